What follows belongs to an exercise in optimizing a design on an open flow for small area, a short achievable clock period and few clock cycles; a production flow would make more cautious choices.
Only simulation tests tie the RTL to the original design; equivalence was not proved.
Order is by start time. A run may have started before the one above it ended, and the first run may already hold edits.
Not every run is shown, and edits may drop behaviour that the tests do not exercise.
Power figures rest on the tool's default switching activity, not on a simulated workload.

**design/flow/run.sh**
```bash
#!/bin/bash
# synth_recipe.tcl (not shown) runs the flow's synth.tcl, then flattens the netlist and writes it again
# the make line also repeats each setting of config.mk as NAME=value (left out here)
make -C /OpenROAD-flow-scripts/flow DESIGN_CONFIG=/design/flow/config.mk WORK_HOME=/design/flow/orfs CLKGATE_MAP_FILE= SYNTH_SCRIPT=/design/flow/synth_recipe.tcl finish
```
**design/flow/config.mk**
```make
export PLATFORM = sky130hd
export DESIGN_NAME = mips
export DESIGN_NICKNAME = mips
export VERILOG_FILES = /design/flow/design.v
export SDC_FILE = /design/flow/constraint.sdc
export NUM_CORES = 4
export LEC_CHECK = 0
export CAP_MARGIN = 20
export CORE_MARGIN = 2
export CORE_UTILIZATION = 40
export PLACE_DENSITY = 0.6
export SLEW_MARGIN = 20
```
**design/flow/constraint.sdc**
```tcl
create_clock -name core_clock -period 12.0 [get_ports {clk}]
set_input_delay 2.4000 -clock core_clock [delete_from_list [all_inputs] [get_ports {clk}]]
set_output_delay 2.4000 -clock core_clock [all_outputs]
set_load 0.01 [all_outputs]
```
**design/flow/design.v**
```verilog
`timescale 1ns / 1ps
module decode(
	input [31:0] instr,
	output [51:0] instrbus,
	output RegWrite,
	output MemWrite,
	output Branch,
	output [4:0] A1,
	output [4:0] A2,
	output [4:0] A3,
	output [15:0] imm,
	output ALUmux,
	output isdm,
	output [2:0] tuse_rs,
	output [2:0] tuse_rt,
	output [2:0] tnew
	);
wire [4:0] rs;
wire [4:0] rt;
wire [4:0] rd;
wire [5:0] op;
wire [5:0] fuction;
assign rs=instr[25:21];
assign rt=instr[20:16];
assign rd=instr[15:11];
assign op=instr[31:26];
assign fuction=instr[5:0];
wire addu=((op==6'b000000)&&(fuction==6'b100001));
wire add=((op==6'b000000)&&(fuction==6'b100000));
wire subu=((op==6'b000000)&&(fuction==6'b100011));
wire sub=((op==6'b000000)&&(fuction==6'b100010));
wire ori=(op==6'b001101);
wire lw=(op==6'b100011);
wire sw=(op==6'b101011);
wire beq=(op==6'b000100);
wire bltz=((op==6'b000001)&&(rt==5'b00000));
wire bgez=((op==6'b000001)&&(rt==5'b00001));
wire bgtz=(op==6'b000111);
wire blez=(op==6'b000110);
wire bne=(op==6'b000101);
wire lui=(op==6'b001111);
wire j=(op==6'b000010);
wire jal=(op==6'b000011);
wire jr=((op==6'b000000)&&(fuction==6'b001000));
wire jalr=((op==6'b000000)&&(fuction==6'b001001));
wire addi=(op==6'b001000);
wire addiu=(op==6'b001001);
wire org=((op==6'b000000)&&(fuction==6'b100101)); 
wire nop=(instr==8'h000000);
wire bgezall=((op==6'b000001)&&(rt==5'b10011));
wire andg=((op==6'b000000)&&(fuction==6'b100100));
wire andi=(op==6'b001100);
wire xorg=((op==6'b000000)&&(fuction==6'b100110));
wire xori=(op==6'b001110);
wire norg=((op==6'b000000)&&(fuction==6'b100111));
wire slt=((op==6'b000000)&&(fuction==6'b101010));
wire sltu=((op==6'b000000)&&(fuction==6'b101011));
wire slti=(op==6'b001010);
wire sltiu=(op==6'b001011);
wire sll=((op==6'b000000)&&(fuction==6'b000000));
wire sllv=((op==6'b000000)&&(fuction==6'b000100));
wire srl=((op==6'b000000)&&(fuction==6'b000010));
wire srlv=((op==6'b000000)&&(fuction==6'b000110));
wire sra=((op==6'b000000)&&(fuction==6'b000011));
wire srav=((op==6'b000000)&&(fuction==6'b000111));
wire lb=(op==6'b100000);
wire lbu=(op==6'b100100);
wire lh=(op==6'b100001);
wire lhu=(op==6'b100101);
wire sb=(op==6'b101000);
wire sh=(op==6'b101001);
wire mult=((op==6'b000000)&&(fuction==6'b011000));
wire multu=((op==6'b000000)&&(fuction==6'b011001));
wire div=((op==6'b000000)&&(fuction==6'b011010));
wire divu=((op==6'b000000)&&(fuction==6'b011011));
wire mfhi=((op==6'b000000)&&(fuction==6'b010000));
wire mflo=((op==6'b000000)&&(fuction==6'b010010));
wire mthi=((op==6'b000000)&&(fuction==6'b010001));
wire mtlo=((op==6'b000000)&&(fuction==6'b010011));
assign instrbus={addu,subu,ori,lw,sw,beq,lui,j,jal,jr,nop,addi,org,add,jalr,bltz,bgezall,sub,addiu,andg,andi,xorg,xori,norg,slt,slti,sltiu,sltu,sll,sllv,srl,srlv,sra,srav,bne,blez,bgtz,bgez,lb,lbu,lh,lhu,sb,sh,mult,multu,div,divu,mfhi,mflo,mthi,mtlo};
assign RegWrite=(addu||subu||ori||lw||lui||jal||addi||org||add||jalr||bgezall||sub||addiu||andg||andi||xorg||xori||norg||slt||slti||sltiu||sltu||sll||sllv||srl||srlv||sra||srav||lb||lbu||lh||lhu||mfhi||mflo);
assign MemWrite=(sw||sb||sh);
assign Branch=beq;
assign ALUmux=(ori||lw||sw||lui||addi||addiu||andi||xori||slti||sltiu||lb||lbu||lh||lhu||sb||sh);
assign isdm=(mult||multu||div||divu||mfhi||mflo||mthi||mtlo);
assign A1=(instr[25:21]);
assign A2=(instr[20:16]);
assign A3=(addu||subu||org||add||jalr||sub||andg||xorg||norg||slt||sltu||sll||sllv||srl||srlv||sra||srav||mfhi||mflo)?(instr[15:11]):
			(jal||bgezall)?(5'b11111) : 
			(ori||lw||lui||addi||addiu||andi||xori||slti||sltiu||lb||lbu||lh||lhu)?(instr[20:16]):0; 
assign imm=instr[15:0];			
assign tuse_rs=(addu||subu||ori||lw||lb||lbu||lh||lhu||sw||sb||sh||addi||org||add||sub||addiu||andg||andi||xorg||xori||norg||slt||slti||sltiu||sltu||sllv||srlv||srav||mult||multu||div||divu||mthi||mtlo)? 1 : 
					(beq||jr||jalr||bltz||bgezall||bgez||bgtz||blez||bne)? 0 : 6 ;
assign tuse_rt=(sw||sb||sh)? 2 :
					(addu||subu||org||add||sub||andg||xorg||norg||slt||sltu||sll||sllv||srl||srlv||sra||srav||mult||multu||div||divu)? 1 : 
					(beq||bne)? 0 : 6 ;
assign tnew=(lw||lb||lbu||lh||lhu)? 3 :
				(addu||subu||ori||lui||addi||org||add||sub||addiu||andg||andi||xorg||xori||norg||slt||slti||sltiu||sltu||sll||sllv||srl||srlv||sra||srav||mfhi||mflo)? 2 : 
				(jal||jalr||bgezall)? 1 : 0;
endmodule
`timescale 1ns / 1ps
module IM_RF(
	input [31:0] instr,
	input [51:0] instrbus,
	input [31:0] pc,
	input [31:0] pc8,
	output reg [31:0] instrF,
	output reg [31:0] pcF,
	output reg [31:0] pc8F,
	input clk,
	input reset,
	input stall,
	input xiao
    );
wire [31:0] instrFL=instrF;
wire [31:0] pcFL=pcF;
wire [31:0] pc8FL=pc8F;
wire addu,subu,ori,lw,sw,beq,lui,j,jal,jr,nop,addi,org,add,jalr,bltz,bgezall,sub,addiu,andg,andi,xorg,xori,norg,slt,slti,sltiu,sltu,sll,sllv,srl,srlv,sra,srav,bne,blez,bgtz,bgez,lb,lbu,lh,lhu,sb,sh,mult,multu,div,divu,mfhi,mflo,mthi,mtlo;
assign {addu,subu,ori,lw,sw,beq,lui,j,jal,jr,nop,addi,org,add,jalr,bltz,bgezall,sub,addiu,andg,andi,xorg,xori,norg,slt,slti,sltiu,sltu,sll,sllv,srl,srlv,sra,srav,bne,blez,bgtz,bgez,lb,lbu,lh,lhu,sb,sh,mult,multu,div,divu,mfhi,mflo,mthi,mtlo}=instrbus;
always@(posedge clk)
begin
	if(reset)
	begin
		instrF<=0;
		pcF<=0;
		pc8F<=0;
	end
	else if(stall)
	begin
	instrF<=instrFL;
	pcF<=pcFL;
	pc8F<=pc8FL;
	end
	else if(xiao&&bgezall)
	begin
		instrF<=0;
		pcF<=0;
		pc8F<=0;
	end
	else
	begin
		instrF<=instr;
		pcF<=pc;
		pc8F<=pc8;
	end
end
endmodule
`timescale 1ns / 1ps
module RF_EX(
	input clk,
	input reset,
	input [31:0]immout,
	input [51:0] instrbus,
	input [31:0] RD1,
	input [31:0] RD2,
	input RegWrite, 
   input MemWrite, 
	input ALUmux,
	input [31:0] pc,
	input [31:0] pc8,
	input [4:0] A3,
	input [4:0] A1,
	input [4:0] A2,
	input [2:0] tnew,
	input [31:0] instr,
	input stall,
	output reg [31:0] immoutD,
	output reg [51:0] instrbusD,
	output reg [31:0] RD1D,
	output reg [31:0] RD2D,
	output reg RegWriteD, 
   output reg MemWriteD, 
	output reg ALUmuxD,
	output reg [31:0] pcD,
	output reg [31:0] pc8D,
	output reg [4:0] A3D,
	output reg [4:0] A1D,
	output reg [4:0] A2D,
	output reg [2:0] tnewD,
	output reg [31:0] instrD
    );
always@(posedge clk)
begin
	if(reset||stall)
	begin
	immoutD<=0;
	instrbusD<=0;
	RD1D<=0;
	RD2D<=0;
	RegWriteD<=0;
	MemWriteD<=0;
	ALUmuxD<=0;
	pcD<=0;
	pc8D<=0;
	A3D<=0;
	A1D<=0;
	A2D<=0;
	tnewD<=0;
	instrD<=0;
	end
	else
	begin
	immoutD<=immout;
	instrbusD<=instrbus;
	RD1D<=RD1;
	RD2D<=RD2;
	RegWriteD<=RegWrite;
	MemWriteD<=MemWrite;
	ALUmuxD<=ALUmux;
	pcD<=pc;
	pc8D<=pc8;
	A3D<=A3;
	A1D<=A1;
	A2D<=A2;
	instrD<=instr;
	if(tnew>0)
	tnewD<=tnew-1;
	else
	tnewD<=0;
	end
end
endmodule
`timescale 1ns / 1ps
module EX_DM(
	input clk,
	input reset,
	input [51:0] instrbus,
	input [31:0] RD1,
	input [31:0] RD2,
	input [31:0] ALUOUT,
	input RegWrite, 
   input MemWrite,
	input [31:0] pc,
	input [31:0] pc8,
	input [4:0] A3,
	input [4:0] A2,
	input [31:0] regdata,
	input [2:0] tnew,
	output reg [51:0] instrbusE,
	output reg [31:0] RD1E,
	output reg [31:0] RD2E,
	output reg [31:0] ALUOUTE,
	output reg RegWriteE, 
   output reg MemWriteE,
	output reg [31:0] pcE,
	output reg [31:0] pc8E,
	output reg [4:0] A3E,
	output reg [4:0] A2E,
	output reg [31:0] regdataE,
	output reg [2:0] tnewE
    );
always@(posedge clk)
begin
	if(reset)
	begin
	instrbusE<=0;
	RD1E<=0;
	RD2E<=0;
	ALUOUTE<=0;
	RegWriteE<=0;
	MemWriteE<=0;
	A3E<=0;
	regdataE<=0;
	A2E<=0;
	pcE<=0;
	pc8E<=0;
	tnewE<=0;
	end
	else
	begin
	instrbusE<=instrbus;
	RD1E<=RD1;
	RD2E<=RD2;
	ALUOUTE<=ALUOUT;
	RegWriteE<=RegWrite;
	MemWriteE<=MemWrite;
	A3E<=A3;
	A2E<=A2;
	regdataE<=regdata;
	pcE<=pc;
	pc8E<=pc8;
	if(tnew>0)
	tnewE<=tnew-1;
	else
	tnewE<=0;
	end
end
endmodule
`timescale 1ns / 1ps
module DM_WB(
	input clk,
	input reset,
	input [51:0] instrbus,
	input RegWrite,
	input [31:0] pc,
	input [4:0] A3,
	input [31:0] regdata,
	output reg [51:0] instrbusM,
	output reg RegWriteM,
	output reg [31:0] pcM,
	output reg [4:0] A3M,
	output reg [31:0] regdataM
    );
always@(posedge clk)
begin
if(reset)
begin
	instrbusM<=0;
	RegWriteM<=0;
	pcM<=0;
	A3M<=0;
	regdataM<=0;
end
else
begin
	instrbusM<=instrbus;
	RegWriteM<=RegWrite;
	pcM<=pc;
	A3M<=A3;
	regdataM<=regdata;
end
end
endmodule
`timescale 1ns / 1ps
module ALU(
    input [31:0] RD1,
    input [31:0] RD2,
    output [31:0] OUT,
	 input [51:0] instrbus,
	 input [31:0] instr,
	 output [31:0] regdata,
	 input [31:0] pc8,
	 input [31:0] hi,
	 input [31:0] lo
    );
wire addu,subu,ori,lw,sw,beq,lui,j,jal,jr,nop,addi,org,add,jalr,bltz,bgezall,sub,addiu,andg,andi,xorg,xori,norg,slt,slti,sltiu,sltu,sll,sllv,srl,srlv,sra,srav,bne,blez,bgtz,bgez,lb,lbu,lh,lhu,sb,sh,mult,multu,div,divu,mfhi,mflo,mthi,mtlo;
assign {addu,subu,ori,lw,sw,beq,lui,j,jal,jr,nop,addi,org,add,jalr,bltz,bgezall,sub,addiu,andg,andi,xorg,xori,norg,slt,slti,sltiu,sltu,sll,sllv,srl,srlv,sra,srav,bne,blez,bgtz,bgez,lb,lbu,lh,lhu,sb,sh,mult,multu,div,divu,mfhi,mflo,mthi,mtlo}=instrbus;
wire [4:0] s;
assign s=(sll||srl||sra) ? instr[10:6] :
			(sllv||srlv||srav) ? RD1[4:0] :
			0;
assign OUT=(addu||lw||sw||addi||add||addiu||lb||lbu||lh||lhu||sb||sh)? RD1+RD2 :
				(subu||sub)? RD1-RD2 :
				(ori||org)? RD1|RD2 :
				(norg) ? (~(RD1|RD2)) :
				(slt&&(($signed(RD1))<($signed(RD2)))) ? 1 :
				(slti&&(($signed(RD1))<($signed(RD2)))) ? 1 :
				((sltiu||sltu)&&(RD1<RD2)) ? 1 :
				(andg||andi) ? RD1&RD2 :
				(xorg||xori) ? (RD1^RD2) :
				(sll||sllv) ? (RD2<<s) :
				(srl||srlv) ? (RD2>>s) :
				(sra||srav) ? ($signed(($signed(RD2))>>>s)) :
				(lui)? {RD2[15:0],{16{1'b0}}} :
				0;
assign regdata=(addu||subu||ori||lui||addi||org||add||sub||addiu||andg||andi||xorg||xori||norg||slt||slti||sltiu||sltu||sll||sllv||srl||srlv||sra||srav) ? OUT :
					(jal||jalr||bgezall)? pc8 :
					(mfhi)? hi :
					(mflo)? lo :
					0;
endmodule
`timescale 1ns / 1ps
module another(
	input [15:0] imm,
	output [31:0] immout,
	input [51:0] instrbus,
	input [31:0] RD1,
	input [31:0] RD2,
	output EQU
    );
wire addu,subu,ori,lw,sw,beq,lui,j,jal,jr,nop,addi,org,add,jalr,bltz,bgezall,sub,addiu,andg,andi,xorg,xori,norg,slt,slti,sltiu,sltu,sll,sllv,srl,srlv,sra,srav,bne,blez,bgtz,bgez,lb,lbu,lh,lhu,sb,sh,mult,multu,div,divu,mfhi,mflo,mthi,mtlo;
assign {addu,subu,ori,lw,sw,beq,lui,j,jal,jr,nop,addi,org,add,jalr,bltz,bgezall,sub,addiu,andg,andi,xorg,xori,norg,slt,slti,sltiu,sltu,sll,sllv,srl,srlv,sra,srav,bne,blez,bgtz,bgez,lb,lbu,lh,lhu,sb,sh,mult,multu,div,divu,mfhi,mflo,mthi,mtlo}=instrbus;
assign immout=(lw||lb||lbu||lh||lhu||sw||sb||sh||beq||j||jr||jal||addi||bltz||bne||blez||bgtz||bgez||bgezall||addiu||slti||sltiu)? {{16{imm[15]}},imm} : {{16{1'b0}},imm};
assign EQU=(RD1==RD2)? 1 : 0;
endmodule
`timescale 1ns / 1ps
module zhuanfa(
    input [31:0] rsyuanRF,
    input [31:0] rtyuanRF,
    input [4:0] rsARF,
    input [4:0] rtARF,
    input [4:0] A3D,
    input [4:0] A3E,
	 input [4:0] A3M,
	 input [31:0] regdataD,
	 input [31:0] regdataE,
	 input [31:0] regdataM,
    output [31:0] rsrealRF,
    output [31:0] rtrealRF,
	 input [31:0] rsyuanEX,
    input [31:0] rtyuanEX,
    input [4:0] rsAEX,
    input [4:0] rtAEX,
    output [31:0] rsrealEX,
    output [31:0] rtrealEX,
	 input [31:0] rtyuanDM,
	 input [4:0] rtADM,
	 output [31:0] rtrealDM,
	 input [2:0] tuse_rs,
	 input [2:0] tuse_rt,
	 input [2:0] tnewD,
	 input [2:0] tnewE,
	 output stall,
	 input start,
	 input busy,
	 input isdm,
	 input [2:0] tnewEDM
    );
assign rsrealRF=((rsARF==A3D)&&(A3D!=0)&&(tnewD==0))? regdataD:
					((rsARF==A3E)&&(A3E!=0)&&(tnewE==0)) ? regdataE:
					rsyuanRF;
assign rtrealRF=((rtARF==A3D)&&(A3D!=0)&&(tnewD==0))? regdataD:
					((rtARF==A3E)&&(A3E!=0)&&(tnewE==0)) ? regdataE:
					rtyuanRF;
assign rsrealEX=((rsAEX==A3E)&&(A3E!=0)&&(tnewEDM==0)) ? regdataE:
					((rsAEX==A3M)&&(A3M!=0)) ? regdataM:
					rsyuanEX;
assign rtrealEX=((rtAEX==A3E)&&(A3E!=0)&&(tnewEDM==0)) ? regdataE:
					((rtAEX==A3M)&&(A3M!=0)) ? regdataM:
					rtyuanEX;
assign rtrealDM=((rtADM==A3M)&&(A3M!=0)) ? regdataM : rtyuanDM;
wire D=(((rsARF==A3D)||(rtARF==A3D))&&(A3D!=0))&&((tuse_rs<tnewD)||(tuse_rt<tnewD));
wire E=(((rsARF==A3E)||(rtARF==A3E))&&(A3E!=0))&&((tuse_rs<tnewE)||(tuse_rt<tnewE));
wire G=((isdm)&&(start||busy));
assign stall=D||E||G;
endmodule
`timescale 1ns / 1ps
module md(
	input [51:0] instrbus,
	input [31:0] RD1,
	input [31:0] RD2,
	output reg busy,
	output start,
	output [31:0] hi,
	output [31:0] lo,
	input clk,
	input reset
    );
reg [63:0] temp;
reg [31:0] count;
assign {hi,lo}=temp;
wire addu,subu,ori,lw,sw,beq,lui,j,jal,jr,nop,addi,org,add,jalr,bltz,bgezall,sub,addiu,andg,andi,xorg,xori,norg,slt,slti,sltiu,sltu,sll,sllv,srl,srlv,sra,srav,bne,blez,bgtz,bgez,lb,lbu,lh,lhu,sb,sh,mult,multu,div,divu,mfhi,mflo,mthi,mtlo;
assign {addu,subu,ori,lw,sw,beq,lui,j,jal,jr,nop,addi,org,add,jalr,bltz,bgezall,sub,addiu,andg,andi,xorg,xori,norg,slt,slti,sltiu,sltu,sll,sllv,srl,srlv,sra,srav,bne,blez,bgtz,bgez,lb,lbu,lh,lhu,sb,sh,mult,multu,div,divu,mfhi,mflo,mthi,mtlo}=instrbus;
assign start=(mult||multu||div||divu) ? 1 : 0;
reg [31:0] RD1R;
reg [31:0] RD2R;
reg [3:0] instr_r;
wire mult_r,multu_r,div_r,divu_r;
assign {mult_r,multu_r,div_r,divu_r}=instr_r;
reg [31:0] dq;       
reg [31:0] dr;       
reg negq;
reg negr;
wire sdiv_a=div&&RD1[31];
wire sdiv_b=div&&RD2[31];
wire [32:0] dtry={dr[31:0],dq[31]}-{1'b0,RD2R};
wire [31:0] qfin=negq ? (~dq+1) : dq;
wire [31:0] rfin=negr ? (~dr+1) : dr;
always@(posedge clk)
begin
if(reset)
	begin
	temp<=0;
	count<=0;
	RD1R<=0;
	RD2R<=0;
	busy<=0;
	instr_r<=0;
	dq<=0;
	dr<=0;
	negq<=0;
	negr<=0;
	end
else if((start)&&(count==0))
	begin
	busy<=1;
	count<=count+1;
	RD1R<=RD1;
	RD2R<=(div&&RD2[31]) ? (~RD2+1) : RD2;
	instr_r<={mult,multu,div,divu};
	dq<=sdiv_a ? (~RD1+1) : RD1;
	dr<=0;
	negq<=sdiv_a^sdiv_b;
	negr<=sdiv_a;
	end
else if((busy==1)&&(count==5)&&(mult_r))
	begin
	busy<=0;
	count<=0;
	temp<=(($signed(RD1R))*($signed(RD2R)));
	instr_r<=0;
	end
else if((busy)&&(count==5)&&(multu_r))
	begin
	busy<=0;
	count<=0;
	temp<=RD1R*RD2R;
	instr_r<=0;
	end
else if((busy)&&(count==33)&&(div_r||divu_r))
	begin
	busy<=0;
	count<=0;
	instr_r<=0;
	if(RD2R!=0)
		begin
		temp[31:0]<=qfin;
		temp[63:32]<=rfin;
		end
	end
else if((busy)&&(div_r||divu_r))
	begin
	count<=count+1;
	if(dtry[32])
		begin
		dr<={dr[30:0],dq[31]};
		dq<={dq[30:0],1'b0};
		end
	else
		begin
		dr<=dtry[31:0];
		dq<={dq[30:0],1'b1};
		end
	end
else if(busy==1)
	count<=count+1;
else if(mthi)
	begin
	count<=0;
	instr_r<=0;
	temp[63:32]<=RD1;
	end
else if(mtlo)
	begin
	count<=0;
	instr_r<=0;
	temp[31:0]<=RD1;
	end
else
	begin
	count<=0;
	instr_r<=0;
	end
end
endmodule
`timescale 1ns / 1ps
module GRF(
    input [4:0] A1,
    input [4:0] A2,
	 input [4:0] A3,
	 output [31:0] RD1,
	 output [31:0] RD2,
	 input [31:0] WD,
	 input [31:0] pc,
	 input clk,
	 input reset
    );
reg [31:0] rst [0:31];
integer i;
always@(posedge clk)
begin
	if(reset)
	begin
		for(i=0;i<=31;i=i+1)
		begin
			rst[i]<=0;
		end
	end
	else if(A3!=0)
	begin
	rst[A3]<=WD;
	end
end
assign RD1=((A1==A3)&&(A3!=0))? WD : rst[A1];
assign RD2=((A2==A3)&&(A3!=0))? WD : rst[A2];
endmodule
`timescale 1ns / 1ps
module IFU(
    input [31:0] imm,
	 input [31:0] instr,
	 input [31:0] RD1,
	 input [31:0] RD2,
	 input [31:0] pcRF,
    input clk,
    input reset,
    input Branch,
    input EQU,
	 input stall,
    output [31:0] out,
	 output [31:0] pc8,
	 output [31:0] wpc,
	 output xiao,
	 input [51:0] instrbus,
	 output [31:0] i_pc,
	 input [31:0] i_instr
    );
reg [31:0] pc;
assign pc8=pc+8;
assign wpc=pc;
wire addu,subu,ori,lw,sw,beq,lui,j,jal,jr,nop,addi,org,add,jalr,bltz,bgezall,sub,addiu,andg,andi,xorg,xori,norg,slt,slti,sltiu,sltu,sll,sllv,srl,srlv,sra,srav,bne,blez,bgtz,bgez,lb,lbu,lh,lhu,sb,sh,mult,multu,div,divu,mfhi,mflo,mthi,mtlo;
assign {addu,subu,ori,lw,sw,beq,lui,j,jal,jr,nop,addi,org,add,jalr,bltz,bgezall,sub,addiu,andg,andi,xorg,xori,norg,slt,slti,sltiu,sltu,sll,sllv,srl,srlv,sra,srav,bne,blez,bgtz,bgez,lb,lbu,lh,lhu,sb,sh,mult,multu,div,divu,mfhi,mflo,mthi,mtlo}=instrbus;
assign xiao=(($signed(RD1))<($signed(0)))? 1 : 0;
wire dayu=(($signed(RD1))>=($signed(0))) ? 1 : 0;
wire da=(($signed(RD1))>($signed(0))) ? 1 : 0;
wire xiaoyu=(($signed(RD1))<=($signed(0)))? 1 : 0;
wire budeng=(RD1!=RD2)? 1 : 0;
wire [31:0] npc;
assign npc=(stall) ? pc :
				(EQU&&Branch)? (pcRF+4+(imm<<2)):
				(bltz&&xiao)? (pcRF+4+(imm<<2)):
				(dayu&&bgezall)? (pcRF+4+(imm<<2)):
				(dayu&&bgez) ? (pcRF+4+(imm<<2)):
				(da&&bgtz) ? (pcRF+4+(imm<<2)):
				(xiaoyu&&blez) ? (pcRF+4+(imm<<2)):
				(budeng&&bne) ? (pcRF+4+(imm<<2)):
				(j||jal) ? {pcRF[31:28],instr[25:0],{2{1'b0}}}:
				(jr||jalr)? RD1 : pc+4;
always@(posedge clk)
begin
	if(reset)
	pc<=32'h00003000;
	else
	pc<=npc;
end
assign i_pc=pc;
assign out=i_instr;
endmodule
`timescale 1ns / 1ps
module DM(
    input [31:0] A,
    output [31:0] RD,
    input [31:0] WD,
	 input [31:0] pc,
	 input [31:0] regdata,
	 input [51:0] instrbus,
	 input [4:0] A3,
	 output [4:0] A3DM,
	 output [31:0] regdataDM,
    input WE,
    input clk,
    input reset,
	 output [31:0] m_addr,
	 output [31:0] m_wdata,
	 output [3:0] m_be,
	 input [31:0] m_rdata
    );
assign A3DM=A3;
wire addu,subu,ori,lw,sw,beq,lui,j,jal,jr,nop,addi,org,add,jalr,bltz,bgezall,sub,addiu,andg,andi,xorg,xori,norg,slt,slti,sltiu,sltu,sll,sllv,srl,srlv,sra,srav,bne,blez,bgtz,bgez,lb,lbu,lh,lhu,sb,sh,mult,multu,div,divu,mfhi,mflo,mthi,mtlo;
assign {addu,subu,ori,lw,sw,beq,lui,j,jal,jr,nop,addi,org,add,jalr,bltz,bgezall,sub,addiu,andg,andi,xorg,xori,norg,slt,slti,sltiu,sltu,sll,sllv,srl,srlv,sra,srav,bne,blez,bgtz,bgez,lb,lbu,lh,lhu,sb,sh,mult,multu,div,divu,mfhi,mflo,mthi,mtlo}=instrbus;
assign m_addr=A;
assign m_wdata=(sb)? {4{WD[7:0]}} :
				(sh)? {2{WD[15:0]}} :
				WD;
assign m_be=(!WE)? 4'b0000 :
				(sw)? 4'b1111 :
				(sb)? (4'b0001<<A[1:0]) :
				(sh)? ((A[1]==0)? 4'b0011 : 4'b1100) :
				4'b0000;
wire [31:0] RDword;
assign RDword=m_rdata;
wire [31:0] lbout;
assign lbout=(A[1:0]==0) ? {{24{RDword[7]}},RDword[7:0]} :
				(A[1:0]==1) ? {{24{RDword[15]}},RDword[15:8]} :
				(A[1:0]==2) ? {{24{RDword[23]}},RDword[23:16]} :
				(A[1:0]==3) ? {{24{RDword[31]}},RDword[31:24]} : 0;
wire [31:0] lbuout;
assign lbuout=(A[1:0]==0) ? {{24{1'b0}},RDword[7:0]} :
				(A[1:0]==1) ? {{24{1'b0}},RDword[15:8]} :
				(A[1:0]==2) ? {{24{1'b0}},RDword[23:16]} :
				(A[1:0]==3) ? {{24{1'b0}},RDword[31:24]} : 0;
wire [31:0] lhout;
assign lhout=((A[1:0]==0)||(A[1:0]==1))?{{16{RDword[15]}},RDword[15:0]} : 
				((A[1:0]==2)||(A[1:0]==3)) ?{{16{RDword[31]}},RDword[31:16]} : 0;
wire [31:0] lhuout;
assign lhuout=((A[1:0]==0)||(A[1:0]==1))?{{16{1'b0}},RDword[15:0]} : 
				((A[1:0]==2)||(A[1:0]==3)) ?{{16{1'b0}},RDword[31:16]} : 0;
assign RD=(lw) ? RDword :
			(lb)? lbout :
			(lbu) ? lbuout :
			(lh) ? lhout :
			(lhu) ?lhuout :
			0;
assign regdataDM=(addu||subu||ori||lui||jal||addi||org||add||jalr||bgezall||sub||addiu||andg||andi||xorg||xori||norg||slt||slti||sltiu||sltu||sll||sllv||srl||srlv||sra||srav||mfhi||mflo)? regdata:
				(lw||lb||lbu||lh||lhu) ? RD : 0;
endmodule
`timescale 1ns / 1ps
module mips(
	input clk,
	input reset,
	output [31:0] i_pc,
	input [31:0] i_instr,
	output [31:0] m_addr,
	output [31:0] m_wdata,
	output [3:0] m_be,
	input [31:0] m_rdata,
	output w_en,
	output [4:0] w_reg,
	output [31:0] w_data,
	output [31:0] w_pc
    );
wire [31:0] immoutRF;
wire [31:0] instrF;
wire [31:0] RD1RF;
wire BranchRF;
wire EQURF;
wire [31:0] instr;
wire [31:0] pc8;
wire [31:0] wpc;
wire [51:0] instrbusRF;
wire stall;
wire [31:0] rsrealRF;
wire [31:0] rtrealRF;
wire [31:0] pcF;
wire xiao;
IFU ifu (
    .imm(immoutRF), 
    .instr(instrF), 
    .RD1(rsrealRF), 
	 .RD2(rtrealRF),
    .clk(clk), 
    .reset(reset), 
    .Branch(BranchRF), 
    .EQU(EQURF), 
    .out(instr), 
    .pc8(pc8), 
    .wpc(wpc),
	 .instrbus(instrbusRF),
	 .stall(stall),
	 .pcRF(pcF),
	 .xiao(xiao),
	 .i_pc(i_pc),
	 .i_instr(i_instr)
    );
wire [31:0] pc8F;
IM_RF im_rf(
    .instr(instr), 
    .pc(wpc), 
    .pc8(pc8), 
    .instrF(instrF), 
    .pcF(pcF), 
    .pc8F(pc8F), 
    .clk(clk), 
    .reset(reset),
	 .stall(stall),
	 .xiao(xiao),
	 .instrbus(instrbusRF)
    );
wire RegWriteRF;
wire MemWriteRF;
wire [4:0] A1;
wire [4:0] A2;
wire [4:0] A3RF;
wire ALUmuxRF;
wire [15:0] imm;
wire [2:0] tuse_rsRF;
wire [2:0] tuse_rtRF;
wire [2:0] tnew;
wire [2:0] tnewD;
wire [2:0] tnewE;
wire isdm;
decode de (
    .instr(instrF), 
    .instrbus(instrbusRF), 
    .RegWrite(RegWriteRF), 
    .MemWrite(MemWriteRF), 
    .Branch(BranchRF), 
    .A1(A1), 
    .A2(A2), 
    .A3(A3RF),
	 .imm(imm),
	 .ALUmux(ALUmuxRF),
	 .isdm(isdm),
	 .tuse_rs(tuse_rsRF),
	 .tuse_rt(tuse_rtRF),
	 .tnew(tnew)
    );
wire [4:0] A3M;
wire [31:0] RD2RF;
wire [31:0] regdataM;
wire [31:0] pcM;
wire RegWriteM;
GRF grf (
    .A1(A1), 
    .A2(A2), 
    .A3(A3M), 
    .RD1(RD1RF), 
    .RD2(RD2RF), 
    .WD(regdataM), 
    .pc(pcM), 
    .clk(clk), 
    .reset(reset)
    );
wire [31:0] pc8D;
wire [4:0] A3D;
wire [4:0] A3E;
wire [31:0] regdataE;
wire busy;
wire start;
zhuanfa cmp (
    .rsyuanRF(RD1RF), 
    .rtyuanRF(RD2RF), 
    .rsARF(A1), 
    .rtARF(A2), 
    .A3D(A3D), 
    .A3E(A3E), 
    .A3M(A3M), 
    .regdataD(pc8D), 
    .regdataE(regdataE), 
    .regdataM(regdataM), 
    .rsrealRF(rsrealRF), 
    .rtrealRF(rtrealRF),
	 .tuse_rs(tuse_rsRF), 
    .tuse_rt(tuse_rtRF), 
    .tnewD(tnewD), 
    .tnewE(tnewE),  
    .stall(stall),
	 .busy(busy),
	 .start(start),
	 .isdm(isdm)
    );
another ano (
    .imm(imm), 
    .immout(immoutRF), 
    .instrbus(instrbusRF),
	 .RD1(rsrealRF),
	 .RD2(rtrealRF),
	 .EQU(EQURF)
    );
wire [31:0] immoutD;
wire [51:0] instrbusD;
wire [31:0] RD1D;
wire [31:0] RD2D;
wire RegWriteD;
wire MemWriteD;
wire ALUmuxD;
wire [31:0] pcD;
wire [4:0] A1D;
wire [4:0] A2D;
wire [31:0] instrD;
RF_EX rf_ex(
	.clk(clk),
	.reset(reset),
	.immout(immoutRF),
	.instrbus(instrbusRF),
	.RD1(rsrealRF),
	.RD2(rtrealRF),
	.RegWrite(RegWriteRF), 
   .MemWrite(MemWriteRF), 
	.ALUmux(ALUmuxRF),
	.pc(pcF),
	.pc8(pc8F),
	.A3(A3RF),
	.A1(A1),
	.A2(A2),
	.tnew(tnew),
	.stall(stall),
	.instr(instrF),
	.immoutD(immoutD),
	.instrbusD(instrbusD),
	.RD1D(RD1D),
	.RD2D(RD2D),
	.RegWriteD(RegWriteD), 
   .MemWriteD(MemWriteD), 
	.ALUmuxD(ALUmuxD),
	.pcD(pcD),
	.pc8D(pc8D),
	.A3D(A3D),
	.A1D(A1D),
	.A2D(A2D),
	.tnewD(tnewD),
	.instrD(instrD)
);
wire [31:0] ALURD2EX;
wire [31:0] ALUOUTEX;
wire [31:0] regdataEX;
wire [31:0] rsrealEX;
wire [31:0] rtrealEX;
wire [31:0] hi;
wire [31:0] lo;
zhuanfa ALU (
    .A3D(A3D), 
    .A3E(A3E), 
    .A3M(A3M), 
    .regdataE(regdataE), 
    .regdataM(regdataM),  
    .rsyuanEX(RD1D), 
    .rtyuanEX(RD2D), 
    .rsAEX(A1D), 
    .rtAEX(A2D), 
    .rsrealEX(rsrealEX), 
    .rtrealEX(rtrealEX),
	 .tnewEDM(tnewE)
    );
assign ALURD2EX=(ALUmuxD==1)?immoutD:rtrealEX;
ALU alu (
    .RD1(rsrealEX), 
    .RD2(ALURD2EX), 
    .OUT(ALUOUTEX),
	 .pc8(pc8D),
	 .regdata(regdataEX),
    .instrbus(instrbusD),
	 .instr(instrD),
	 .hi(hi),
	 .lo(lo)
    );
md md (
    .instrbus(instrbusD), 
    .RD1(rsrealEX), 
    .RD2(ALURD2EX), 
    .busy(busy), 
    .start(start), 
    .hi(hi), 
    .lo(lo), 
    .clk(clk), 
    .reset(reset)
    );
wire [51:0] instrbusE;
wire [31:0] RD1E;
wire [31:0] RD2E;
wire [31:0] ALUOUTE;
wire RegWriteE;
wire MemWriteE;
wire [31:0] pcE;
wire [31:0] pc8E;
wire [4:0] A2E;
EX_DM ex_dm(
	.clk(clk),
	.reset(reset),
	.instrbus(instrbusD),
	.RD1(rsrealEX),
	.RD2(rtrealEX),
	.ALUOUT(ALUOUTEX),
	.RegWrite(RegWriteD), 
   .MemWrite(MemWriteD), 
	.pc(pcD),
	.pc8(pc8D),
	.A3(A3D),
	.A2(A2D),
	.regdata(regdataEX),
	.tnew(tnewD),
	.instrbusE(instrbusE),
	.RD1E(RD1E),
	.RD2E(RD2E),
	.ALUOUTE(ALUOUTE),
	.RegWriteE(RegWriteE), 
   .MemWriteE(MemWriteE),
	.pcE(pcE),
	.pc8E(pc8E),
	.A3E(A3E),
	.A2E(A2E),
	.regdataE(regdataE),
	.tnewE(tnewE)
);
wire [31:0] regdataDM;
wire [31:0] RDDM;
wire [31:0] rtrealDM;
wire [4:0] A3DM;
zhuanfa dmf (
    .A3M(A3M), 
    .regdataE(regdataE), 
    .regdataM(regdataM), 
    .rtyuanDM(RD2E), 
    .rtADM(A2E), 
    .rtrealDM(rtrealDM)
    );
DM dm (
	.instrbus(instrbusE),
	.regdata(regdataE),
	.regdataDM(regdataDM),
    .A(ALUOUTE), 
    .RD(RDDM), 
    .WD(rtrealDM), 
    .pc(pcE), 
    .WE(MemWriteE), 
    .clk(clk),
    .reset(reset),
	 .A3DM(A3DM),
	 .A3(A3E),
	 .m_addr(m_addr),
	 .m_wdata(m_wdata),
	 .m_be(m_be),
	 .m_rdata(m_rdata)
    );
wire [51:0] instrbusM;
DM_WB dm_wb(
	.clk(clk),
	.reset(reset),
	.instrbus(instrbusE),
	.RegWrite(RegWriteE),  
	.pc(pcE),
	.A3(A3DM),
	.regdata(regdataDM),
	.instrbusM(instrbusM),
	.RegWriteM(RegWriteM), 
	.pcM(pcM),
	.A3M(A3M),
	.regdataM(regdataM)
);
assign w_en=(A3M!=0);
assign w_reg=A3M;
assign w_data=regdataM;
assign w_pc=pcM;
endmodule
```
==> results of run 1 <==
==> worst max-delay path: cells and delay by family (launching register included) <==
family	cells	cell delay (ns)
fa+ha+maj	9	4.42
buf+inv	5	0.28
simple gates	4	0.91
compound gates	9	2.68
xor+xnor	1	0.19
flops	1	1.01
==> where the power goes <==
group          switching (uW)  total (uW)  leakage [uW]  internal (uW)
Sequential                456        7490        0.0172           7030
Clock                    2790        6490       0.00327           3700
Combinational            5680        8310        0.0474           2630
==> cells in the mapped netlist, drive strengths merged, types with 319 or more instances <==
cell	instances	share of area, %
and2	515	2.0
mux4	583	8.3
ha	588	4.7
nor3	1096	3.5
edfxtp	1024	19
nor2	831	2.0
clkbuf	999	2.4
inv	2014	4.8
fa	1476	19
mux2i	319	2.0
dfxtp	820	10
a21oi	677	2.1
nand2	1540	3.7
o21ai	548	1.8
==> stage by stage <==
stage,instances,utilization (%)
after floorplan,16100,-
after CTS,21000,43.9
final,21000,43.9
after global routing,21000,43.9
after detailed placement,20700,42.2
after global placement,20700,42.2
==> how the worst max path moves through the flow <==
stage | startpoint | end | slack (ns) | depth (start not counted)
detailed placement | md.RD2R[8]$_SDFFE_PP0P_ | md.temp[63]$_SDFFE_PP0P_ | 2.47 | 28
floorplan | md.RD2R[5]$_SDFFE_PP0P_ | md.temp[63]$_SDFFE_PP0P_ | 3.59 | 32
finish | md.RD2R[8]$_SDFFE_PP0P_ | md.temp[63]$_SDFFE_PP0P_ | 2.43 | 28
CTS | md.RD2R[8]$_SDFFE_PP0P_ | md.temp[63]$_SDFFE_PP0P_ | 2.45 | 28
global placement | md.RD2R[14]$_SDFFE_PP0P_ | md.temp[63]$_SDFFE_PP0P_ | 2.48 | 28
global route | md.RD2R[8]$_SDFFE_PP0P_ | md.temp[63]$_SDFFE_PP0P_ | 2.11 | 30
==> registers in the layout, summed over array words and instances (netlist names), 10 cells and up, named ones only <==
signal,cells
dm_wb.pcM,32
ex_dm.regdataE,32
im_rf.pcF,29
dm_wb.regdataM,32
md.count,32
grf.rst,1024
im_rf.pc8F,32
rf_ex.instrD,10
rf_ex.RD2D,32
ex_dm.RD2E,32
rf_ex.pc8D,29
md.RD2R,32
rf_ex.pcD,32
ex_dm.ALUOUTE,32
md.RD1R,32
rf_ex.instrbusD,43
ex_dm.pcE,32
ifu.pc,32
ex_dm.instrbusE,37
im_rf.instrF,32
md.dr,32
md.temp,64
md.dq,32
rf_ex.RD1D,32
==> layer usage <==
layer / track usage (%) / vias up / routed length (um)
met3: 7.82 / 1586 / 73300
li1: - / 54300 / -
met5: 0 / - / 248
met4: 17.2 / 38 / 42900
met2: 47.0 / 7652 / 276000
met1: 43.3 / 65800 / 255000
==> area by class of cell <==
type,count,area [um^2]
Antenna cell,22,55.1
Fill cell,37700,220000
Sequential cell,1844,47200
Timing Repair Buffer,662,5740
Tap cell,5220,6530
Clock buffer,267,5650
Multi-Input combinational cell,10900,98400
Inverter,2039,7660
Clock inverter,96,1030
==> kinds of logic (layout without fill, tap and decap cells) <==
kind of cell	count (synthesis)	in the layout	share of synthesized area, %
mux	939	939	10.6
other cells	1	55	0.00238
fa+ha+maj	2064	2064	23.4
xor+xnor	458	458	2.54
compound gates	2556	2556	10.8
flops	1844	1844	29.9
buf+inv	3334	3064	8.23
simple gates	4847	4847	14.6
==> results.sh, run 1 <==
export IMPL_syn_inst=16000
export IMPL_place_gp_congestion=1.06
export IMPL_area_delta_synth_final_pct=9.21
export IMPL_synth_cell_type_count=117
export IMPL_min_path_type="register to register"
export IMPL_die_w_um=632
export IMPL_drive_gt1_share_pct=10.2
export IMPL_drcViolationCount=0
export IMPL_setup_ws_ns=2.43
export IMPL_cts_resized=0
export IMPL_io_buffers=235
export IMPL_cts_buffers=206
export IMPL_r2r_end="md.temp[63]$_SDFFE_PP0P_"
export IMPL_powerDensity_nw_per_um2=129
export IMPL_synth_seq_cells=1844
export IMPL_finalSetupViolations=0
export IMPL_ff2ff_setup_slack_ns=2.43
export IMPL_post_dp_cell_area_um2=166000
export IMPL_cts_root_buf="clkbuf_16"
export IMPL_placeableCoreArea_um2=393000
export IMPL_globalRoute_totalOverflow=0
export IMPL_ys_flop_type="edfxtp_1"
export IMPL_slew_headroom_pct=11.4
export IMPL_reg2reg_from="md.RD2R[8]$_SDFFE_PP0P_"
export IMPL_fin_crit_sh_pct=79.8
export IMPL_rsz0062_at_grt="no"
export IMPL_dieHeight_um=632
export IMPL_cpMostUsedCell="fa_1"
export IMPL_synth_seq_area_share_pct=29.9
export IMPL_ctsHoldBuffers=0
export IMPL_start_util_pct=40.2
export IMPL_drtIter0Drc=16900
export IMPL_gr_usage_all_layers_pct=31.9
export IMPL_startpoint_type="register"
export IMPL_cp_slowest_stage_delay_ns=1.01
export IMPL_r2r_cells=28
export IMPL_core_rowCount=230
export IMPL_end_kind="register"
export IMPL_synth_edf_count=1024
export IMPL_clk_latency_ns=0.91
export IMPL_clock_path_buffers=4
export IMPL_worstHoldPathCells=1
export IMPL_final_cell_mix="2004 x inv_1, 1533 x nand2_1, 1476 x fa_1, 1089 x nor3_1, 1024 x edfxtp_1"
export IMPL_vias=129000
export IMPL_post_cts_repair_setup_buffers=0
export IMPL_async_flop_share_pct=0
export IMPL_drtPass1Iterations=7
export IMPL_hold_start="ex_dm.pcE[9]$_SDFF_PP0_"
export IMPL_min_period_ns=9.57
export IMPL_worstMarginPinSlew_ns=1.32
export IMPL_cp_data_arrival_time_ns=10.36
export IMPL_fin_tns_setup_ns=0
export IMPL_postLayoutCellArea_um2=172000
export IMPL_syn_area_um2=158000
export IMPL_finalHoldViolCount=0
export IMPL_leakage_uw=0.0679
export IMPL_p_total_uw=22300
export IMPL_worstSetupPathType="register to register"
export IMPL_cts_sinks=1844
export IMPL_grt_max_degree=130
export IMPL_wirelength_um=647000
export IMPL_via_per_inst=6.15
export IMPL_critPathMaxFanout=35
export IMPL_cap_viol_max_count=0
export IMPL_min_to="dm_wb.pcM[9]$_SDFF_PP0_"
export IMPL_fmax_ghz=0.104
export IMPL_timing_hold_ws_ns=0.433
export IMPL_peakVddDrop_uv=122
export IMPL_postRouteAntennaNets=0
export IMPL_nets=17800
export IMPL_hpwl_um=472000
export IMPL_num_io_pins=236
export IMPL_syn_area_per_cell_um2=9.84
export IMPL_htreeDepth=4
export IMPL_antenna_found_initial=49
export IMPL_die_area_um2=400000
export IMPL_yosysWarnings=7
export IMPL_critical_path_required_ns=12.79
export IMPL_outcome="timing/DRC/antenna clean"
export IMPL_final_common_cell="inv_1"
export IMPL_cpMaxStageDelayCell="dfxtp_2"
export IMPL_wl_per_cell_um=30.8
export IMPL_skew_ns=0.0891
export IMPL_clk_pin_slew_worst_paths_ns=0.06
export IMPL_grt_pass1_vias=127000
export IMPL_grt_pass1_wl_um=928000
export IMPL_dp_slack_ns=2.47
export IMPL_tritoncts="built"
export IMPL_slew_viol_final=0
Testbench counts, summed over its fixed seeds: cycles 36,352.
==> inputs of run 2 (changes only) <==
==> design/flow/design.v (replaced) <==
`timescale 1ns / 1ps
module md(
	input clk,
	input reset,
	input mult,
	input multu,
	input div,
	input divu,
	input mthi,
	input mtlo,
	input [31:0] a,
	input [31:0] b,
	output reg busy,
	output [31:0] hi,
	output [31:0] lo
    );
reg [32:0] h;       
reg [31:0] l;       
reg [32:0] d;       
reg [34:0] d3;      
reg dc;
reg [4:0] cnt;
reg isdiv, ucor, negq, negr, last, pre;
reg one0, two0, neg0, one1, two1, neg1;    
assign hi = h[31:0];
assign lo = l;
function [2:0] booth(input [2:0] g);
	booth = {g[1] ^ g[0], (g == 3'b100) | (g == 3'b011), g[2] & ~(g[1] & g[0])};
endfunction
wire [36:0] dx = {{4{d[32]}}, d};
wire [36:0] pp0 = (({37{one0}} & dx) | ({37{two0}} & {dx[35:0], 1'b0})) ^ {37{neg0}};
wire [36:0] pp1 = (({37{one1}} & {dx[34:0], 2'b0}) | ({37{two1}} & {dx[33:0], 3'b0})) ^ {{35{neg1}}, 2'b0};
wire [36:0] hx = {{4{h[32]}}, h};
wire [36:0] cs_s = hx ^ pp0 ^ pp1;
wire [36:0] cs_c = {(hx[35:0] & pp0[35:0]) | (hx[35:0] & pp1[35:0]) | (pp0[35:0] & pp1[35:0]), neg0};
wire [36:0] ms = cs_s + cs_c + {34'd0, neg1, 2'b0};
wire [2:0] bn0 = booth(cnt == 5'd7 ? {2'b00, l[3]} : {l[5], l[4], l[3]});
wire [2:0] bn1 = booth(cnt == 5'd7 ? 3'b000 : {l[7], l[6], l[5]});
wire [2:0] bs0 = booth({b[1], b[0], 1'b0});
wire [2:0] bs1 = booth({b[3], b[2], b[1]});
wire [32:0] x1 = {h[31:0], l[31]};
wire [33:0] x2 = {h[31:0], l[31], l[30]};
wire [34:0] t1w = {2'b0, x1, 1'b1} + {{2{d[32]}}, d, dc};          
wire [35:0] taw = {2'b0, x2, 1'b1} + {{3{d[32]}}, d, dc};          
wire [35:0] tbw = {1'b0, x2, 1'b1} + {d3, dc};                     
wire [33:0] t1 = t1w[34:1];
wire [34:0] ta = taw[35:1];
wire [34:0] tb = tbw[35:1];
wire q1 = ~t1[33];
wire [32:0] x2s = q1 ? {t1[31:0], l[30]} : x2[32:0];       
wire q2 = q1 ? ~tb[34] : ~ta[34];
wire [31:0] r2 = q2 ? (q1 ? tb[31:0] : ta[31:0]) : x2s[31:0];
wire sb = div & b[31];
wire [31:0] lneg = ~l + 32'd1;
always @(posedge clk) begin
	if (reset) begin
		h <= 33'd0;
		l <= 32'd0;
		busy <= 1'b0;
	end else if (busy) begin
		cnt <= cnt + 5'd1;
		if (isdiv) begin
			if (pre) begin
				if (dc && (&d[31:0])) begin
					l <= d3[31:0];
					busy <= 1'b0;
				end else begin
					h <= 33'd0;
					if (negr) l <= lneg;
				end
				d3 <= {{2{d[32]}}, d} + {d[32], d, dc} + {34'd0, dc};
				pre <= 1'b0;
			end else if (last) begin
				h <= negr ? {1'b0, ~h[31:0] + 32'd1} : h;
				if (negq) l <= lneg;
				busy <= 1'b0;
			end else begin
				h <= {1'b0, r2};
				l <= {l[29:0], q1, q2};
				if (cnt == 5'd16) last <= 1'b1;
			end
		end else if (last) begin
			h <= ms[32:0];
			busy <= 1'b0;
		end else begin
			h <= ms[36:4];
			l <= {ms[3:0], l[31:4]};
			{one0, two0, neg0} <= bn0;
			{one1, two1, neg1} <= bn1;
			if (cnt == 5'd7) begin
				if (ucor) last <= 1'b1;
				else busy <= 1'b0;
			end
		end
	end else if (mult | multu) begin
		busy <= 1'b1;
		isdiv <= 1'b0;
		last <= 1'b0;
		cnt <= 5'd0;
		d <= {mult & a[31], a};
		h <= 33'd0;
		l <= b;
		{one0, two0, neg0} <= bs0;
		{one1, two1, neg1} <= bs1;
		ucor <= multu & b[31];
	end else if (div | divu) begin
		busy <= 1'b1;
		isdiv <= 1'b1;
		pre <= 1'b1;
		last <= 1'b0;
		cnt <= 5'd0;
		d <= {1'b1, sb ? b : ~b};
		dc <= ~sb;
		d3 <= {3'd0, l};
		l <= a;
		negq <= (div & a[31]) ^ sb;
		negr <= div & a[31];
	end else if (mthi) begin
		h <= {1'b0, a};
	end else if (mtlo) begin
		l <= a;
	end
end
endmodule
`timescale 1ns / 1ps
module GRF(
	input clk,
	input reset,
	input [4:0] ra,
	input [4:0] rb,
	input [4:0] wa,
	input [31:0] wd,
	output [31:0] qa,
	output [31:0] qb
    );
wire [31:0] wdm = wd & {32{~reset}};
reg [31:0] q [1:31];
genvar g;
generate for (g = 1; g < 32; g = g + 1) begin: R
	always @(posedge clk) if (reset || wa == g) q[g] <= wdm;
end endgenerate
reg [31:0] a, b;
integer i;
always @(*) begin
	a = 32'd0;
	b = 32'd0;
	for (i = 1; i < 32; i = i + 1) begin
		a = a | (q[i] & {32{ra == i}});
		b = b | (q[i] & {32{rb == i}});
	end
end
assign qa = a;
assign qb = b;
endmodule
`timescale 1ns / 1ps
module mips(
	input clk,
	input reset,
	output [31:0] i_pc,
	input [31:0] i_instr,
	output [31:0] m_addr,
	output [31:0] m_wdata,
	output [3:0] m_be,
	input [31:0] m_rdata,
	output w_en,
	output [4:0] w_reg,
	output [31:0] w_data,
	output [31:0] w_pc
    );
localparam OP_ADD=4'd0, OP_SUB=4'd1, OP_OR=4'd2, OP_AND=4'd3, OP_XOR=4'd4,
           OP_NOR=4'd5, OP_SLT=4'd6, OP_SLTU=4'd7, OP_SLL=4'd8, OP_SRL=4'd9,
           OP_SRA=4'd10, OP_PASSB=4'd12;
reg [31:0] pc;
reg [31:0] f_ins;
reg [31:0] f_pc;
reg        f_drop;      
reg [31:0] d_rs, d_rt, d_sd;
reg [15:0] d_imm;
reg [31:0] d_pc;
reg [4:0]  d_a3;
reg [1:0]  d_tnew;
reg [3:0]  d_aluop;
reg        d_shv;
reg        d_fe_rs, d_fe_rt, d_fe_sd;
reg        d_mult, d_multu, d_div, d_divu, d_mthi, d_mtlo;
reg        d_ld;
reg [2:0]  d_ldt;
reg [1:0]  d_st;
reg        d_beq, d_bne, d_bltz, d_bgez, d_bgtz, d_blez, d_jr, d_bgezall;
reg [31:0] e_res, e_pc, e_wd;
reg [3:0]  e_be;
reg [4:0]  e_a3;
reg        e_ld;
reg [2:0]  e_ldt;
reg [31:0] w_d, w_pcr;
reg [4:0]  w_a3;
reg        w_we;
wire [31:0] pc4 = pc + 32'd4;
assign i_pc = pc;
wire [5:0] op = f_ins[31:26];
wire [5:0] fn = f_ins[5:0];
wire [4:0] rs = f_ins[25:21];
wire [4:0] rt = f_ins[20:16];
wire [4:0] rd = f_ins[15:11];
wire [15:0] imm = f_ins[15:0];
wire rtyp   = (op==6'b000000);
wire i_addu = rtyp && fn==6'b100001;
wire i_add  = rtyp && fn==6'b100000;
wire i_subu = rtyp && fn==6'b100011;
wire i_sub  = rtyp && fn==6'b100010;
wire i_and  = rtyp && fn==6'b100100;
wire i_or   = rtyp && fn==6'b100101;
wire i_xor  = rtyp && fn==6'b100110;
wire i_nor  = rtyp && fn==6'b100111;
wire i_slt  = rtyp && fn==6'b101010;
wire i_sltu = rtyp && fn==6'b101011;
wire i_sll  = rtyp && fn==6'b000000;
wire i_srl  = rtyp && fn==6'b000010;
wire i_sra  = rtyp && fn==6'b000011;
wire i_sllv = rtyp && fn==6'b000100;
wire i_srlv = rtyp && fn==6'b000110;
wire i_srav = rtyp && fn==6'b000111;
wire i_jr   = rtyp && fn==6'b001000;
wire i_jalr = rtyp && fn==6'b001001;
wire i_mult = rtyp && fn==6'b011000;
wire i_multu= rtyp && fn==6'b011001;
wire i_div  = rtyp && fn==6'b011010;
wire i_divu = rtyp && fn==6'b011011;
wire i_mfhi = rtyp && fn==6'b010000;
wire i_mflo = rtyp && fn==6'b010010;
wire i_mthi = rtyp && fn==6'b010001;
wire i_mtlo = rtyp && fn==6'b010011;
wire i_bltz = (op==6'b000001) && rt==5'b00000;
wire i_bgez = (op==6'b000001) && rt==5'b00001;
wire i_bgezall = (op==6'b000001) && rt==5'b10011;
wire i_j    = (op==6'b000010);
wire i_jal  = (op==6'b000011);
wire i_beq  = (op==6'b000100);
wire i_bne  = (op==6'b000101);
wire i_blez = (op==6'b000110);
wire i_bgtz = (op==6'b000111);
wire i_addi = (op==6'b001000);
wire i_addiu= (op==6'b001001);
wire i_slti = (op==6'b001010);
wire i_sltiu= (op==6'b001011);
wire i_andi = (op==6'b001100);
wire i_ori  = (op==6'b001101);
wire i_xori = (op==6'b001110);
wire i_lui  = (op==6'b001111);
wire i_lb   = (op==6'b100000);
wire i_lh   = (op==6'b100001);
wire i_lw   = (op==6'b100011);
wire i_lbu  = (op==6'b100100);
wire i_lhu  = (op==6'b100101);
wire i_sb   = (op==6'b101000);
wire i_sh   = (op==6'b101001);
wire i_sw   = (op==6'b101011);
wire c_load  = i_lb|i_lh|i_lw|i_lbu|i_lhu;
wire c_store = i_sb|i_sh|i_sw;
wire c_alur  = i_addu|i_add|i_subu|i_sub|i_and|i_or|i_xor|i_nor|i_slt|i_sltu|
               i_sll|i_srl|i_sra|i_sllv|i_srlv|i_srav;
wire c_alui  = i_addi|i_addiu|i_slti|i_sltiu|i_andi|i_ori|i_xori|i_lui;
wire c_link  = i_jal|i_jalr|i_bgezall;
wire c_mdop  = i_mult|i_multu|i_div|i_divu;
wire c_mf    = i_mfhi|i_mflo;
wire c_isdm  = c_mdop|c_mf|i_mthi|i_mtlo;
wire c_brrs  = i_beq|i_bne|i_bltz|i_bgez|i_bgezall|i_blez|i_bgtz|i_jr|i_jalr;
wire [4:0] a3 = (c_alur|i_jalr|c_mf) ? rd :
                (i_jal|i_bgezall) ? 5'd31 :
                (c_alui|c_load) ? rt : 5'd0;
wire [1:0] tnew = c_load ? 2'd2 : (c_alur|c_alui|c_mf) ? 2'd1 : 2'd0;
wire use_rs = c_alur&~(i_sll|i_srl|i_sra) | c_alui&~i_lui | c_load | c_store | c_mdop | i_mthi | i_mtlo | c_brrs;
wire use_rt = c_alur | c_mdop | i_beq | i_bne;
wire use_sd = c_store;
wire d_rs_m = (rs==d_a3) && (d_a3!=5'd0);
wire d_rt_m = (rt==d_a3) && (d_a3!=5'd0);
wire e_rs_m = (rs==e_a3) && (e_a3!=5'd0);
wire e_rt_m = (rt==e_a3) && (e_a3!=5'd0);
wire w_rs_m = (rs==w_a3) && (w_a3!=5'd0);
wire w_rt_m = (rt==w_a3) && (w_a3!=5'd0);
wire md_busy;
wire d_mdop = d_mult|d_multu|d_div|d_divu;
wire stall_rs = d_rs_m && use_rs && d_tnew==2'd2;
wire stall_rt = d_rt_m && (use_rt || use_sd) && d_tnew==2'd2;
wire stall_md = c_isdm && (d_mdop || md_busy) || c_mf && (d_mthi || d_mtlo);
wire stall = (stall_rs | stall_rt | stall_md) & ~f_drop;
wire [31:0] rf_rs, rf_rt;
GRF grf(.clk(clk), .reset(reset), .ra(rs), .rb(rt), .wa(w_a3), .wd(w_d), .qa(rf_rs), .qb(rf_rt));
wire [31:0] ldata;
wire [31:0] e_val = e_ld ? ldata : e_res;
wire [31:0] rsv = (d_rs_m && d_tnew==2'd0) ? d_rt :
                  e_rs_m ? e_val :
                  w_rs_m ? w_d : rf_rs;
wire [31:0] rtv = (d_rt_m && d_tnew==2'd0) ? d_rt :
                  e_rt_m ? e_val :
                  w_rt_m ? w_d : rf_rt;
wire [31:0] hi, lo;
wire [31:0] immv = i_lui ? {imm, 16'd0} :
                   (i_andi|i_ori|i_xori) ? {16'd0, imm} : {{16{imm[15]}}, imm};
wire [31:0] jtgt = {f_pc[31:28], f_ins[25:0], 2'b00};
wire redirect, kill;
wire [31:0] rtgt;
wire [31:0] npc = redirect ? rtgt :
                  kill ? pc4 :
                  stall ? pc :
                  ((i_j|i_jal) & ~f_drop) ? jtgt : pc4;
wire [3:0] aluop = (i_subu|i_sub) ? OP_SUB :
                   (i_or|i_ori) ? OP_OR :
                   (i_and|i_andi) ? OP_AND :
                   (i_xor|i_xori) ? OP_XOR :
                   i_nor ? OP_NOR :
                   (i_slt|i_slti) ? OP_SLT :
                   (i_sltu|i_sltiu) ? OP_SLTU :
                   (i_sll|i_sllv) ? OP_SLL :
                   (i_srl|i_srlv) ? OP_SRL :
                   (i_sra|i_srav) ? OP_SRA :
                   (i_lui|c_link|c_mf) ? OP_PASSB : OP_ADD;
always @(posedge clk) begin
	if (reset) pc <= 32'h00003000;
	else pc <= npc;
end
always @(posedge clk) begin
	if (reset) begin
		f_ins <= 32'd0;
		f_drop <= 1'b0;
	end else if (kill || !stall) begin
		f_ins <= i_instr;
		f_pc  <= pc;
		f_drop <= redirect;
	end else begin
		f_drop <= 1'b0;
	end
end
always @(posedge clk) begin
	if (reset || stall || kill || f_drop) begin
		d_a3 <= 5'd0;
		d_tnew <= 2'd0;
		d_mult <= 1'b0; d_multu <= 1'b0; d_div <= 1'b0; d_divu <= 1'b0;
		d_mthi <= 1'b0; d_mtlo <= 1'b0;
		d_ld <= 1'b0;
		d_st <= 2'd0;
		d_beq <= 1'b0; d_bne <= 1'b0; d_bltz <= 1'b0; d_bgez <= 1'b0;
		d_bgtz <= 1'b0; d_blez <= 1'b0; d_jr <= 1'b0; d_bgezall <= 1'b0;
	end else begin
		d_a3 <= a3;
		d_tnew <= tnew;
		d_mult <= i_mult; d_multu <= i_multu; d_div <= i_div; d_divu <= i_divu;
		d_mthi <= i_mthi; d_mtlo <= i_mtlo;
		d_ld <= c_load;
		d_st <= i_sw ? 2'd3 : i_sh ? 2'd2 : i_sb ? 2'd1 : 2'd0;
		d_beq <= i_beq; d_bne <= i_bne; d_bltz <= i_bltz; d_bgez <= i_bgez | i_bgezall;
		d_bgtz <= i_bgtz; d_blez <= i_blez; d_jr <= i_jr | i_jalr; d_bgezall <= i_bgezall;
	end
	d_rs <= rsv;
	d_rt <= c_link ? pc4 :
	        i_mfhi ? hi :
	        i_mflo ? lo :
	        (c_alui|c_load|c_store) ? immv : rtv;
	d_sd <= rtv;
	d_imm <= imm;
	d_pc <= f_pc;
	d_aluop <= aluop;
	d_shv <= i_sllv|i_srlv|i_srav;
	d_fe_rs <= d_rs_m;
	d_fe_rt <= d_rt_m & use_rt;
	d_fe_sd <= d_rt_m;
	d_ldt <= {i_lw, i_lh|i_lhu, i_lb|i_lh};
end
wire [31:0] ea = d_fe_rs ? e_res : d_rs;
wire [31:0] eb = d_fe_rt ? e_res : d_rt;
wire [31:0] esd = d_fe_sd ? e_res : d_sd;
wire [4:0] sh = d_shv ? ea[4:0] : d_imm[10:6];
reg [31:0] alu;
always @(*) begin
	case (d_aluop)
	OP_ADD:  alu = ea + eb;
	OP_SUB:  alu = ea - eb;
	OP_OR:   alu = ea | eb;
	OP_AND:  alu = ea & eb;
	OP_XOR:  alu = ea ^ eb;
	OP_NOR:  alu = ~(ea | eb);
	OP_SLT:  alu = {31'd0, $signed(ea) < $signed(eb)};
	OP_SLTU: alu = {31'd0, ea < eb};
	OP_SLL:  alu = eb << sh;
	OP_SRL:  alu = eb >> sh;
	OP_SRA:  alu = $signed(eb) >>> sh;
	OP_PASSB: alu = eb;
	default: alu = ea + eb;
	endcase
end
wire e_neg  = ea[31];
wire e_zero = (ea == 32'd0);
wire e_eq   = (ea == eb);
wire taken  = (d_beq & e_eq) | (d_bne & ~e_eq) | (d_bltz & e_neg) | (d_bgez & ~e_neg) |
              (d_bgtz & ~e_neg & ~e_zero) | (d_blez & (e_neg | e_zero));
assign redirect = taken | d_jr;
assign kill = d_bgezall & e_neg;
wire [31:0] btgt = d_pc + 32'd4 + {{14{d_imm[15]}}, d_imm, 2'b00};
assign rtgt = d_jr ? ea : btgt;
wire [1:0] alo = ea[1:0] + d_rt[1:0];
wire [31:0] wd = (d_st==2'd1) ? {4{esd[7:0]}} :
                 (d_st==2'd2) ? {2{esd[15:0]}} : esd;
wire [3:0] be = (d_st==2'd3) ? 4'b1111 :
                (d_st==2'd2) ? (alo[1] ? 4'b1100 : 4'b0011) :
                (d_st==2'd1) ? (4'b0001 << alo) : 4'b0000;
md mdu(
	.clk(clk), .reset(reset),
	.mult(d_mult), .multu(d_multu), .div(d_div), .divu(d_divu),
	.mthi(d_mthi), .mtlo(d_mtlo),
	.a(ea), .b(eb),
	.busy(md_busy), .hi(hi), .lo(lo)
);
always @(posedge clk) begin
	if (reset) begin
		e_a3 <= 5'd0;
		e_ld <= 1'b0;
		e_be <= 4'd0;
	end else begin
		e_a3 <= d_a3;
		e_ld <= d_ld;
		e_be <= be;
	end
	e_res <= alu;
	e_wd <= wd;
	e_pc <= d_pc;
	e_ldt <= d_ldt;
end
assign m_addr = e_res;
assign m_wdata = e_wd;
assign m_be = e_be;
wire [15:0] lhalf = e_res[1] ? m_rdata[31:16] : m_rdata[15:0];
wire [7:0]  lbyte = e_res[0] ? lhalf[15:8] : lhalf[7:0];
assign ldata = e_ldt[2] ? m_rdata :
               e_ldt[1] ? {{16{e_ldt[0] & lhalf[15]}}, lhalf} :
                          {{24{e_ldt[0] & lbyte[7]}}, lbyte};
always @(posedge clk) begin
	if (reset) begin
		w_a3 <= 5'd0;
		w_we <= 1'b0;
	end else begin
		w_a3 <= e_a3;
		w_we <= (e_a3 != 5'd0);
	end
	w_d <= e_val;
	w_pcr <= e_pc;
end
assign w_en = w_we;
assign w_reg = w_a3;
assign w_data = w_d;
assign w_pc = w_pcr;
endmodule
==> design/flow/flow/run.sh (new file) <==
#!/bin/bash
set -euo pipefail
cd "$(dirname "$0")/.."
if ! bash standard.sh SETUP_SLACK_MARGIN=8 finish > orfs_make.log 2>&1; then
  tail -50 orfs_make.log
  exit 1
fi
tail -5 orfs_make.log
==> design/flow/standard.sh (new file) <==
#!/bin/bash
# synth_recipe.tcl (not shown) runs the flow's synth.tcl, then flattens the netlist and writes it again
# the make line also repeats each setting of config.mk as NAME=value (left out here)
make -C /OpenROAD-flow-scripts/flow DESIGN_CONFIG=/design/flow/config.mk WORK_HOME=/design/flow/orfs CLKGATE_MAP_FILE= SYNTH_SCRIPT=/design/flow/synth_recipe.tcl "${@:-finish}"
--- a/design/flow/config.mk
+++ b/design/flow/config.mk
@@ -6,7 +6,7 @@
 export NUM_CORES = 4
 export LEC_CHECK = 0
-export CAP_MARGIN = 20
+export CAP_MARGIN = 40
 export CORE_MARGIN = 2
-export CORE_UTILIZATION = 40
-export PLACE_DENSITY = 0.6
+export CORE_UTILIZATION = 50
+export PLACE_DENSITY = 0.65
 export SLEW_MARGIN = 20
removed: design/flow/run.sh
==> run 2 against run 1 <==
Against the previous run:
- clock power down 12%
- area after synthesis down 41%
- synthesized cell count is 42% lower
- final cell count decreased by 41%
- sequential power grew 12%
- sequential share of layout area is 11 points higher
- count of clock-buffer cells in the layout down 40
- non-clock buffer count increased by 317
- critical endpoint is now mdu.h[30]$_SDFFE_PP0P_
==> results.sh, run 2 <==
export IMPL_synth_top_family_by_area="compound AO/OA/AOI/OAI gates"
export IMPL_slew_headroom_pct=26.3
export IMPL_reg_top3="grf.q: 992 flops, mdu.d3: 35 flops"
export IMPL_critical_path_required_ns=12.74
export IMPL_slew_viol_final=0
export IMPL_dp_cells=11600
export IMPL_wl_per_cell_um=42.7
export IMPL_ys_flop_type="edfxtp_1"
export IMPL_final_cell_mix="1110 x edfxtp_1, 655 x nor2_1, 639 x nand2_1, 528 x a21oi_1, 523 x a22oi_1"
export IMPL_worstSetupPathType="register to register"
export IMPL_leakage_uw=0.0435
export IMPL_outcome="timing/DRC/antenna clean"
export IMPL_cts_root_buf="clkbuf_16"
export IMPL_p_total_uw=20900
export IMPL_drive_gt1_share_pct=19.1
export IMPL_fin_crit_sh_pct=40.7
export IMPL_synth_cell_type_count=109
export IMPL_min_period_ns=4.88
export IMPL_cts_sinks=1598
export IMPL_area_delta_synth_final_pct=21.9
export IMPL_ctsHoldBuffers=0
export IMPL_final_common_cell="edfxtp_1"
export IMPL_yosysWarnings=4
export IMPL_async_flop_share_pct=0
export IMPL_yosysTopAreaCell="edfxtp_1"
export IMPL_rsz0062_at_grt="yes"
export IMPL_synth_most_common_cell="edfxtp_1"
export IMPL_cts_buffers=172
export IMPL_peakVddDrop_uv=178
export IMPL_worstMarginPinSlew_ns=1.10
export IMPL_postRouteAntennaNets=0
export IMPL_die_area_um2=189000
export IMPL_syn_area_per_cell_um2=10.1
export IMPL_finalSetupViolations=0
export IMPL_synth_area_leaders="edfxtp_1 36%, dfxtp_1 11%, ha_1 5.0%"
export IMPL_multi_input_area_um2=50000
export IMPL_synth_common_cells="1110 x edfxtp_1, 703 x nor2_1, 646 x nand2_1"
export IMPL_synth_fa_ha_area_share_pct=5.95
export IMPL_drtIter0Drc=19500
export IMPL_placeableCoreArea_um2=185000
export IMPL_dieHeight_um=435
export IMPL_instances_no_fill=12400
export IMPL_seq_area_um2=43500
export IMPL_synth_simple_area_share_pct=13.2
export IMPL_num_io_pins=236
export IMPL_synth_seq_cells=1598
export IMPL_largest_reg_flops=992
export IMPL_skew_ns=0.0811
export IMPL_yosysTopAreaCellShare_pct=35.9
export IMPL_clk_latency_ns=0.90
export IMPL_grt_max_degree=79
export IMPL_io_buffers=235
export IMPL_globalRoute_totalOverflow=0
export IMPL_min_path_type="register to register"
export IMPL_synth_xor_area_share_pct=3.68
export IMPL_place_gp_congestion=1.04
export IMPL_grt_pass1_wl_um=710000
export IMPL_syn_inst=9235
export IMPL_wirelength_um=528000
export IMPL_synth_seq_area_share_pct=46.4
export IMPL_critPathMaxFanout=6
export IMPL_nets=10200
export IMPL_dp_slack_ns=6.35
export IMPL_htreeDepth=4
export IMPL_vias=94500
export IMPL_fin_tns_setup_ns=0
export IMPL_synth_edf_count=1110
export IMPL_gr_usage_all_layers_pct=53.5
export IMPL_synth_compound_area_share_pct=23.1
export IMPL_start_util_pct=50.2
export IMPL_hpwl_um=346000
export IMPL_top_register="grf.q"
export IMPL_startpoint_type="register"
export IMPL_tritoncts="built"
export IMPL_drcViolationCount=0
export IMPL_powerDensity_nw_per_um2=185
export IMPL_fmax_ghz=0.205
export IMPL_grt_pass1_vias=86500
export IMPL_clock_path_buffers=3
export IMPL_syn_area_um2=92900
export IMPL_antenna_found_initial=68
export IMPL_fillers=15500
export IMPL_finalHoldViolCount=0
export IMPL_core_rowCount=158
export IMPL_synthMuxAreaShare_pct=3.72
export IMPL_end_kind="register"
export IMPL_setup_ws_ns=7.12
export IMPL_clk_pin_slew_worst_paths_ns=0.07
export IMPL_via_per_inst=7.65
export IMPL_cp_data_arrival_time_ns=5.62
export IMPL_drtPass1Iterations=12
export IMPL_die_w_um=435
export IMPL_cap_viol_max_count=0
[run 2: cell types whose count changed after synthesis, moves of 332 or more]
cell / delta
a22oi_1: +469
nor3_1: -929
and2_1: -459
fa_1: -1433
dfxtp_1: -332
inv_1: -1805
clkbuf_1: -472
mux4_2: -577
nand2_1: -893
[run 2: metal layers]
metal | wire (um) | vias to the layer above | global-route usage (%)
met5 | 894 | - | 1.99
met4 | 65000 | 68 | 48.9
met3 | 81100 | 3340 | 21.2
met2 | 211000 | 9630 | 75.5
met1 | 170000 | 44700 | 62.0
li1 | - | 36700 | -
[run 2: path summary, 6_finish.rpt]
kind,from,to,slack (ns),cells past startpoint
worst max-delay path,mdu.two0$_DFFE_PP_,mdu.h[30]$_SDFFE_PP0P_,7.12,18
worst min-delay path,e_pc[29]$_DFF_P_,w_pcr[29]$_DFF_P_,0.32,0
worst max register to register,mdu.two0$_DFFE_PP_,mdu.h[30]$_SDFFE_PP0P_,7.12,18
worst min register to register,e_pc[29]$_DFF_P_,w_pcr[29]$_DFF_P_,0.32,0
[run 2: cells by family after synthesis]
family	Yosys count
flip-flops	1598
XOR/XNOR	390
AND/OR/NAND/NOR	2553
AO/OA/AOI/OAI	3048
buffers and inverters	903
adder cells (fa/ha/maj)	416
multiplexers	327
[run 2: stage by stage]
stage	hold slack, ns	cell area, um^2	utilization [%]
floorplan	0.310	93400	-
global placement	0.311	98800	53.4
finish	0.325	113000	61.2
global route	0.328	113000	61.1
detailed placement	0.312	100000	54.1
CTS	0.326	110000	59.5
[run 2: timing repair]
| action | in CTS | in global routing |
|---|---|---|
| setup endpoints to repair | 957 | 208 |
| resized for setup | 951 | 372 |
| setup buffers | 195 | 123 |
| pin swaps | 106 | 140 |
| cloned | 8 | 3 |
[run 2: final cells by class]
| cell class | count | area share (%) |
|---|---|---|
| multi-input cells | 6734 | 44.2 |
| flip-flops and latches | 1598 | 38.4 |
| repair buffers | 979 | 8.63 |
| clock buffers | 227 | 4.19 |
| well taps | 2480 | 2.74 |
| clock inverters | 90 | 1.04 |
| inverters | 203 | 0.735 |
| diodes | 44 | 0.0973 |
[run 2: power breakdown]
part | switching (uW) | internal [uW] | total [uW]
logic | 4500 | 2340 | 6840
registers | 1100 | 7270 | 8370
clock network | 2500 | 3200 | 5700
[run 2: worst max-delay path, stage by stage (launching register included)]
cell and delay [ns]:
edfxtp_1 0.44, buf_12 0.17, a22oi_2 0.22, xnor2_2 0.10, fa_1 0.50, inv_2 0.04
fa_1 0.52, inv_2 0.06, ha_4 0.22, a211oi_4 0.26, o21bai_4 0.12, o2111ai_4 0.28
a211o_1 0.25, o21ai_4 0.08, a211o_4 0.36, xor2_2 0.18, a222oi_1 0.50, a31oi_4 0.19
o31a_1 0.26
Testbench counts for the RTL of run 2, summed over its fixed seeds: cycles 33,181.
==> inputs of run 3 (changes only) <==
--- a/design/flow/design.v
+++ b/design/flow/design.v
@@ -11,4 +11,5 @@
 	input [31:0] a,
 	input [31:0] b,
+	input bz,           
 	output reg busy,
 	output [31:0] hi,
@@ -30,13 +31,16 @@
 wire [36:0] dx = {{4{d[32]}}, d};
 wire [36:0] pp0 = (({37{one0}} & dx) | ({37{two0}} & {dx[35:0], 1'b0})) ^ {37{neg0}};
-wire [36:0] pp1 = (({37{one1}} & {dx[34:0], 2'b0}) | ({37{two1}} & {dx[33:0], 3'b0})) ^ {{35{neg1}}, 2'b0};
+wire [36:0] nx = {{2{d3[34]}}, d3};
+wire [36:0] dm = neg1 ? nx : dx;
+wire [36:0] pp1 = ({37{one1}} & {dm[34:0], 2'b0}) | ({37{two1}} & {dm[33:0], 3'b0}) |
+                  {35'd0, pre & isdiv & dc, 1'b0};
 wire [36:0] hx = {{4{h[32]}}, h};
 wire [36:0] cs_s = hx ^ pp0 ^ pp1;
 wire [36:0] cs_c = {(hx[35:0] & pp0[35:0]) | (hx[35:0] & pp1[35:0]) | (pp0[35:0] & pp1[35:0]), neg0};
-wire [36:0] ms = cs_s + cs_c + {34'd0, neg1, 2'b0};
+wire [36:0] ms = cs_s + cs_c;
 wire [2:0] bn0 = booth(cnt == 5'd7 ? {2'b00, l[3]} : {l[5], l[4], l[3]});
 wire [2:0] bn1 = booth(cnt == 5'd7 ? 3'b000 : {l[7], l[6], l[5]});
-wire [2:0] bs0 = booth({b[1], b[0], 1'b0});
-wire [2:0] bs1 = booth({b[3], b[2], b[1]});
+wire [2:0] bs0 = booth({l[1], l[0], 1'b0});
+wire [2:0] bs1 = booth({l[3], l[2], l[1]});
 wire [32:0] x1 = {h[31:0], l[31]};
 wire [33:0] x2 = {h[31:0], l[31], l[30]};
@@ -58,16 +62,12 @@
 		l <= 32'd0;
 		busy <= 1'b0;
+		pre <= 1'b0;
 	end else if (busy) begin
 		cnt <= cnt + 5'd1;
 		if (isdiv) begin
 			if (pre) begin
-				if (dc && (&d[31:0])) begin
-					l <= d3[31:0];
-					busy <= 1'b0;
-				end else begin
-					h <= 33'd0;
-					if (negr) l <= lneg;
-				end
-				d3 <= {{2{d[32]}}, d} + {d[32], d, dc} + {34'd0, dc};
+				d3 <= ms[34:0];
+				h <= 33'd0;
+				if (negr) l <= lneg;
 				pre <= 1'b0;
 			end else if (last) begin
@@ -80,4 +80,10 @@
 				if (cnt == 5'd16) last <= 1'b1;
 			end
+		end else if (pre) begin
+			d3 <= ms[34:0];
+			{one0, two0, neg0} <= bs0;
+			{one1, two1, neg1} <= bs1;
+			cnt <= 5'd0;
+			pre <= 1'b0;
 		end else if (last) begin
 			h <= ms[32:0];
@@ -96,13 +102,13 @@
 		busy <= 1'b1;
 		isdiv <= 1'b0;
+		pre <= 1'b1;
 		last <= 1'b0;
-		cnt <= 5'd0;
 		d <= {mult & a[31], a};
 		h <= 33'd0;
 		l <= b;
-		{one0, two0, neg0} <= bs0;
-		{one1, two1, neg1} <= bs1;
+		{one0, two0, neg0} <= 3'b101;
+		{one1, two1, neg1} <= 3'b000;
 		ucor <= multu & b[31];
-	end else if (div | divu) begin
+	end else if ((div | divu) && !bz) begin
 		busy <= 1'b1;
 		isdiv <= 1'b1;
@@ -111,6 +117,8 @@
 		cnt <= 5'd0;
 		d <= {1'b1, sb ? b : ~b};
+		h <= {1'b1, sb ? b : ~b};
 		dc <= ~sb;
-		d3 <= {3'd0, l};
+		{one0, two0, neg0} <= 3'b010;
+		{one1, two1, neg1} <= 3'b000;
 		l <= a;
 		negq <= (div & a[31]) ^ sb;
@@ -181,7 +189,7 @@
 reg [1:0]  d_tnew;
 reg [3:0]  d_aluop;
-reg        d_shv;
+reg        d_shv, d_sub;
 reg        d_fe_rs, d_fe_rt, d_fe_sd;
-reg        d_mult, d_multu, d_div, d_divu, d_mthi, d_mtlo;
+reg        d_mult, d_multu, d_div, d_divu, d_mthi, d_mtlo, d_bz;
 reg        d_ld;
 reg [2:0]  d_ldt;
@@ -283,5 +291,6 @@
 wire stall_rs = d_rs_m && use_rs && d_tnew==2'd2;
 wire stall_rt = d_rt_m && (use_rt || use_sd) && d_tnew==2'd2;
-wire stall_md = c_isdm && (d_mdop || md_busy) || c_mf && (d_mthi || d_mtlo);
+wire stall_md = c_isdm && (d_mdop || md_busy) || c_mf && (d_mthi || d_mtlo) ||
+                (i_div|i_divu) && d_rt_m && d_tnew!=2'd0;
 wire stall = (stall_rs | stall_rt | stall_md) & ~f_drop;
 wire [31:0] rf_rs, rf_rt;
@@ -358,8 +367,10 @@
 	        (c_alui|c_load|c_store) ? immv : rtv;
 	d_sd <= rtv;
+	d_bz <= (rtv == 32'd0);
 	d_imm <= imm;
 	d_pc <= f_pc;
 	d_aluop <= aluop;
 	d_shv <= i_sllv|i_srlv|i_srav;
+	d_sub <= i_subu|i_sub|i_slt|i_slti|i_sltu|i_sltiu;
 	d_fe_rs <= d_rs_m;
 	d_fe_rt <= d_rt_m & use_rt;
@@ -371,20 +382,29 @@
 wire [31:0] esd = d_fe_sd ? e_res : d_sd;
 wire [4:0] sh = d_shv ? ea[4:0] : d_imm[10:6];
+wire [31:0] bx = eb ^ {32{d_sub}};
+wire [32:0] sum = {1'b0, ea} + {1'b0, bx} + {32'd0, d_sub};
+wire slt  = (ea[31] ^ eb[31]) ? ea[31] : sum[31];
+wire sltu = ~sum[32];
+function [31:0] rev(input [31:0] x);
+	integer k;
+	for (k = 0; k < 32; k = k + 1) rev[k] = x[31-k];
+endfunction
+wire sleft = (d_aluop == OP_SLL);
+wire [31:0] shin = sleft ? rev(eb) : eb;
+wire [32:0] shx = {(d_aluop == OP_SRA) & eb[31], shin};
+wire [32:0] shr = $signed(shx) >>> sh;
+wire [31:0] shout = sleft ? rev(shr[31:0]) : shr[31:0];
 reg [31:0] alu;
 always @(*) begin
 	case (d_aluop)
-	OP_ADD:  alu = ea + eb;
-	OP_SUB:  alu = ea - eb;
 	OP_OR:   alu = ea | eb;
 	OP_AND:  alu = ea & eb;
 	OP_XOR:  alu = ea ^ eb;
 	OP_NOR:  alu = ~(ea | eb);
-	OP_SLT:  alu = {31'd0, $signed(ea) < $signed(eb)};
-	OP_SLTU: alu = {31'd0, ea < eb};
-	OP_SLL:  alu = eb << sh;
-	OP_SRL:  alu = eb >> sh;
-	OP_SRA:  alu = $signed(eb) >>> sh;
+	OP_SLT:  alu = {31'd0, slt};
+	OP_SLTU: alu = {31'd0, sltu};
+	OP_SLL, OP_SRL, OP_SRA: alu = shout;
 	OP_PASSB: alu = eb;
-	default: alu = ea + eb;
+	default: alu = sum[31:0];
 	endcase
 end
@@ -396,5 +416,6 @@
 assign redirect = taken | d_jr;
 assign kill = d_bgezall & e_neg;
-wire [31:0] btgt = d_pc + 32'd4 + {{14{d_imm[15]}}, d_imm, 2'b00};
+wire [16:0] boff = {d_imm[15], d_imm} - 17'd1;
+wire [31:0] btgt = pc + {{13{boff[16]}}, boff, 2'b00};
 assign rtgt = d_jr ? ea : btgt;
 wire [1:0] alo = ea[1:0] + d_rt[1:0];
@@ -408,5 +429,5 @@
 	.mult(d_mult), .multu(d_multu), .div(d_div), .divu(d_divu),
 	.mthi(d_mthi), .mtlo(d_mtlo),
-	.a(ea), .b(eb),
+	.a(ea), .b(eb), .bz(d_bz),
 	.busy(md_busy), .hi(hi), .lo(lo)
 );
==> run 3 against run 2 <==
Against the previous run:
- critical endpoint is now mdu.h[27]$_SDFFE_PP0P_
- fmax is 4.5% higher
- area after synthesis shrank 6.1%
- combinational power is 25% lower
- still clean on timing, DRC and antenna
==> results.sh, run 3 <==
export IMPL_slew_headroom_pct=29.9
export IMPL_finalSetupViolations=0
export IMPL_clk_pin_slew_worst_paths_ns=0.07
export IMPL_grt_pass1_vias=77000
export IMPL_min_path_type="register to register"
export IMPL_yosysWarnings=4
export IMPL_die_area_um2=178000
export IMPL_die_w_um=422
export IMPL_grt_max_degree=96
export IMPL_worstMarginPinSlew_ns=1.05
export IMPL_nets=9308
export IMPL_slew_viol_final=0
export IMPL_min_period_ns=4.67
export IMPL_globalRoute_totalOverflow=0
export IMPL_vias=84000
export IMPL_startpoint_type="register"
export IMPL_cp_data_arrival_time_ns=5.42
export IMPL_end_kind="register"
export IMPL_htreeDepth=4
export IMPL_ys_flop_type="edfxtp_1"
export IMPL_ctsHoldBuffers=0
export IMPL_dr_wl_met2_um=181000
export IMPL_area_delta_synth_final_pct=22.8
export IMPL_outcome="timing/DRC/antenna clean"
export IMPL_top_register="grf.q"
export IMPL_fmax_ghz=0.214
export IMPL_peakVddDrop_uv=196
export IMPL_top_layer="met5"
export IMPL_wirelength_um=449000
export IMPL_core_rowCount=153
export IMPL_dieHeight_um=422
export IMPL_final_cell_mix="1109 x edfxtp_1, 717 x a22oi_1, 649 x nand2_1, 625 x nor2_1, 501 x a21oi_1"
export IMPL_timing_hold_ws_ns=0.324
export IMPL_cts_sinks=1600
export IMPL_yosysTopAreaCellShare_pct=38.2
export IMPL_startpoint="mdu.neg1$_SDFFCE_PN0P_"
export IMPL_drive_gt1_share_pct=20.3
export IMPL_powerDensity_nw_per_um2=178
export IMPL_via_per_inst=7.36
export IMPL_synth_edf_count=1109
export IMPL_drtPass1Iterations=17
export IMPL_cp_slowest_stage_delay_ns=0.50
export IMPL_synth_area_leaders="edfxtp_1 38%, dfxtp_1 11%, a22oi_1 6.2%"
export IMPL_cts_root_buf="clkbuf_16"
export IMPL_skew_ns=0.0608
export IMPL_reg2reg_from="mdu.neg1$_SDFFCE_PN0P_"
export IMPL_hpwl_um=289000
export IMPL_crit_family="adder cells"
export IMPL_hold_start="d_pc[19]$_DFF_P_"
export IMPL_setup_ws_ns=7.33
export IMPL_wl_met3_um=68100
export IMPL_cts_buffers=172
export IMPL_final_common_cell="edfxtp_1"
export IMPL_synth_most_common_cell="edfxtp_1"
export IMPL_synth_cell_type_count=105
export IMPL_critPathMaxFanout=8
export IMPL_syn_area_um2=87200
export IMPL_yosysTopAreaCell="edfxtp_1"
export IMPL_worstSetupPathType="register to register"
export IMPL_cpMaxStageDelayCell="fa_1"
export IMPL_fin_tns_setup_ns=0
export IMPL_synth_seq_area_share_pct=49.5
export IMPL_placeableCoreArea_um2=174000
export IMPL_cpMostUsedCell="buf_4"
export IMPL_m1WireLength_um=153000
export IMPL_fillers=14200
export IMPL_reg_top3="grf.q: 992 flops, mdu.d3: 35 flops"
export IMPL_async_flop_share_pct=0
export IMPL_postRouteAntennaNets=0
export IMPL_syn_area_per_cell_um2=10.3
export IMPL_syn_inst=8442
export IMPL_crit_buf_inv=6
export IMPL_leakage_uw=0.0402
export IMPL_gr_usage_all_layers_pct=48.3
export IMPL_tritoncts="built"
export IMPL_synth_seq_cells=1600
export IMPL_fin_crit_sh_pct=39.0
export IMPL_finalHoldViolCount=0
export IMPL_drtIter0Drc=16200
export IMPL_num_io_pins=236
export IMPL_rsz0062_at_grt="yes"
export IMPL_ff2ff_setup_slack_ns=7.33
export IMPL_dp_slack_ns=6.22
export IMPL_cap_viol_max_count=0
export IMPL_grt_pass1_wl_um=608000
export IMPL_wl_per_cell_um=39.4
export IMPL_start_util_pct=50.2
export IMPL_antenna_found_initial=38
export IMPL_io_buffers=235
export IMPL_clk_latency_ns=0.89
export IMPL_largest_reg_flops=992
export IMPL_synth_common_cells="1109 x edfxtp_1, 721 x a22oi_1, 681 x nor2_1"
export IMPL_place_gp_congestion=1.04
export IMPL_clock_path_buffers=3
export IMPL_crit_chain="buf_4 > buf_4 > buf_4 > buf_6 > buf_16 > buf_4 > mux2_2 > a22o_1 > fa_1 > ha_2 > and3_2 > and3_1 > nand4_1 > o2111ai_4 > a21oi_2 > xnor2_2 > mux2_1 > nand3_1 > a311oi_1"
export IMPL_drcViolationCount=0
export IMPL_critical_path_required_ns=12.74
[run 3: cell types whose count changed after synthesis, sizes merged, moves of 31 or more]
cell,change
nand3,-149
inv,-36
a2111oi,-45
a21o,-43
ha,-95
a221oi,-77
buf,-83
mux2,+39
and3,-163
o22ai,-38
a211oi,-42
a31oi,-35
a22oi,+185
o211ai,-31
[run 3: final timing paths]
kind | depth (start not counted) | endpoint
max | 19 | mdu.h[27]$_SDFFE_PP0P_
max reg2reg | 19 | mdu.h[27]$_SDFFE_PP0P_
min | 0 | e_pc[19]$_DFF_P_
min reg2reg | 0 | e_pc[19]$_DFF_P_
[run 3: power by group]
part | internal [uW] | switching [uW]
sequential | 7180 | 1020
combinational | 1800 | 3310
clock | 3260 | 2480
total | 12200 | 6810
[run 3: metrics by stage]
step           cell area (um^2)  cells  util (%)  power (uW)
6_report                 107000  11400      61.7       19000
4_1_cts                  103000  11200      59.5       18300
2_1_floorplan             87700   8442         -        9800
5_1_grt                  107000  11400      61.7       19300
3_5_place_dp              94200  10700      54.3       12400
3_3_place_gp              93100  10600      53.6       12300
[run 3: worst reg2reg max path: cells and delay by family (launching register included)]
family | cells | cell delay [ns]
flops | 1 | 0.42
buf+inv | 6 | 0.87
fa+ha+maj | 2 | 0.95
simple gates | 4 | 0.82
mux | 2 | 0.50
compound gates | 4 | 0.79
xor+xnor | 1 | 0.22
[run 3: cell type report]
class	count	area [um^2]	area share (%)
multi-input combinational	6068	45100	42.1
sequential	1600	43500	40.6
timing repair buffer	916	8900	8.31
clock buffer	211	4580	4.28
tap	2325	2910	2.72
clock inverter	111	1430	1.33
inverter	167	646	0.603
antenna	15	37.5	0.0351
[run 3: layer usage]
metal	global-route usage, %	vias to the layer above
met5	1.72	-
met4	36.7	54
met3	18.6	2388
met2	68.5	7828
met1	59.1	40100
li1	-	33600
[run 3: logic make-up after synthesis]
kind of cell	share of synthesized area, %
AND/OR/NAND/NOR	11.8
flip-flops	49.5
adder cells (fa/ha/maj)	4.92
XOR/XNOR	3.73
multiplexers	4.32
AO/OA/AOI/OAI	22.3
buffers and inverters	3.47
[run 3: what timing repair did]
item,in CTS,in global routing
gates cloned,5,6
pin swaps,70,163
buffers inserted,137,195
setup endpoints to repair,629,242
resized for setup,868,404
Testbench counts for the RTL of run 3, summed over its fixed seeds: cycles 33,328.
==> inputs of run 4 (changes only) <==
--- a/design/flow/design.v
+++ b/design/flow/design.v
@@ -183,4 +183,5 @@
 reg [31:0] f_pc;
 reg        f_drop;      
+reg        reset_r;
 reg [31:0] d_rs, d_rt, d_sd;
 reg [15:0] d_imm;
@@ -295,13 +296,17 @@
 wire stall = (stall_rs | stall_rt | stall_md) & ~f_drop;
 wire [31:0] rf_rs, rf_rt;
-GRF grf(.clk(clk), .reset(reset), .ra(rs), .rb(rt), .wa(w_a3), .wd(w_d), .qa(rf_rs), .qb(rf_rt));
+GRF grf(.clk(clk), .reset(reset_r), .ra(rs), .rb(rt), .wa(w_a3), .wd(w_d), .qa(rf_rs), .qb(rf_rt));
 wire [31:0] ldata;
 wire [31:0] e_val = e_ld ? ldata : e_res;
-wire [31:0] rsv = (d_rs_m && d_tnew==2'd0) ? d_rt :
-                  e_rs_m ? e_val :
+wire rs_ld = e_rs_m && e_ld && !(d_rs_m && d_tnew==2'd0);
+wire rt_ld = e_rt_m && e_ld && !(d_rt_m && d_tnew==2'd0);
+wire [31:0] rsx = (d_rs_m && d_tnew==2'd0) ? d_rt :
+                  e_rs_m ? e_res :
                   w_rs_m ? w_d : rf_rs;
-wire [31:0] rtv = (d_rt_m && d_tnew==2'd0) ? d_rt :
-                  e_rt_m ? e_val :
+wire [31:0] rtx = (d_rt_m && d_tnew==2'd0) ? d_rt :
+                  e_rt_m ? e_res :
                   w_rt_m ? w_d : rf_rt;
+wire [31:0] rsv = rs_ld ? ldata : rsx;
+wire [31:0] rtv = rt_ld ? ldata : rtx;
 wire [31:0] hi, lo;
 wire [31:0] immv = i_lui ? {imm, 16'd0} :
@@ -326,4 +331,5 @@
                    (i_lui|c_link|c_mf) ? OP_PASSB : OP_ADD;
 always @(posedge clk) begin
+	reset_r <= reset;
 	if (reset) pc <= 32'h00003000;
 	else pc <= npc;
@@ -331,6 +337,5 @@
 always @(posedge clk) begin
 	if (reset) begin
-		f_ins <= 32'd0;
-		f_drop <= 1'b0;
+		f_drop <= 1'b1;
 	end else if (kill || !stall) begin
 		f_ins <= i_instr;
@@ -362,10 +367,11 @@
 	end
 	d_rs <= rsv;
-	d_rt <= c_link ? pc4 :
+	d_rt <= (rt_ld && !(c_link|c_mf|c_alui|c_load|c_store)) ? ldata :
+	        c_link ? pc4 :
 	        i_mfhi ? hi :
 	        i_mflo ? lo :
-	        (c_alui|c_load|c_store) ? immv : rtv;
+	        (c_alui|c_load|c_store) ? immv : rtx;
 	d_sd <= rtv;
-	d_bz <= (rtv == 32'd0);
+	d_bz <= rt_ld ? (ldata == 32'd0) : (rtx == 32'd0);
 	d_imm <= imm;
 	d_pc <= f_pc;
@@ -426,5 +432,5 @@
                 (d_st==2'd1) ? (4'b0001 << alo) : 4'b0000;
 md mdu(
-	.clk(clk), .reset(reset),
+	.clk(clk), .reset(reset_r),
 	.mult(d_mult), .multu(d_multu), .div(d_div), .divu(d_divu),
 	.mthi(d_mthi), .mtlo(d_mtlo),
==> run 4 against run 3 <==
Against the previous run:
- die area rose by 1.3%
- register-to-register slack got worse by 0.097 ns
- largest cell class unchanged
- critical path depth fell by 1
- highest routed layer unchanged
- sequential cell count rose by 1
- fmax fell by 2.0%
- utilization fell by 0.12 points
- synthesized cell count rose by 0.52%
==> results.sh, run 4 <==
export IMPL_outcome="timing/DRC/antenna clean"
export IMPL_drtPass1Iterations=14
export IMPL_drive_gt1_share_pct=20.0
export IMPL_synth_fa_ha_area_share_pct=4.85
export IMPL_utilization_pct=61.6
export IMPL_reg_top3="grf.q: 992 flops, mdu.d3: 35 flops"
export IMPL_cp_data_arrival_time_ns=5.50
export IMPL_finalHoldViolCount=0
export IMPL_ys_flop_type="edfxtp_1"
export IMPL_synthMuxAreaShare_pct=4.22
export IMPL_fin_tns_setup_ns=0
export IMPL_final_common_cell="edfxtp_1"
export IMPL_postRouteAntennaNets=0
export IMPL_synth_seq_cells=1601
export IMPL_nets=9396
export IMPL_multi_input_area_um2=45700
export IMPL_drtIter0Drc=18400
export IMPL_worstMarginPinSlew_ns=1.08
export IMPL_syn_area_per_cell_um2=10.4
export IMPL_area_delta_synth_final_pct=22.6
export IMPL_startpoint_type="register"
export IMPL_ff2ff_setup_slack_ns=7.23
export IMPL_dieHeight_um=424
export IMPL_syn_inst=8486
export IMPL_start_util_pct=50.2
export IMPL_hold_start="d_pc[9]$_DFF_P_"
export IMPL_finalSetupViolations=0
export IMPL_cts_buffers=169
export IMPL_setup_ws_ns=7.23
export IMPL_async_flop_share_pct=0
export IMPL_worstSetupPathType="register to register"
export IMPL_place_gp_congestion=1.08
export IMPL_p_clk_share_pct=28.4
export IMPL_final_cell_mix="1141 x edfxtp_1, 717 x nand2_1, 632 x a22oi_1, 539 x buf_4, 488 x nor2_1"
export IMPL_grt_pass1_wl_um=634000
export IMPL_seq_area_um2=43800
export IMPL_synth_compound_area_share_pct=22.7
export IMPL_via_per_inst=7.57
export IMPL_grt_max_degree=128
export IMPL_die_area_um2=180000
export IMPL_fmax_ghz=0.210
export IMPL_leakage_uw=0.0411
export IMPL_ctsHoldBuffers=0
export IMPL_switchingPower_uw=7260
export IMPL_min_path_type="register to register"
export IMPL_fin_crit_sh_pct=39.8
export IMPL_globalRoute_totalOverflow=0
export IMPL_grt_pass1_vias=79400
export IMPL_vias=87300
export IMPL_num_io_pins=236
export IMPL_yosysWarnings=4
export IMPL_wl_per_cell_um=40.9
export IMPL_synth_cell_type_count=112
export IMPL_seqPwrFrac_pct=41.9
export IMPL_slew_headroom_pct=27.6
export IMPL_synth_top_family_by_area="compound AO/OA/AOI/OAI gates"
export IMPL_largest_reg_flops=992
export IMPL_yosysTopAreaCellShare_pct=38.8
export IMPL_critical_path_required_ns=12.72
export IMPL_hpwl_um=302000
export IMPL_rsz0062_at_grt="yes"
export IMPL_clock_path_buffers=3
export IMPL_yosysTopAreaCell="edfxtp_1"
export IMPL_clk_pin_slew_worst_paths_ns=0.07
export IMPL_antenna_found_initial=68
export IMPL_synth_xor_area_share_pct=3.75
export IMPL_drcViolationCount=0
export IMPL_slew_viol_final=0
export IMPL_wirelength_um=472000
export IMPL_synth_simple_area_share_pct=11.9
export IMPL_clk_latency_ns=0.90
export IMPL_peakVddDrop_uv=211
export IMPL_critPathMaxFanout=5
export IMPL_placeableCoreArea_um2=176000
export IMPL_syn_area_um2=88300
export IMPL_synth_area_leaders="edfxtp_1 39%, dfxtp_1 10%, a22oi_1 5.4%"
export IMPL_synth_most_common_cell="edfxtp_1"
export IMPL_top_register="grf.q"
export IMPL_r2r_cells=18
export IMPL_pwr_share_comb_pct=29.6
export IMPL_htreeDepth=4
export IMPL_reg2reg_from="mdu.neg1$_SDFFCE_PN0P_"
export IMPL_p_sw_share_pct=37.2
export IMPL_skew_ns=0.0922
export IMPL_worstHoldPathCells=0
export IMPL_tritoncts="built"
export IMPL_powerDensity_nw_per_um2=180
export IMPL_gr_usage_all_layers_pct=50.3
export IMPL_min_period_ns=4.77
export IMPL_io_buffers=235
export IMPL_r2r_end="mdu.h[30]$_SDFFE_PP0P_"
export IMPL_core_rowCount=154
export IMPL_end_kind="register"
export IMPL_cts_root_buf="clkbuf_16"
export IMPL_min_to="e_pc[9]$_DFF_P_"
export IMPL_fillers=14300
export IMPL_synth_common_cells="1141 x edfxtp_1, 727 x nand2_1, 635 x a22oi_1"
export IMPL_cts_sinks=1601
export IMPL_synth_seq_area_share_pct=49.2
export IMPL_cap_viol_max_count=0
export IMPL_intPower_uw=12300
export IMPL_dp_slack_ns=6.37
export IMPL_die_w_um=424
export IMPL_synth_edf_count=1141
[run 4: cell types whose count changed after synthesis, moves of 39 or more]
cell | previous run | this run
a21oi_1 | 561 | 522
o21ai_1 | 85 | 29
a22oi_1 | 721 | 635
o211ai_1 | 81 | 144
nand2_1 | 662 | 727
nor2_1 | 681 | 548
o21ai_0 | 313 | 368
[run 4: metal layers]
layer / part of all wire (%) / vias up / global-route usage [%]
met3: 16 / 3003 / 21.6
met5: 0.11 / - / 0.529
met2: 40 / 8726 / 70.7
li1: - / 34100 / -
met1: 33 / 41400 / 59.2
met4: 11 / 58 / 42.2
[run 4: metrics by stage]
step	instance area, um^2	power (uW)	cells	hold slack (ns)
2_1_floorplan	88700	9910	8486	0.310
3_3_place_gp	94500	12600	10700	0.310
3_5_place_dp	95500	12700	10800	0.312
4_1_cts	105000	18600	11300	0.321
5_1_grt	108000	19700	11500	0.323
6_report	108000	19500	11500	0.316
[run 4: cell families (layout without fill, tap and decap cells)]
logic type | count (synthesis) | count (layout)
compound gates | 2854 | 2854
simple gates | 2214 | 2217
flops | 1601 | 1601
buf+inv | 774 | 1440
xor+xnor | 376 | 376
mux | 349 | 349
fa+ha+maj | 318 | 318
other cells | 0 | 42
[run 4: worst max-delay path by stage]
stage          slack, ns                     end               startpoint  depth (start not counted)
2_1_floorplan       7.56  mdu.h[30]$_SDFFE_PP0P_  mdu.isdiv$_SDFFCE_PN0P_                         19
3_3_place_gp        6.27  mdu.h[30]$_SDFFE_PP0P_       mdu.one0$_DFFE_PP_                         17
3_5_place_dp        6.37      pc[2]$_SDFFE_PP0N_          d_fe_rt$_DFF_P_                         13
4_1_cts             7.22  mdu.h[30]$_SDFFE_PP0P_   mdu.neg1$_SDFFCE_PN0P_                         18
5_1_grt             7.10  mdu.h[30]$_SDFFE_PP0P_   mdu.neg1$_SDFFCE_PN0P_                         18
6_report            7.23  mdu.h[30]$_SDFFE_PP0P_   mdu.neg1$_SDFFCE_PN0P_                         18
[run 4: worst max-delay path, cell delays in order, from the launching register on]
cell and delay [ns]:
edfxtp_1 0.44, buf_12 0.17, mux2_4 0.30, a22o_1 0.24, fa_1 0.53, ha_4 0.23, o21a_4 0.23, a211oi_4 0.29
o32ai_4 0.12, a221oi_2 0.25, buf_4 0.19, o2111ai_4 0.14, a311o_1 0.35, a221o_1 0.36, xor2_2 0.17, mux2i_1 0.18
o221ai_1 0.14, nor3_1 0.20, nor4_1 0.07
[run 4: power groups by stage]
| stage | logic (uW) | registers (uW) | clock network (uW) |
|---|---|---|---|
| floorplan | 2180 | 7720 | 0 |
| global placement | 4490 | 8150 | 0 |
| detailed placement | 4550 | 8150 | 0 |
| CTS | 5060 | 8060 | 5500 |
| global route | 5790 | 8180 | 5720 |
| finish | 5780 | 8180 | 5550 |
[run 4: cell type report]
type                    instances  share of cell area [%]
repair buffers                970                    8.64
multi-input cells            6114                    42.2
inverters                     157                   0.564
diodes                         42                  0.0971
flip-flops and latches       1601                    40.5
clock inverters               101                    1.06
well taps                    2340                    2.70
clock buffers                 212                    4.25
[run 4: what timing repair did]
item                       CTS  global route
gates cloned                10             7
pin swaps                   92           125
setup endpoints to repair  424           172
gates resized for setup    878           338
setup buffers              174           165
Testbench counts for the RTL of run 4, summed over its fixed seeds: cycles 33,328.

## re-timing with driven ports
The flow's constraints put no driver on any port. The routed layouts listed below were extracted and timed again, unchanged, in two steps.
Step 1 assumes that a clkbuf_16 drives the clock port and a buf_2 every other input.
Step 2 moves the port delays by t, midway between the first and last clock arrival at a register: inputs arrive t later, outputs are due t later. That takes back most of the time a late clock gives input paths.
Three values: no drivers, after step 1, after step 2; two values: the first two.
run	shift t [ns]	slack for setup (ns)	latest minus earliest clock arrival (ns)	worst register clock-pin slew, ns	cell pins on the clock port's net
run 1	0.988	2.427 / 2.427 / 2.427	0.135 / 0.135	0.08 / 0.08	1
run 2	0.963	7.117 / 7.117 / 6.974	0.082 / 0.082	0.07 / 0.07	1
run 3	0.958	7.326 / 7.326 / 6.935	0.069 / 0.069	0.07 / 0.07	1
run 4	0.946	7.228 / 7.228 / 7.199	0.093 / 0.093	0.07 / 0.07	1
After both steps every run listed still meets setup and hold. The setup slack of run 3, which loses most, moves by 0.000 ns with the drivers and by -0.391 ns with both steps.
